Context: an optimization exercise on an open-source flow, tuned for a short achievable clock period and few clock cycles. The choices shown serve that exercise and are no tape-out recipe.
At most, simulation tests tie the RTL to the original design; equivalence was not proved.
The runs stand in the order in which they began. Some may have run side by side, so a run need not build on the results above it, and the first need not be the original design.
The series may have gaps, and a smaller design here may also do less where the tests do not look.
For run 1, only the layout was checked, not whether the RTL still works.

### config.mk
export PLATFORM = sky130hd
export DESIGN_NAME = core
export DESIGN_NICKNAME = core
export VERILOG_FILES = /design/flow/design.v
export SDC_FILE = /design/flow/constraint.sdc
export NUM_CORES = 4
export LEC_CHECK = 0
export CAP_MARGIN = 20
export CORE_MARGIN = 2
export CORE_UTILIZATION = 40
export PLACE_DENSITY = 0.6
export SLEW_MARGIN = 20
### constraint.sdc
create_clock -name core_clock -period 10.0 [get_ports {clk}]
set_input_delay 2.0000 -clock core_clock [delete_from_list [all_inputs] [get_ports {clk}]]
set_output_delay 2.0000 -clock core_clock [all_outputs]
set_load 0.01 [all_outputs]
### design.v
typedef logic [31:0] word;
localparam true = 1'b1;
localparam false = 1'b0;
localparam one = 1'b1;
localparam zero = 1'b0;
typedef logic [32-1:0] instruction;
typedef logic [4:0] regname; 
typedef logic [6:0] opcode;
typedef logic [2:0] funct3;
typedef logic [6:0] funct7;
typedef logic [4:0] shamt;
typedef enum {
     r_format = 0
    ,i_format
    ,s_format
    ,b_format
    ,u_format
    ,j_format
} instr_format;
typedef enum logic[2:0] {
	ADD_SUB_BEQ = 3'b000,
	SLL_BNE = 3'b001,
	SLT = 3'b010,
	SLTU = 3'b011,
	XOR_BLT = 3'b100,
	SRL_SRA_BGE = 3'b101,
	OR_BLTU = 3'b110,
	AND_BGEU = 3'b111
}	funct3_t;
typedef enum logic [6:0] {
	ADD_SRL = 7'b0000000,
	SUB_SRA = 7'b0100000
} funct7_t;
function automatic logic [4:0] get_rd(logic [31:0] instr);
  get_rd = instr[11:7];
endfunction
function automatic logic [4:0] get_rs1(logic [31:0] instr);
  get_rs1 = instr[19:15];
endfunction
function automatic logic [4:0] get_rs2(logic [31:0] instr);
  get_rs2 = instr[24:20];
endfunction
typedef enum logic [4:0] {
    q_load   = 5'b00000,
    q_store  = 5'b01000,
    q_op     = 5'b01100,
    q_op_i   = 5'b00100,
    q_auipc  = 5'b00101,
    q_lui    = 5'b01101,
    q_jal    = 5'b11011,
    q_jalr   = 5'b11001,
    q_branch = 5'b11000,
    q_unknown = 5'b11111
} opcode_q;
function automatic logic [4:0] get_opcode(logic [31:0] instr);
    case (instr[6:2])
            q_load:     get_opcode = q_load;
            q_store:    get_opcode = q_store;
            q_branch:   get_opcode = q_branch;
            q_jalr:     get_opcode = q_jalr;
            q_jal:      get_opcode = q_jal;
            q_op_i:     get_opcode = q_op_i;
            q_op:       get_opcode = q_op;
            q_auipc:    get_opcode = q_auipc;
            q_lui:      get_opcode = q_lui;
        default:
            get_opcode = q_unknown;
    endcase
endfunction
function automatic logic [2:0] get_funct3(logic [31:0] instr);
  get_funct3 = instr[14:12];
endfunction
function automatic logic [6:0] get_funct7(logic [31:0] instr);
  get_funct7 = instr[31:25];
endfunction
function automatic logic [2:0] get_format(logic [4:0] op);
    case(op)
        q_load, q_op_i, q_jalr:  get_format = i_format;
        q_op:                     get_format = r_format;
        q_store:                  get_format = s_format;
        q_lui, q_auipc:           get_format = u_format;
        q_branch:                 get_format = b_format;
        q_jal:                    get_format = j_format;   
        default:                  get_format = r_format;
    endcase
endfunction
function automatic logic [32-1:0] get_imm(logic [31:0] instr, logic [2:0] format);
    case(format)
        i_format : get_imm = { {(32 - 32 + 21){instr[31]}},           instr[30:25], instr[24:21], instr[20] };
        s_format : get_imm = { {(32 - 32 + 21){instr[31]}},           instr[30:25], instr[11:8], instr[7] };
        b_format: get_imm = {{20{instr[31]}}, instr[7], instr[30:25], instr[11:8], 1'b0};  
        u_format : get_imm = { instr[31], instr[30:20], instr[19:12], {12{1'b0}} };
        j_format: get_imm = {{12{instr[31]}}, instr[19:12], instr[20], instr[30:25], instr[24:21], 1'b0};  
        default: get_imm = {32{1'b0}};       
    endcase 
endfunction
function automatic logic [4:0] get_shamt(logic [31:0] instr);
    get_shamt = instr[24:20];
endfunction
function automatic logic get_writeback(logic [4:0] in);
    case (in)
        q_load:   get_writeback = 1'b1;
        q_op_i:   get_writeback = 1'b1;
        q_op:     get_writeback = 1'b1;
        q_auipc:  get_writeback = 1'b1;
        q_lui:    get_writeback = 1'b1;
        q_jal:    get_writeback = 1'b1;
        q_jalr:   get_writeback = 1'b1;
        default:  get_writeback = 1'b0;
    endcase
endfunction
typedef enum logic [2:0] {
     memory_b = 0
    ,memory_h = 1
    ,memory_w = 2
    ,memory_bu = 4
    ,memory_hu = 5
}   memory_op;
function automatic logic [2:0] cast_to_memory_op(logic [2:0] in);
    case (in)
        memory_b: cast_to_memory_op = memory_b;
        memory_h: cast_to_memory_op = memory_h;
        memory_w: cast_to_memory_op = memory_w;
        memory_bu: cast_to_memory_op = memory_bu;
        memory_hu: cast_to_memory_op = memory_hu;
        default: cast_to_memory_op = memory_b;
    endcase;
endfunction
function automatic logic [31:0] shuffle_load_data(logic [31:0] in, logic [31:0] low_addr); begin
    case (low_addr[1:0])
        2'b00:  shuffle_load_data = { in[31:24], in[23:16], in[15:8], in[7:0] };
        2'b01:  shuffle_load_data = { in[7:0], in[31:24], in[23:16], in[15:8] };
        2'b10:  shuffle_load_data = { in[15:8], in[7:0], in[31:24], in[23:16] };
        2'b11:  shuffle_load_data = { in[23:16], in[15:8], in[7:0], in[31:24] };
    endcase
end
endfunction
function automatic logic [31:0] shuffle_store_data(logic [31:0] in, logic [31:0] low_addr); begin
    case (low_addr[1:0])
        2'b00:  shuffle_store_data = { in[31:24], in[23:16], in[15:8], in[7:0] };
        2'b01:  shuffle_store_data = { in[23:16], in[15:8], in[7:0], in[31:24] };
        2'b10:  shuffle_store_data = { in[15:8], in[7:0], in[31:24], in[23:16] };
        2'b11:  shuffle_store_data = { in[7:0], in[31:24], in[23:16], in[15:8] };
    endcase
end
endfunction
function automatic logic [31:0] subset_load_data(logic [31:0] in, logic [2:0] op);
    case (op)
        memory_b:   subset_load_data = { {24{in[7]}}, in[7:0] };
        memory_h:   subset_load_data = { {16{in[15]}}, in[15:0] };
        memory_w:   subset_load_data = in;
        memory_bu:  subset_load_data = { {24{1'b0}}, in[7:0] };
        memory_hu:  subset_load_data = { {16{1'b0}}, in[15:0] };
        default:    subset_load_data = in;
    endcase
endfunction
function automatic logic [3:0] shuffle_store_mask(logic [3:0] mask, logic [31:0] low_addr);
    case (low_addr[1:0])
        2'b00:  shuffle_store_mask = { mask[3], mask[2], mask[1], mask[0] };
        2'b01:  shuffle_store_mask = { mask[2], mask[1], mask[0], mask[3] };
        2'b10:  shuffle_store_mask = { mask[1], mask[0], mask[3], mask[2] };
        2'b11:  shuffle_store_mask = { mask[0], mask[3], mask[2], mask[1] };
    endcase
endfunction
function automatic logic [3:0] memory_mask(logic [2:0] op);
    case (op)
        memory_b, memory_bu:    memory_mask = 4'b0001;
        memory_h, memory_hu:    memory_mask = 4'b0011;
        default:                memory_mask = 4'b1111;
    endcase
endfunction
module register_file(
	input logic clk,
	input logic rst,
	input logic read_enable,
	input logic write_enable,
	input logic [31:0] write_data,  
	input logic [4:0] rs1,  
	input logic [4:0] rs2,  
	input logic [4:0] rd,   
	output logic [31:0] read_data1,
	output logic [31:0] read_data2
);
	logic [31:0] registers [31:0];
	always_ff@(posedge clk) begin
		if (rst) begin
			for (int i = 0; i<32; i++)
				registers[i] <= 32'b0;
		end
		else if (write_enable & rd != 0) 
			registers[rd] <= write_data;
	end
	always_ff@(posedge clk) begin
		if (read_enable) begin
			read_data1 <= registers[rs1];
			read_data2 <= registers[rs2];
		end
	end
endmodule
module alu (
    input logic enable,
    input logic [31:0] pc,
    input logic [31:0] operand_1,
    input logic [31:0] operand_2,
    input logic [4:0] opcode_t,
    input logic [31:0] immediate,
    input logic [2:0] function3,
    input logic [6:0] function7,
    output logic [31:0] result,
    output logic [31:0] next_pc
);
    always_comb begin
        result = 32'b0;
        if (enable) begin
            next_pc = pc + 4;  
            case (opcode_t)
                q_load, q_store: result = operand_1 + $signed(immediate); 
                q_op: begin
                    case (function3)
                        ADD_SUB_BEQ: begin
                            case (function7)
                                ADD_SRL: result = operand_1 + operand_2;
                                SUB_SRA: result = operand_1 - operand_2;
                                default: result = 32'b0;
                            endcase
                        end
                        SLL_BNE: result = operand_1 << operand_2[4:0];
                        SLT: result = ($signed(operand_1) < $signed(operand_2)) ? 32'b1 : 32'b0;  
                        SLTU: result = (operand_1 < operand_2) ? 32'b1 : 32'b0; 
                        XOR_BLT: result = operand_1 ^ operand_2;
                        SRL_SRA_BGE: begin
                            case (function7)
                                ADD_SRL: result = operand_1 >> operand_2[4:0]; 
                                SUB_SRA: result = $signed(operand_1) >>> operand_2[4:0]; 
                                default: result = 32'b0;
                            endcase
                        end
                        OR_BLTU: result = operand_1 | operand_2;
                        AND_BGEU: result = operand_1 & operand_2;
                        default: result = 32'b0;
                    endcase
                end
                q_op_i: begin
                    case (function3)
                        ADD_SUB_BEQ: result = operand_1 + $signed(immediate); 
                        SLL_BNE: result = operand_1 << immediate[4:0];
                        SLT: result = ($signed(operand_1) < $signed(immediate)) ? 32'b1 : 32'b0; 
                        SLTU: result = (operand_1 < immediate) ? 32'b1 : 32'b0; 
                        XOR_BLT: result = operand_1 ^ immediate;
                        SRL_SRA_BGE: begin
                            case (function7)
                                ADD_SRL: result = operand_1 >> immediate[4:0]; 
                                SUB_SRA: result = $signed(operand_1) >>> immediate[4:0]; 
                                default: result = 32'b0;
                            endcase
                        end
                        OR_BLTU: result = operand_1 | immediate;
                        AND_BGEU: result = operand_1 & immediate;
                        default: result = 32'b0;
                    endcase
                end
                q_branch: begin
                    case (function3)
                        ADD_SUB_BEQ: if (operand_1 == operand_2) next_pc = pc + $signed(immediate);
                        SLL_BNE: if (operand_1 != operand_2) next_pc = pc + $signed(immediate);
                        XOR_BLT: if ($signed(operand_1) < $signed(operand_2)) next_pc = pc + $signed(immediate);
                        SRL_SRA_BGE: if ($signed(operand_1) >= $signed(operand_2)) next_pc = pc + $signed(immediate);
                        OR_BLTU: if (operand_1 < operand_2) next_pc = pc + immediate;
                        AND_BGEU: if (operand_1 >= operand_2) next_pc = pc + immediate;
                        default: next_pc = pc + 4;
                    endcase
                end
                q_lui: result = immediate;
                q_auipc: result = pc + immediate;
                q_jal: begin
                    result = pc + 4;
                    next_pc = pc + $signed(immediate);
                end
                q_jalr: begin
                    result = pc + 4;
                    next_pc = (operand_1 + $signed(immediate)) & ~32'b1;  
                end
                default: result = 32'b0;
            endcase
        end else begin
            result = 32'b0;  
            next_pc = pc;    
        end
    end
endmodule
module core(
    input logic       clk
    ,input logic      reset
    ,input logic      [32-1:0] reset_pc
    ,output logic     imem_valid
    ,output logic     [32-1:0] imem_addr
    ,input  logic     imem_ready
    ,input  logic     imem_rvalid
    ,input  logic     [31:0] imem_rdata
    ,output logic     dmem_valid
    ,output logic     [32-1:0] dmem_addr
    ,output logic     [31:0] dmem_wdata
    ,output logic     [3:0] dmem_rmask
    ,output logic     [3:0] dmem_wmask
    ,input  logic     dmem_ready
    ,input  logic     dmem_rvalid
    ,input  logic     [31:0] dmem_rdata
    );
typedef enum logic [2:0] {
    stage_fetch
    ,stage_decode
    ,stage_execute
    ,stage_mem
    ,stage_writeback
}   stage;
stage   current_stage;
logic [4:0] inst_code;
funct3 inst_funct3;
funct7 inst_funct7;
word imm;
regname rs1;
regname rs2;
regname rd;
word data1;
word data2;
word write_data;
word alu_data;
word alu_result;
logic [2:0] format;
logic write_enable;
logic read_enable;
logic exec_enable;
logic wb_valid;
logic is_mem_op;
logic memory_stage_complete;
logic fetch_pending;
word pc;
word next_pc;
register_file r (
    .clk(clk), 
    .rst(reset), 
    .read_enable(read_enable),
    .write_enable(write_enable), 
    .write_data(write_data), 
    .rs1(rs1), 
    .rs2(rs2), 
    .rd(rd), 
    .read_data1(data1), 
    .read_data2(data2)
);
alu a (
    .enable(exec_enable),
    .pc(pc),
    .operand_1(data1), 
    .operand_2(data2), 
    .opcode_t(inst_code), 
    .immediate(imm), 
    .function3(inst_funct3), 
    .function7(inst_funct7), 
    .result(alu_data),
    .next_pc(next_pc)
);
instruction latched_instruction;
always @(posedge clk) begin
	if (current_stage == stage_fetch && fetch_pending && imem_rvalid) 
		latched_instruction <= imem_rdata;
end
instruction fetched_instruction;
assign fetched_instruction = latched_instruction;
assign imem_addr = pc;
assign imem_valid = (stage_fetch == current_stage) && !fetch_pending;
always_ff @(posedge clk) begin
    if (reset)
        fetch_pending <= false;
    else if (imem_valid && imem_ready)
        fetch_pending <= true;
    else if (imem_rvalid)
        fetch_pending <= false;
end
assign read_enable = (current_stage == stage_decode) ? true : false;
assign wb_valid = get_writeback(inst_code);
assign is_mem_op = (inst_code == q_load || inst_code == q_store);
always_comb begin
    if (is_mem_op) begin
        if (dmem_rvalid)
            memory_stage_complete = true;
        else
            memory_stage_complete = false;
    end else
        memory_stage_complete = true;
end
assign write_enable = (memory_stage_complete && current_stage == stage_writeback && wb_valid) ? true: false;
always_comb begin
	inst_code = get_opcode(fetched_instruction);
	inst_funct3 = get_funct3(fetched_instruction);
	inst_funct7 = get_funct7(fetched_instruction);
	rs1 = get_rs1(fetched_instruction);
	rs2 = get_rs2(fetched_instruction);
	rd = get_rd(fetched_instruction); 
	format = get_format(inst_code);
	imm = get_imm(fetched_instruction, format);
end
assign exec_enable = (current_stage == stage_execute) ? true : false;
always_ff @(posedge clk) begin
    if (exec_enable)
        alu_result <= alu_data;
end
always_comb begin
    dmem_valid = false;
    dmem_addr = 0;
    dmem_wdata = 0;
    dmem_rmask = 0;
    dmem_wmask = 0;
    if (current_stage == stage_mem && is_mem_op) begin
        dmem_addr = alu_result[32 - 1:0];
        dmem_valid = true;
        if (inst_code == q_store) begin
            dmem_wmask = shuffle_store_mask(memory_mask(cast_to_memory_op(inst_funct3)), alu_result);
            dmem_wdata = shuffle_store_data(data2, alu_result);
        end else begin
            dmem_rmask = shuffle_store_mask(memory_mask(cast_to_memory_op(inst_funct3)), alu_result);
        end
    end
end
always_comb begin
    if (inst_code == q_load)
        write_data = subset_load_data(
                    shuffle_load_data(dmem_rdata, alu_result),
                    cast_to_memory_op(inst_funct3));
    else
        write_data = alu_result;
end
always @(posedge clk) begin
   if (reset)
      pc <= reset_pc;
   else if (current_stage == stage_execute)
      pc <= next_pc;
end
always_ff @(posedge clk) begin
    if (reset)
        current_stage <= stage_fetch;
    else begin
        case (current_stage)
            stage_fetch: begin
                if (fetch_pending && imem_rvalid)
                    current_stage <= stage_decode;
            end stage_decode: begin
                current_stage <= stage_execute;
            end stage_execute: begin
                current_stage <= stage_mem;
            end stage_mem: begin
                if (!is_mem_op || dmem_ready)
                    current_stage <= stage_writeback;
            end stage_writeback: begin
                if (memory_stage_complete)
                    current_stage <= stage_fetch;
            end default: begin
                current_stage <= stage_fetch;
            end
        endcase
    end
end
endmodule
### run.sh
#!/bin/bash
# synth_recipe.tcl (not shown) runs the flow's synth.tcl, then flattens the netlist and writes it again
# the make line also repeats each setting of config.mk as NAME=value (left out here)
make -C /OpenROAD-flow-scripts/flow DESIGN_CONFIG=/design/flow/config.mk WORK_HOME=/design/flow/orfs CLKGATE_MAP_FILE= SYNTH_SCRIPT=/design/flow/synth_recipe.tcl finish
==> results.ini, run 1 <==
[floorplan]
pin_count=208
floorplan.die.height_um=456
std_cell_rows=165
floorplan.initialDensity_pct=40.3
placeableCoreArea_mm2=0.203
fp.dieArea_mm2=0.208
chipWidth_um=456

[detailed_routing]
drt_wl_total_um=367000
first_pass_iters=6
post-route-drc-count=0
vias_per_cell=6.78
ant_nets=0
dr.first_iter.drc_count=9894
via_count=66975
detail_route.wl_per_cell_um=37.1

[finish]
layout.nets=7446
layout-area-overhead-vs-synth_pct=11.6
post_route_cells_drive_above_1_share_pct=19.8
stdcell_area_mm2=0.0911

[clocking]
clock_sink_count=1191
worst_setup_hold_path_clk_slew_ps=60
max-clock-path-buffers=3
cts_htree_levels=4
hold_buf_count_cts=0
numCtsBuffers=132
post-cts-setup-buffers=0
clock_latency_ps=810
post_cts_sizing=0
cts_tree=built
cts-root-buf=sky130_fd_sc_hd__clkbuf_16

[critical_path]
critical_path_peak_fanout=23
nature_of_the_critical_path_startpoint=flop
cp_common_cell=sky130_fd_sc_hd__a21oi_1
worstSetupEndpointType=flop
crit-reg2reg-capture=alu_result[29]
cp_slowest_cell=sky130_fd_sc_hd__a211oi_1
worstSetupPathType=flop to flop
critPathRequiredTime_ps=10490
register_to_register_setup_slack_ps=3190
path_cells=buf_4 > clkinv_1 > nor2_1 > buf_4 > nand3b_1 > nand2_1 > a21oi_1 > inv_1 > ha_1 > nand2b_1 > a21oi_1 > o21ai_0 > nand4_1 > a211oi_1 > o2111ai_1 > a21oi_1 > nor3_1 > o32ai_1 > nand3_1
critical_path_buf_inv_count=4
data_arrival_critical_path_ps=7300
cpPeakStageDelay_ps=810
crit-reg2reg-launch=a.opcode_t[0]
worst_reg_to_reg_path_cell_count=19
timing.critical_path.max_delay_family=compound AO/OA/AOI/OAI gates

[worst_hold_path]
hp-class=flop to flop
worstHoldPathCells=2
worst_hold_startpoint=fetch_pending
hold_ep=current_stage[2]

[synthesis]
postSynth.topFlopCell=sky130_fd_sc_hd__edfxtp_1
sequential_fraction_of_the_synthesis_area_pct=43.7
dominant_combinational_cell_family_by_area_after_synthesis=multiplexers
synth_adder_area_share_pct=3.93
netlist_instances=7156
post_synth_xor_area_fraction_pct=1.19
synth_async_sr_flop_share_pct=0
synth-compound-area-share_pct=11.9
synth-warning-count=3
post_synth_mux_area_share_pct=22.7
synth.cell_area_mm2=0.0816
ys_seq_elements=1191
yosys.area_share.simple_pct=12.3
syn_area_per_cell_um2=11.4
synth_cell_type_count=111
synth_edf_count=1182

[place]
port_buffers=205
place_congestion=1.06
dpl-instance-area_mm2=0.0868
hpwl_um=249000

[sta]
slew-limit-headroom_pct=13.6
final-hold-violation-count=0
setup_viol=0
tns_ps=0
worst_clock_skew_ps=28.8
max_freq_mhz=147
grt_setup_unrepaired=no
period_minus_slack_ps=6810
final_min_period_over_clock_period_pct=68.1
report.final.slew_viol_count=0
tightest_slew_ps=1280

[global_route]
grt_pass1_vias=64223
grtUsageTotal_pct=34.5
grt_pass1_wl_um=505000
globalRouteOverflowTotal=0
antenna_found_initial=26
grt_start_max_net_pins=124

[run_status]
outcome=finished clean

[run]
cap_violations=0

-- worst reg2reg max path, stage by stage, from the launching register on --
cell and delay (ps):
sky130_fd_sc_hd__dfxtp_1 320, sky130_fd_sc_hd__buf_4 350, sky130_fd_sc_hd__clkinv_1 560, sky130_fd_sc_hd__nor2_1 290, sky130_fd_sc_hd__buf_4 220, sky130_fd_sc_hd__nand3b_1 350, sky130_fd_sc_hd__nand2_1 610, sky130_fd_sc_hd__a21oi_1 260
sky130_fd_sc_hd__inv_1 290, sky130_fd_sc_hd__ha_1 360, sky130_fd_sc_hd__nand2b_1 150, sky130_fd_sc_hd__a21oi_1 60, sky130_fd_sc_hd__o21ai_0 260, sky130_fd_sc_hd__nand4_1 250, sky130_fd_sc_hd__a211oi_1 810, sky130_fd_sc_hd__o2111ai_1 280
sky130_fd_sc_hd__a21oi_1 320, sky130_fd_sc_hd__nor3_1 110, sky130_fd_sc_hd__o32ai_1 490, sky130_fd_sc_hd__nand3_1 190
-- flip-flops by register name, indices dropped and copies added, names as in the netlist --
register             count
pc                      32
alu_result              32
r.read_data2            32
fetch_pending            1
a.opcode_t               5
latched_instruction     30
r.registers           1024
current_stage            3
r.read_data1            32
-- cells in the final DEF, fill, tap and decap left out, drive strengths merged, types with 19 or more instances in the layout --
cell type      instances
nor3                  79
a21o                  48
o31ai                 30
a221oi                45
a21oi                343
nand2                368
o211ai                93
and3                  90
mux4                 747
xnor2                 65
nand3                169
o221ai                34
a211oi                92
nor2                1396
a22oi                 27
ha                   250
a211o                 27
and2                  19
o21bai                28
or3                   36
nor2b                 29
mux2                  90
inv                  188
o21ai                385
clkinv                59
clkdlybuf4s50        204
o311ai                22
clkbuf               167
a31oi                 52
nor4                  29
nand2b                36
o21a                  23
mux2i                 72
xor2                  41
buf                  242
edfxtp              1182
nand4                 28
o22ai                 78
conb                  32
-- cell type report --
cell class,count,area (um^2)
Tap cell,2672,3340
Multi-Input combinational cell,5130,43100
Inverter,189,712
Clock inverter,69,721
Fill cell,18572,111000
Timing Repair Buffer,446,4010
Sequential cell,1191,35700
Antenna cell,11,27.5
Clock buffer,167,3520
-- metrics by stage --
| step | setup WS (ps) | utilization, % | instances | hold slack [ps] |
|---|---|---|---|---|
| floorplan | 4270 | - | 7187 | 489 |
| global placement | 3510 | 42.8 | 9622 | 534 |
| detailed placement | 3590 | 42.9 | 9627 | 555 |
| CTS | 3570 | 45.0 | 9863 | 573 |
| global route | 3120 | 45.0 | 9865 | 603 |
| finish | 3190 | 45.0 | 9875 | 569 |
-- kinds of logic (layout without fill, tap and decap cells) --
logic type,Yosys count,count (layout)
and+or+nand+nor,2335,2335
muxes,909,909
buffers and inverters,866,871
AOI/OAI and AO/OA,1493,1493
DFF,1191,1191
other,1,43
xor gates and xnor gates,107,107
adders and majority gates,254,254
-- worst max-delay path by stage --
stage                           from              end  slack [ps]  cells after the start
global route           a.opcode_t[0]           pc[29]        3120                     19
CTS                    a.opcode_t[0]   alu_result[29]        3570                     19
finish                 a.opcode_t[0]   alu_result[29]        3190                     19
floorplan           current_stage[0]  r.read_data1[0]        4270                      1
global placement       a.opcode_t[0]           pc[30]        3510                     17
detailed placement     a.opcode_t[0]           pc[29]        3590                     19
-- synth_stat cells, types with 21 or more instances --
| cell type | instances | area share, % |
|---|---|---|
| sky130_fd_sc_hd__mux4_2 | 747 | 21 |
| sky130_fd_sc_hd__o311ai_0 | 21 | 0.23 |
| sky130_fd_sc_hd__o211ai_1 | 92 | 0.85 |
| sky130_fd_sc_hd__o21a_1 | 23 | 0.21 |
| sky130_fd_sc_hd__a22oi_1 | 27 | 0.25 |
| sky130_fd_sc_hd__a21o_1 | 48 | 0.44 |
| sky130_fd_sc_hd__a31oi_1 | 52 | 0.40 |
| sky130_fd_sc_hd__inv_1 | 178 | 0.82 |
| sky130_fd_sc_hd__edfxtp_1 | 1182 | 43 |
| sky130_fd_sc_hd__xnor2_1 | 64 | 0.69 |
| sky130_fd_sc_hd__buf_1 | 93 | 0.43 |
| sky130_fd_sc_hd__nand4_1 | 28 | 0.21 |
| sky130_fd_sc_hd__a211o_1 | 27 | 0.29 |
| sky130_fd_sc_hd__o31ai_1 | 30 | 0.28 |
| sky130_fd_sc_hd__ha_1 | 250 | 3.8 |
| sky130_fd_sc_hd__a21oi_1 | 343 | 2.1 |
| sky130_fd_sc_hd__o21bai_1 | 28 | 0.26 |
| sky130_fd_sc_hd__o21ai_1 | 27 | 0.17 |
| sky130_fd_sc_hd__nor2b_1 | 29 | 0.22 |
| sky130_fd_sc_hd__and3_1 | 90 | 0.69 |
| sky130_fd_sc_hd__mux2_2 | 90 | 1.2 |
| sky130_fd_sc_hd__o22ai_1 | 78 | 0.60 |
| sky130_fd_sc_hd__mux2i_1 | 72 | 0.88 |
| sky130_fd_sc_hd__nand2b_1 | 36 | 0.28 |
| sky130_fd_sc_hd__or3_1 | 35 | 0.27 |
| sky130_fd_sc_hd__nor4_1 | 25 | 0.19 |
| sky130_fd_sc_hd__xor2_1 | 41 | 0.44 |
| sky130_fd_sc_hd__o21ai_0 | 356 | 2.2 |
| sky130_fd_sc_hd__o221ai_1 | 34 | 0.36 |
| sky130_fd_sc_hd__nor3_1 | 76 | 0.47 |
| sky130_fd_sc_hd__buf_2 | 86 | 0.53 |
| sky130_fd_sc_hd__a211oi_1 | 89 | 0.82 |
| sky130_fd_sc_hd__nor2_1 | 1392 | 6.4 |
| sky130_fd_sc_hd__nand2_1 | 368 | 1.7 |
| sky130_fd_sc_hd__clkbuf_1 | 484 | 2.2 |
| sky130_fd_sc_hd__a221oi_1 | 44 | 0.47 |
| sky130_fd_sc_hd__nand3_1 | 168 | 1.0 |
-- metal layers --
layer / routed length [um] / track usage (%)
met3: 36000 / 6.37
met1: 129000 / 42.5
met2: 168000 / 54.0
met5: 74 / 0
met4: 33200 / 26.1
Power of run 1 is not shown: the default activity estimate is doubtful for this run.
==> run 2: changes to the inputs <==
==> design.v (replaced) <==
module core(
    input  logic        clk,
    input  logic        reset,
    input  logic [31:0] reset_pc,
    output logic        imem_valid,
    output logic [31:0] imem_addr,
    input  logic        imem_ready,
    input  logic        imem_rvalid,
    input  logic [31:0] imem_rdata,
    output logic        dmem_valid,
    output logic [31:0] dmem_addr,
    output logic [31:0] dmem_wdata,
    output logic [3:0]  dmem_rmask,
    output logic [3:0]  dmem_wmask,
    input  logic        dmem_ready,
    input  logic        dmem_rvalid,
    input  logic [31:0] dmem_rdata
);
    logic [31:0] pc_f;       
    logic [31:0] pc_dn;      
    logic [1:0]  out_cnt;    
    logic [1:0]  disc_cnt;   
    logic [1:0]  fq_cnt;     
    logic [31:0] fq0, fq1;
    logic        e_valid;
    logic [31:0] e_pc, e_link, e_imm, e_a, e_b;
    logic        e_fa_m, e_fa_w, e_fb_m, e_fb_w;
    logic        e_use_imm, e_sub, e_alt;
    logic [2:0]  e_f3;
    logic        e_is_load, e_is_store, e_is_br, e_is_jal, e_is_jalr;
    logic        e_sel_add, e_sel_sll, e_sel_slt, e_sel_sltu, e_sel_xor,
                 e_sel_sr, e_sel_or, e_sel_and, e_sel_pcimm, e_sel_link;
    logic [4:0]  e_rd;
    logic        e_wen;
    logic        m_valid;
    logic [31:0] m_res, m_wdata;
    logic [3:0]  m_rmask, m_wmask;
    logic        m_is_load, m_mem, m_issued;
    logic [4:0]  m_rd;
    logic        m_wen;
    logic [2:0]  m_f3;
    logic        w_valid;
    logic [31:0] w_res;
    logic        w_is_load, w_mem;
    logic [4:0]  w_rd;
    logic        w_wen;
    logic [2:0]  w_f3;
    logic [31:0] rf [1:31];
    logic w_done, m_go, hazard, d_go, take, redirect;
    logic [31:0] target;
    assign w_done = !w_valid || !w_mem || dmem_rvalid;
    assign m_go   = (!m_valid || !m_mem || m_issued || dmem_ready) && w_done;
    logic f_acc, resp_ok, d_avail;
    logic [31:0] d_inst;
    assign imem_addr  = pc_f;
    assign imem_valid = ({1'b0, out_cnt} + {1'b0, fq_cnt}) < 3'd2;
    assign f_acc      = imem_valid && imem_ready;
    assign resp_ok    = imem_rvalid && (disc_cnt == 2'd0);
    assign d_inst     = (fq_cnt != 2'd0) ? fq0 : imem_rdata;
    assign d_avail    = (fq_cnt != 2'd0) || resp_ok;
    assign take       = d_avail && d_go && !redirect;
    logic [1:0] out_next;
    assign out_next = out_cnt + {1'b0, f_acc} - {1'b0, imem_rvalid};
    always_ff @(posedge clk) begin
        if (reset) begin
            pc_f     <= reset_pc;
            pc_dn    <= reset_pc;
            out_cnt  <= 2'd0;
            disc_cnt <= 2'd0;
            fq_cnt   <= 2'd0;
        end else begin
            out_cnt <= out_next;
            if (redirect) begin
                pc_f     <= target;
                pc_dn    <= target;
                disc_cnt <= out_next;
                fq_cnt   <= 2'd0;
            end else begin
                if (f_acc) pc_f <= pc_f + 32'd4;
                if (take) pc_dn <= pc_dn + 32'd4;
                if (imem_rvalid && disc_cnt != 2'd0) disc_cnt <= disc_cnt - 2'd1;
                case (fq_cnt)
                    2'd0: if (resp_ok && !take) begin
                        fq0 <= imem_rdata; fq_cnt <= 2'd1;
                    end
                    2'd1: begin
                        if (take && resp_ok) fq0 <= imem_rdata;
                        else if (take) fq_cnt <= 2'd0;
                        else if (resp_ok) begin fq1 <= imem_rdata; fq_cnt <= 2'd2; end
                    end
                    default: begin
                        if (take) begin
                            fq0 <= fq1;
                            if (resp_ok) fq1 <= imem_rdata;
                            else fq_cnt <= 2'd1;
                        end
                    end
                endcase
            end
        end
    end
    logic [4:0] d_op, d_rs1, d_rs2, d_rd;
    logic [2:0] d_f3;
    logic d_is_lui, d_is_auipc, d_is_jal, d_is_jalr, d_is_br, d_is_load,
          d_is_store, d_is_opi, d_is_op, d_wen, d_use1, d_use2;
    logic [31:0] d_imm, d_ra, d_rb;
    assign d_op  = d_inst[6:2];
    assign d_f3  = d_inst[14:12];
    assign d_rs1 = d_inst[19:15];
    assign d_rs2 = d_inst[24:20];
    assign d_rd  = d_inst[11:7];
    assign d_is_load  = d_op == 5'b00000;
    assign d_is_store = d_op == 5'b01000;
    assign d_is_op    = d_op == 5'b01100;
    assign d_is_opi   = d_op == 5'b00100;
    assign d_is_auipc = d_op == 5'b00101;
    assign d_is_lui   = d_op == 5'b01101;
    assign d_is_jal   = d_op == 5'b11011;
    assign d_is_jalr  = d_op == 5'b11001;
    assign d_is_br    = d_op == 5'b11000;
    assign d_wen  = (d_is_load || d_is_op || d_is_opi || d_is_auipc || d_is_lui ||
                     d_is_jal || d_is_jalr) && (d_rd != 5'd0);
    assign d_use1 = d_is_load || d_is_store || d_is_op || d_is_opi || d_is_jalr || d_is_br;
    assign d_use2 = d_is_store || d_is_op || d_is_br;
    always_comb begin
        if (d_is_store)
            d_imm = {{21{d_inst[31]}}, d_inst[30:25], d_inst[11:7]};
        else if (d_is_br)
            d_imm = {{20{d_inst[31]}}, d_inst[7], d_inst[30:25], d_inst[11:8], 1'b0};
        else if (d_is_lui || d_is_auipc)
            d_imm = {d_inst[31:12], 12'b0};
        else if (d_is_jal)
            d_imm = {{12{d_inst[31]}}, d_inst[19:12], d_inst[20], d_inst[30:21], 1'b0};
        else
            d_imm = {{21{d_inst[31]}}, d_inst[30:20]};
    end
    logic [31:0] w_ld_sh, w_ld, w_wd;
    assign w_ld_sh = dmem_rdata >> {w_res[1:0], 3'b000};
    always_comb begin
        case (w_f3)
            3'b000:  w_ld = {{24{w_ld_sh[7]}}, w_ld_sh[7:0]};
            3'b001:  w_ld = {{16{w_ld_sh[15]}}, w_ld_sh[15:0]};
            3'b100:  w_ld = {24'b0, w_ld_sh[7:0]};
            3'b101:  w_ld = {16'b0, w_ld_sh[15:0]};
            default: w_ld = w_ld_sh;
        endcase
    end
    assign w_wd = w_is_load ? w_ld : w_res;
    always_comb begin
        if (w_valid && w_wen && w_rd == d_rs1) d_ra = w_wd;
        else if (d_rs1 == 5'd0) d_ra = 32'b0;
        else d_ra = rf[d_rs1];
        if (w_valid && w_wen && w_rd == d_rs2) d_rb = w_wd;
        else if (d_rs2 == 5'd0) d_rb = 32'b0;
        else d_rb = rf[d_rs2];
    end
    logic d_fa_m, d_fa_w, d_fb_m, d_fb_w;
    assign d_fa_m = d_use1 && e_valid && e_wen && e_rd == d_rs1;
    assign d_fa_w = d_use1 && m_valid && m_wen && m_rd == d_rs1 && !d_fa_m;
    assign d_fb_m = d_use2 && e_valid && e_wen && e_rd == d_rs2;
    assign d_fb_w = d_use2 && m_valid && m_wen && m_rd == d_rs2 && !d_fb_m;
    assign hazard = (e_valid && e_is_load && e_wen &&
                     ((d_use1 && e_rd == d_rs1) || (d_use2 && e_rd == d_rs2))) ||
                    (m_valid && m_is_load && m_wen &&
                     ((d_use1 && m_rd == d_rs1) || (d_use2 && m_rd == d_rs2)));
    assign d_go = m_go && !hazard;
    logic [31:0] fa, fb, opb, sum, sll_r, res;
    logic [32:0] sr_r;
    logic eq, ltu, lt, cond, taken;
    assign fa  = e_fa_m ? m_res : (e_fa_w ? w_res : e_a);
    assign fb  = e_fb_m ? m_res : (e_fb_w ? w_res : e_b);
    assign opb = e_use_imm ? e_imm : fb;
    assign sum = fa + (e_sub ? ~opb : opb) + {31'b0, e_sub};
    assign eq  = fa == opb;
    assign ltu = fa < opb;
    assign lt  = (fa[31] ^ opb[31]) ? fa[31] : ltu;
    assign sll_r = fa << opb[4:0];
    assign sr_r  = $signed({e_alt & fa[31], fa}) >>> opb[4:0];
    assign res = ({32{e_sel_add}}   & sum)
               | ({32{e_sel_sll}}   & sll_r)
               | ({32{e_sel_slt}}   & {31'b0, lt})
               | ({32{e_sel_sltu}}  & {31'b0, ltu})
               | ({32{e_sel_xor}}   & (fa ^ opb))
               | ({32{e_sel_sr}}    & sr_r[31:0])
               | ({32{e_sel_or}}    & (fa | opb))
               | ({32{e_sel_and}}   & (fa & opb))
               | ({32{e_sel_pcimm}} & (e_pc + e_imm))
               | ({32{e_sel_link}}  & e_link);
    always_comb begin
        case (e_f3)
            3'b000:  cond = eq;
            3'b001:  cond = !eq;
            3'b100:  cond = lt;
            3'b101:  cond = !lt;
            3'b110:  cond = ltu;
            3'b111:  cond = !ltu;
            default: cond = 1'b0;
        endcase
    end
    assign taken    = e_valid && (e_is_jal || e_is_jalr || (e_is_br && cond));
    assign redirect = taken && m_go;
    assign target   = e_is_jalr ? {sum[31:1], 1'b0} : (e_pc + e_imm);
    logic [3:0] e_lanes;
    always_comb begin
        case (e_f3[1:0])
            2'b00:   e_lanes = 4'b0001 << sum[1:0];
            2'b01:   e_lanes = 4'b0011 << sum[1:0];
            default: e_lanes = 4'b1111;
        endcase
    end
    assign dmem_valid = m_valid && m_mem && !m_issued;
    assign dmem_addr  = m_res;
    assign dmem_wdata = m_wdata;
    assign dmem_rmask = m_rmask;
    assign dmem_wmask = m_wmask;
    always_ff @(posedge clk) begin
        if (reset) begin
            e_valid <= 1'b0;
        end else if (m_go) begin
            e_valid <= take;
        end
        if (m_go) begin
            e_pc      <= pc_dn;
            e_link    <= pc_dn + 32'd4;
            e_imm     <= d_imm;
            e_a       <= d_is_lui ? 32'b0 : d_ra;
            e_b       <= d_rb;
            e_fa_m    <= d_fa_m;
            e_fa_w    <= d_fa_w;
            e_fb_m    <= d_fb_m;
            e_fb_w    <= d_fb_w;
            e_use_imm <= !(d_is_op || d_is_br);
            e_sub     <= d_is_op && d_inst[30] && d_f3 == 3'b000;
            e_alt     <= d_inst[30];
            e_f3      <= d_f3;
            e_is_load <= d_is_load;
            e_is_store<= d_is_store;
            e_is_br   <= d_is_br;
            e_is_jal  <= d_is_jal;
            e_is_jalr <= d_is_jalr;
            e_sel_add <= ((d_is_op || d_is_opi) && d_f3 == 3'b000) || d_is_lui ||
                         d_is_load || d_is_store;
            e_sel_sll <= (d_is_op || d_is_opi) && d_f3 == 3'b001;
            e_sel_slt <= (d_is_op || d_is_opi) && d_f3 == 3'b010;
            e_sel_sltu<= (d_is_op || d_is_opi) && d_f3 == 3'b011;
            e_sel_xor <= (d_is_op || d_is_opi) && d_f3 == 3'b100;
            e_sel_sr  <= (d_is_op || d_is_opi) && d_f3 == 3'b101;
            e_sel_or  <= (d_is_op || d_is_opi) && d_f3 == 3'b110;
            e_sel_and <= (d_is_op || d_is_opi) && d_f3 == 3'b111;
            e_sel_pcimm <= d_is_auipc;
            e_sel_link  <= d_is_jal || d_is_jalr;
            e_rd      <= d_rd;
            e_wen     <= d_wen;
        end else begin
            e_a    <= fa;
            e_b    <= fb;
            e_fa_m <= 1'b0;
            e_fa_w <= 1'b0;
            e_fb_m <= 1'b0;
            e_fb_w <= 1'b0;
        end
    end
    always_ff @(posedge clk) begin
        if (reset) begin
            m_valid  <= 1'b0;
            m_issued <= 1'b0;
        end else if (m_go) begin
            m_valid  <= e_valid;
            m_issued <= 1'b0;
        end else if (dmem_valid && dmem_ready) begin
            m_issued <= 1'b1;
        end
        if (m_go) begin
            m_res     <= res;
            m_wdata   <= fb << {sum[1:0], 3'b000};
            m_rmask   <= e_is_load ? e_lanes : 4'b0;
            m_wmask   <= e_is_store ? e_lanes : 4'b0;
            m_is_load <= e_is_load;
            m_mem     <= e_is_load || e_is_store;
            m_rd      <= e_rd;
            m_wen     <= e_wen;
            m_f3      <= e_f3;
        end
    end
    always_ff @(posedge clk) begin
        if (reset) begin
            w_valid <= 1'b0;
        end else if (m_valid && m_go) begin
            w_valid <= 1'b1;
        end else if (w_done) begin
            w_valid <= 1'b0;
        end
        if (m_valid && m_go) begin
            w_res     <= m_res;
            w_is_load <= m_is_load;
            w_mem     <= m_mem;
            w_rd      <= m_rd;
            w_wen     <= m_wen;
            w_f3      <= m_f3;
        end
    end
    always_ff @(posedge clk) begin
        if (w_valid && w_wen && w_done)
            rf[w_rd] <= w_wd;
    end
endmodule
==> run 2 against run 1 <==
Fmax decreased by 4.9%. Synthesized area decreased by 2.0%. Sequential share of layout area increased by 7.8 points. Core utilization increased by 0.40 points. Register-to-register slack got worse by 350 ps.
==> results.ini, run 2 <==
[run_status]
outcome=finished clean

[finish]
layout-area-overhead-vs-synth_pct=13.1
layoutNonFillerInstCount=10146
fillerInstances=18163
stdcell_area_mm2=0.0905
post_route_cells_drive_above_1_share_pct=9.63
layout.cells.most_common=sky130_fd_sc_hd__edfxtp_1
most-common-layout-cells=sky130_fd_sc_hd__edfxtp_1 (1,361), sky130_fd_sc_hd__nand2_1 (1,301), sky130_fd_sc_hd__mux2i_1 (543), sky130_fd_sc_hd__a21oi_1 (415), sky130_fd_sc_hd__nor2_1 (331)
largest_register_ffs=992
layout.nets=7626
max_flop_register=rf

[global_route]
grtUsageTotal_pct=28.7
globalRouteOverflowTotal=0
grt_start_max_net_pins=136
grt_pass1_vias=61912
antenna_found_initial=21
grt_pass1_wl_um=432000

[detailed_routing]
drt_wl_total_um=302000
m1WireLength_um=118000
first_pass_iters=6
via_count=64686
route.met3.wl_um=33500
dr.first_iter.drc_count=8494
met2WireLength_um=134000
route.top_layer_used=met5
vias_per_cell=6.38
ant_nets=0
detail_route.wl_per_cell_um=29.8
post-route-drc-count=0

[worst_hold_path]
hp-class=flop to flop

[sta]
report.final.slew_viol_count=0
tns_ps=0
worst_clock_skew_ps=48.7
grt_setup_unrepaired=no
slew-limit-headroom_pct=17.3
period_minus_slack_ps=7170
final-hold-violation-count=0
tightest_slew_ps=1240
worst_slack_ps=2830
setup_viol=0
final_min_period_over_clock_period_pct=71.7
max_freq_mhz=140

[clocking]
worst_setup_hold_path_clk_slew_ps=60
post-cts-setup-buffers=0
cts-root-buf=sky130_fd_sc_hd__clkbuf_16
clock_latency_ps=850
cts_htree_levels=4
post_cts_sizing=0
clock_sink_count=1439
hold_buf_count_cts=0
max-clock-path-buffers=3
numCtsBuffers=157
cts_tree=built

[synthesis]
synth.cell_area_mm2=0.0800
yosys.area.top_type=sky130_fd_sc_hd__edfxtp_1
synth_area_leaders=sky130_fd_sc_hd__edfxtp_1 (51%), sky130_fd_sc_hd__mux2i_1 (6.8%), sky130_fd_sc_hd__nand2_1 (6.1%)
syn_area_per_cell_um2=10.8
yosysTopAreaCellShare_pct=51.1
synth-warning-count=1
netlist_instances=7401
netlist_top_cells_count=sky130_fd_sc_hd__edfxtp_1 (1,361), sky130_fd_sc_hd__nand2_1 (1,305), sky130_fd_sc_hd__mux2i_1 (547)
sequential_fraction_of_the_synthesis_area_pct=53.0
synth_async_sr_flop_share_pct=0
dominant_combinational_cell_family_by_area_after_synthesis=compound AO/OA/AOI/OAI gates
synth_most_common_cell=sky130_fd_sc_hd__edfxtp_1
yosys.area_share.simple_pct=13.7
post_synth_mux_area_share_pct=9.98
synth_cell_type_count=97
synth_edf_count=1361
ys_seq_elements=1439
postSynth.topFlopCell=sky130_fd_sc_hd__edfxtp_1
synth_adder_area_share_pct=2.61
post_synth_xor_area_fraction_pct=1.86
synth-compound-area-share_pct=15.3

[place]
port_buffers=205
place_congestion=0.981
placed_cells_incl_taps=9855
dpl-instance-area_mm2=0.0852
hpwl_um=190000
placement.setup.worst_slack_ps=2970

[critical_path]
critical_path_peak_fanout=30
worstSetupEndpointType=flop
nature_of_the_critical_path_startpoint=flop
worstSetupPathType=flop to flop
critPathRequiredTime_ps=10460
data_arrival_critical_path_ps=7630

[floorplan]
chipWidth_um=451
floorplan.die.height_um=451
floorplan.initialDensity_pct=40.2
fp.dieArea_mm2=0.204
placeableCoreArea_mm2=0.199
std_cell_rows=164
pin_count=208

[run]
cap_violations=0

-- run 2: cell count changes after synthesis, moves of 81 or more --
cell	previous run	this run
sky130_fd_sc_hd__nor2_1	1392	374
sky130_fd_sc_hd__nand2_1	368	1305
sky130_fd_sc_hd__mux4_2	747	65
sky130_fd_sc_hd__mux2i_1	72	547
sky130_fd_sc_hd__a311oi_1	12	327
sky130_fd_sc_hd__o21ai_0	356	129
sky130_fd_sc_hd__a211oi_1	89	299
sky130_fd_sc_hd__edfxtp_1	1182	1361
sky130_fd_sc_hd__nand3_1	168	328
sky130_fd_sc_hd__and3_1	90	224
sky130_fd_sc_hd__ha_1	250	162
sky130_fd_sc_hd__a21oi_1	343	424
-- run 2: final cells by class --
type                    instances  area, um^2  share of cell area [%]
clock inverters                90        1030                    1.14
inverters                     114         430                   0.476
repair buffers                405        3770                    4.17
multi-input cells            5242       35300                    39.0
well taps                    2656        3320                    3.67
diodes                          4        10.0                  0.0111
clock buffers                 196        4150                    4.58
flip-flops and latches       1439       42400                    46.9
-- run 2: routing by layer --
layer	vias to the layer above	global-route usage [%]
met3	805	7.00
li1	28118	-
met5	-	0
met2	3963	43.8
met1	31784	37.9
met4	16	14.6
-- run 2: kinds of logic (layout without fill, tap and decap cells) --
family,after synthesis,after routing
other,0,4
buffers and inverters,720,805
AOI/OAI and AO/OA,1725,1725
DFF,1439,1439
xor gates and xnor gates,170,170
adders and majority gates,165,165
and+or+nand+nor,2478,2478
muxes,704,704
-- run 2: per-stage QoR --
step                hold WS (ps)  util, %
CTS                          440     45.4
floorplan                    400        -
global placement             408     42.8
detailed placement           426     42.8
finish                       440     45.4
global route                 457     45.4
-- run 2: critical path, stage by stage (launching register included) --
cell and delay (ps):
sky130_fd_sc_hd__dfxtp_2 680, sky130_fd_sc_hd__buf_4 400, sky130_fd_sc_hd__mux2i_1 220, sky130_fd_sc_hd__nor2_1 50, sky130_fd_sc_hd__a21oi_1 390, sky130_fd_sc_hd__nor2_1 80
sky130_fd_sc_hd__a21oi_1 350, sky130_fd_sc_hd__ha_1 330, sky130_fd_sc_hd__nor4bb_1 730, sky130_fd_sc_hd__nand4_1 670, sky130_fd_sc_hd__nor4_1 660, sky130_fd_sc_hd__a21o_1 190
sky130_fd_sc_hd__nand3_1 140, sky130_fd_sc_hd__a221o_1 290, sky130_fd_sc_hd__buf_4 250, sky130_fd_sc_hd__a21oi_4 410, sky130_fd_sc_hd__inv_4 250, sky130_fd_sc_hd__nor3_4 220
sky130_fd_sc_hd__buf_4 400
-- run 2: worst paths after layout --
check | from | endpoint | slack [ps] | depth (start not counted)
setup / recovery | e_fb_w | fq1[24] | 2830 | 18
hold / removal | m_f3[0] | w_f3[0] | 440 | 0
setup reg to reg | e_fb_w | fq1[24] | 2830 | 18
hold reg to reg | m_f3[0] | w_f3[0] | 440 | 0
Testbench counts for the RTL of run 2, summed over its fixed seeds: cycles 16,467.
Power of run 2 is not shown: the default activity estimate is doubtful for this run.
==> run 3: changes to the inputs <==
==> design.v (replaced) <==
module ks_add (
    input  logic [31:0] a,
    input  logic [31:0] b,
    input  logic        cin,
    output logic [31:0] s,
    output logic        cout
);
    logic [31:0] p0, g0, g1, p1, g2, p2, g3, p3, g4, p4, g5;
    always_comb begin
        p0 = a ^ b;
        g0 = a & b;
        g0[0] = g0[0] | (p0[0] & cin);
        for (int i = 0; i < 32; i++) begin
            g1[i] = (i >= 1) ? (g0[i] | (p0[i] & g0[i-1])) : g0[i];
            p1[i] = (i >= 1) ? (p0[i] & p0[i-1]) : p0[i];
        end
        for (int i = 0; i < 32; i++) begin
            g2[i] = (i >= 2) ? (g1[i] | (p1[i] & g1[i-2])) : g1[i];
            p2[i] = (i >= 2) ? (p1[i] & p1[i-2]) : p1[i];
        end
        for (int i = 0; i < 32; i++) begin
            g3[i] = (i >= 4) ? (g2[i] | (p2[i] & g2[i-4])) : g2[i];
            p3[i] = (i >= 4) ? (p2[i] & p2[i-4]) : p2[i];
        end
        for (int i = 0; i < 32; i++) begin
            g4[i] = (i >= 8) ? (g3[i] | (p3[i] & g3[i-8])) : g3[i];
            p4[i] = (i >= 8) ? (p3[i] & p3[i-8]) : p3[i];
        end
        for (int i = 0; i < 32; i++) begin
            g5[i] = (i >= 16) ? (g4[i] | (p4[i] & g4[i-16])) : g4[i];
        end
        s[0] = p0[0] ^ cin;
        for (int i = 1; i < 32; i++)
            s[i] = p0[i] ^ g5[i-1];
        cout = g5[31];
    end
endmodule
module core(
    input  logic        clk,
    input  logic        reset,
    input  logic [31:0] reset_pc,
    output logic        imem_valid,
    output logic [31:0] imem_addr,
    input  logic        imem_ready,
    input  logic        imem_rvalid,
    input  logic [31:0] imem_rdata,
    output logic        dmem_valid,
    output logic [31:0] dmem_addr,
    output logic [31:0] dmem_wdata,
    output logic [3:0]  dmem_rmask,
    output logic [3:0]  dmem_wmask,
    input  logic        dmem_ready,
    input  logic        dmem_rvalid,
    input  logic [31:0] dmem_rdata
);
    logic        ev_slow, ev_fast, ev_dred, facc_q;
    logic [31:0] cand_t, cand_t4, cand_d;
    logic [31:0] pc_seq;     
    logic [31:0] pc_dq;      
    logic [1:0]  out_cnt;    
    logic [1:0]  disc_cnt;   
    logic [1:0]  fq_cnt;
    logic [31:0] fq [0:2];
    logic [31:1] fq_oh1 [0:2];   
    logic        fq_pred [0:2];  
    logic        fp [0:2];       
    logic        btb_v   [0:3];
    logic [31:2] btb_tag [0:3];
    logic [31:2] btb_tgt [0:3];
    logic [1:0]  btb_rr;
    logic [31:1] fq_oh2 [0:2];
    logic        e_valid;
    logic [31:0] e_target, e_link, e_pc, e_a, e_b, e_sd;
    logic        e_pred;     
    logic        e_fast;     
    logic        e_btb;      
    logic        e_sub, e_alt;
    logic [2:0]  e_f3;
    logic        e_is_load, e_is_store, e_is_br, e_is_jal, e_is_jalr;
    logic        e_sel_add, e_sel_sll, e_sel_slt, e_sel_sltu, e_sel_xor,
                 e_sel_sr, e_sel_or, e_sel_and, e_sel_pcimm, e_sel_link;
    logic [4:0]  e_rd;
    logic        e_wen;      
    logic        x_valid;
    logic [4:0]  x_rd;
    logic [31:0] x_res;
    logic        m_valid;
    logic [31:0] m_addr, m_wdata;
    logic [3:0]  m_rmask, m_wmask;
    logic [4:0]  m_rd;
    logic [2:0]  m_f3;
    logic        m_load;
    logic [2:0]  sq_cnt;
    logic [1:0]  sq_wp, sq_rp;
    logic [31:0] sq_addr  [0:3];
    logic [31:0] sq_wdata [0:3];
    logic [3:0]  sq_rmask [0:3];
    logic [3:0]  sq_wmask [0:3];
    logic [4:0]  sq_rd    [0:3];
    logic [2:0]  sq_f3    [0:3];
    logic        sq_load  [0:3];
    logic [1:0]  oq_cnt, oq_wp, oq_rp;
    logic [4:0]  oq_rd    [0:3];
    logic [2:0]  oq_f3    [0:3];
    logic [1:0]  oq_alow  [0:3];
    logic        oq_load  [0:3];
    logic        wb_valid;
    logic [4:0]  wb_rd;
    logic [2:0]  wb_f3;
    logic [1:0]  wb_alow;
    logic [31:0] wb_data;
    logic [31:1] pending;
    logic        sq_ld_valid;    
    logic [4:0]  sq_ld_rd;
    logic [31:0] rf [1:31];
    logic take, d_shift, redirect, hazard, d_redir, d_pred;
    logic [31:0] d_tgt;
    logic [31:0] target;
    logic f_acc, resp_ok, d_valid;
    logic [1:0] out_next;
    logic [31:0] pc_f, pc_d;
    assign pc_f = ev_slow ? cand_t : ev_fast ? (facc_q ? cand_t4 : cand_t) :
                  ev_dred ? cand_d : pc_seq;
    assign pc_d = (ev_slow || ev_fast) ? cand_t : ev_dred ? cand_d : pc_dq;
    logic        fast_redir, slow_redir;
    logic [31:0] fast_tgt, fast_tgt4;
    assign fast_tgt   = e_pred ? e_link : e_target;
    assign fast_tgt4  = fast_tgt + 32'd4;
    assign imem_addr  = fast_redir ? fast_tgt : pc_f;
    assign imem_valid = ({1'b0, out_cnt} + {1'b0, fq_cnt}) < 3'd3;
    assign f_acc      = imem_valid && imem_ready;
    assign resp_ok    = imem_rvalid && (disc_cnt == 2'd0);
    assign out_next   = out_cnt + {1'b0, f_acc} - {1'b0, imem_rvalid};
    assign d_valid    = fq_cnt != 2'd0;
    logic        f_hit;
    logic [31:0] f_ptgt;
    always_comb begin
        f_hit  = 1'b0;
        f_ptgt = pc_f + 32'd4;
        for (int i = 0; i < 4; i++)
            if (btb_v[i] && btb_tag[i] == pc_f[31:2]) begin
                f_hit  = 1'b1;
                f_ptgt = {btb_tgt[i], 2'b00};
            end
    end
    logic [1:0] fp_pos;
    assign fp_pos = out_cnt - {1'b0, imem_rvalid};
    always_ff @(posedge clk) begin
        for (int i = 0; i < 3; i++) begin
            if (f_acc && fp_pos == i[1:0])
                fp[i] <= f_hit && !fast_redir;
            else if (imem_rvalid)
                fp[i] <= fp[(i < 2) ? i + 1 : i];
        end
    end
    always_ff @(posedge clk) begin
        cand_t  <= reset ? reset_pc : (e_pred ? e_link : target);
        cand_t4 <= fast_tgt4;
        cand_d  <= d_tgt;
        facc_q  <= f_acc;
        pc_seq  <= f_acc ? f_ptgt : pc_f;
        pc_dq   <= d_shift ? (d_pred ? d_tgt : pc_d + 32'd4) : pc_d;
        if (reset) begin
            ev_slow  <= 1'b1;
            ev_fast  <= 1'b0;
            ev_dred  <= 1'b0;
            out_cnt  <= 2'd0;
            disc_cnt <= 2'd0;
            fq_cnt   <= 2'd0;
        end else begin
            ev_slow <= slow_redir;
            ev_fast <= fast_redir;
            ev_dred <= d_redir;
            out_cnt <= out_next;
            if (redirect || d_redir) begin
                disc_cnt <= fast_redir ? out_next - {1'b0, f_acc} : out_next;
                fq_cnt   <= 2'd0;
            end else begin
                if (imem_rvalid && disc_cnt != 2'd0) disc_cnt <= disc_cnt - 2'd1;
                fq_cnt <= fq_cnt + {1'b0, resp_ok} - {1'b0, d_shift};
            end
        end
    end
    logic [31:1] in_oh1, in_oh2;
    always_comb begin
        for (int r = 1; r < 32; r++) begin
            in_oh1[r] = imem_rdata[19:15] == r[4:0];
            in_oh2[r] = imem_rdata[24:20] == r[4:0];
        end
    end
    logic [31:0] fq_keep [0:2];
    logic [31:0] fq_next [0:2];
    logic [31:1] oh1_keep [0:2], oh1_next [0:2], oh2_keep [0:2], oh2_next [0:2];
    logic        pr_keep [0:2], pr_next [0:2];
    always_comb begin
        for (int i = 0; i < 3; i++) begin
            if (fq_cnt == i[1:0]) begin    
                fq_keep[i] = imem_rdata; oh1_keep[i] = in_oh1; oh2_keep[i] = in_oh2;
                pr_keep[i] = fp[0];
            end else begin
                fq_keep[i] = fq[i]; oh1_keep[i] = fq_oh1[i]; oh2_keep[i] = fq_oh2[i];
                pr_keep[i] = fq_pred[i];
            end
            if (fq_cnt == i[1:0] + 2'd1) begin
                fq_next[i] = imem_rdata; oh1_next[i] = in_oh1; oh2_next[i] = in_oh2;
                pr_next[i] = fp[0];
            end else begin
                pr_next[i]  = fq_pred[(i < 2) ? i + 1 : i];
                fq_next[i]  = fq[(i < 2) ? i + 1 : i];
                oh1_next[i] = fq_oh1[(i < 2) ? i + 1 : i];
                oh2_next[i] = fq_oh2[(i < 2) ? i + 1 : i];
            end
        end
    end
    always_ff @(posedge clk) begin
        for (int i = 0; i < 3; i++) begin
            fq[i]     <= d_shift ? fq_next[i]  : fq_keep[i];
            fq_oh1[i] <= d_shift ? oh1_next[i] : oh1_keep[i];
            fq_oh2[i] <= d_shift ? oh2_next[i] : oh2_keep[i];
            fq_pred[i] <= d_shift ? pr_next[i] : pr_keep[i];
        end
    end
    logic [31:0] d_inst;
    logic [4:0]  d_op, d_rs1, d_rs2, d_rd;
    logic [2:0]  d_f3;
    logic d_is_lui, d_is_auipc, d_is_jal, d_is_jalr, d_is_br, d_is_load,
          d_is_store, d_is_opi, d_is_op, d_wen, d_use1, d_use2, d_mem;
    logic [31:0] d_imm, d_ra, d_rb;
    assign d_inst = fq[0];
    assign d_op   = d_inst[6:2];
    assign d_f3   = d_inst[14:12];
    assign d_rs1  = d_inst[19:15];
    assign d_rs2  = d_inst[24:20];
    assign d_rd   = d_inst[11:7];
    assign d_is_load  = d_op == 5'b00000;
    assign d_is_store = d_op == 5'b01000;
    assign d_is_op    = d_op == 5'b01100;
    assign d_is_opi   = d_op == 5'b00100;
    assign d_is_auipc = d_op == 5'b00101;
    assign d_is_lui   = d_op == 5'b01101;
    assign d_is_jal   = d_op == 5'b11011;
    assign d_is_jalr  = d_op == 5'b11001;
    assign d_is_br    = d_op == 5'b11000;
    assign d_mem      = d_is_load || d_is_store;
    assign d_wen  = (d_is_load || d_is_op || d_is_opi || d_is_auipc || d_is_lui ||
                     d_is_jal || d_is_jalr) && (d_rd != 5'd0);
    assign d_use1 = d_is_load || d_is_store || d_is_op || d_is_opi || d_is_jalr || d_is_br;
    assign d_use2 = d_is_store || d_is_op || d_is_br;
    always_comb begin
        if (d_is_store)
            d_imm = {{21{d_inst[31]}}, d_inst[30:25], d_inst[11:7]};
        else if (d_is_br)
            d_imm = {{20{d_inst[31]}}, d_inst[7], d_inst[30:25], d_inst[11:8], 1'b0};
        else if (d_is_lui || d_is_auipc)
            d_imm = {d_inst[31:12], 12'b0};
        else if (d_is_jal)
            d_imm = {{12{d_inst[31]}}, d_inst[19:12], d_inst[20], d_inst[30:21], 1'b0};
        else
            d_imm = {{21{d_inst[31]}}, d_inst[30:20]};
    end
    logic [31:0] rf_a, rf_b;
    always_comb begin
        rf_a = 32'b0;
        rf_b = 32'b0;
        for (int r = 1; r < 32; r++) begin
            rf_a = rf_a | ({32{fq_oh1[0][r]}} & rf[r]);
            rf_b = rf_b | ({32{fq_oh2[0][r]}} & rf[r]);
        end
        d_ra = (x_valid && x_rd == d_rs1) ? x_res : rf_a;
        d_rb = (x_valid && x_rd == d_rs2) ? x_res : rf_b;
    end
    logic [2:0] mem_inflight;
    assign mem_inflight = sq_cnt + {2'b0, m_valid} +
                          {2'b0, e_valid && (e_is_load || e_is_store)};
    logic d_pend1, d_pend2, d_pendd;
    assign d_pend1 = |(fq_oh1[0] & pending);
    assign d_pend2 = |(fq_oh2[0] & pending);
    assign d_pendd = (d_rd  != 5'd0) && pending[d_rd];
    assign hazard = (d_use1 && d_pend1) || (d_use2 && d_pend2) || (d_wen && d_pendd) ||
                    (d_mem && mem_inflight >= 3'd3);
    assign d_shift = d_valid && !hazard;
    logic d_fa, d_fb;
    assign d_fa = d_use1 && e_valid && e_wen && e_rd == d_rs1;
    assign d_fb = e_valid && e_wen && e_rd == d_rs2;
    assign take    = d_shift && !redirect;
    assign d_pred  = fq_pred[0];
    assign d_tgt   = pc_d + d_imm;
    assign d_redir = d_shift && d_is_jal && !d_pred && !redirect;
    logic [31:0] fa, fb, opb, sum, sll_r, res;
    logic [32:0] sr_r;
    logic eq, ltu, lt, ge_u, cond, taken;
    assign fa  = e_a;
    assign opb = e_b;        
    assign fb  = e_sd;       
    ks_add add_i (.a(fa), .b(opb ^ {32{e_sub}}), .cin(e_sub), .s(sum), .cout());
    ks_add cmp_i (.a(fa), .b(~opb), .cin(1'b1), .s(), .cout(ge_u));
    assign eq  = fa == opb;
    assign ltu = !ge_u;
    assign lt  = (fa[31] ^ opb[31]) ? fa[31] : ltu;
    assign sll_r = fa << opb[4:0];
    assign sr_r  = $signed({e_alt & fa[31], fa}) >>> opb[4:0];
    assign res = ({32{e_sel_add}}   & sum)
               | ({32{e_sel_sll}}   & sll_r)
               | ({32{e_sel_slt}}   & {31'b0, lt})
               | ({32{e_sel_sltu}}  & {31'b0, ltu})
               | ({32{e_sel_xor}}   & (fa ^ opb))
               | ({32{e_sel_sr}}    & sr_r[31:0])
               | ({32{e_sel_or}}    & (fa | opb))
               | ({32{e_sel_and}}   & (fa & opb))
               | ({32{e_sel_pcimm}} & e_target)
               | ({32{e_sel_link}}  & e_link);
    always_comb begin
        case (e_f3)
            3'b000:  cond = eq;
            3'b001:  cond = !eq;
            3'b100:  cond = lt;
            3'b101:  cond = !lt;
            3'b110:  cond = ltu;
            3'b111:  cond = !ltu;
            default: cond = 1'b0;
        endcase
    end
    assign taken    = e_is_jal || e_is_jalr || (e_is_br && cond);
    assign redirect = e_valid && (taken != e_pred);
    assign fast_redir = e_valid && e_fast && ((eq ^ e_f3[0]) != e_pred);
    assign slow_redir = redirect && !e_fast;
    assign target   = e_is_jalr ? {sum[31:1], 1'b0} : e_target;
    logic [3:0] e_lanes;
    always_comb begin
        case (e_f3[1:0])
            2'b00:   e_lanes = 4'b0001 << sum[1:0];
            2'b01:   e_lanes = 4'b0011 << sum[1:0];
            default: e_lanes = 4'b1111;
        endcase
    end
    always_ff @(posedge clk) begin
        if (reset) e_valid <= 1'b0;
        else       e_valid <= take;
        e_target  <= d_tgt;
        e_fast    <= d_is_br && d_f3[2:1] == 2'b00;
        e_pc      <= pc_d;
        e_pred    <= d_pred || d_is_jal;
        e_btb     <= d_pred;
        e_link    <= pc_d + 32'd4;
        e_a       <= d_fa ? res : (d_is_lui ? 32'b0 : d_ra);
        e_b       <= (d_is_op || d_is_br) ? (d_fb ? res : d_rb) : d_imm;
        e_sd      <= d_fb ? res : d_rb;
        e_sub     <= d_is_op && d_inst[30] && d_f3 == 3'b000;
        e_alt     <= d_inst[30];
        e_f3      <= d_f3;
        e_is_load <= d_is_load;
        e_is_store<= d_is_store;
        e_is_br   <= d_is_br;
        e_is_jal  <= d_is_jal;
        e_is_jalr <= d_is_jalr;
        e_sel_add <= ((d_is_op || d_is_opi) && d_f3 == 3'b000) || d_is_lui ||
                     d_is_load || d_is_store;
        e_sel_sll <= (d_is_op || d_is_opi) && d_f3 == 3'b001;
        e_sel_slt <= (d_is_op || d_is_opi) && d_f3 == 3'b010;
        e_sel_sltu<= (d_is_op || d_is_opi) && d_f3 == 3'b011;
        e_sel_xor <= (d_is_op || d_is_opi) && d_f3 == 3'b100;
        e_sel_sr  <= (d_is_op || d_is_opi) && d_f3 == 3'b101;
        e_sel_or  <= (d_is_op || d_is_opi) && d_f3 == 3'b110;
        e_sel_and <= (d_is_op || d_is_opi) && d_f3 == 3'b111;
        e_sel_pcimm <= d_is_auipc;
        e_sel_link  <= d_is_jal || d_is_jalr;
        e_rd      <= d_rd;
        e_wen     <= d_wen && !d_is_load;
    end
    always_ff @(posedge clk) begin
        if (reset) begin
            for (int i = 0; i < 4; i++) btb_v[i] <= 1'b0;
            btb_rr <= 2'd0;
        end else if (e_valid && taken && !e_btb && (e_is_br || e_is_jal)) begin
            btb_v[btb_rr]   <= 1'b1;
            btb_tag[btb_rr] <= e_pc[31:2];
            btb_tgt[btb_rr] <= e_target[31:2];
            btb_rr <= btb_rr + 2'd1;
        end
    end
    always_ff @(posedge clk) begin
        if (reset) x_valid <= 1'b0;
        else       x_valid <= e_valid && e_wen;
        x_rd  <= e_rd;
        x_res <= res;
    end
    always_ff @(posedge clk) begin
        if (reset) m_valid <= 1'b0;
        else       m_valid <= e_valid && (e_is_load || e_is_store);
        m_addr  <= sum;
        m_wdata <= fb << {sum[1:0], 3'b000};
        m_rmask <= e_is_load ? e_lanes : 4'b0;
        m_wmask <= e_is_store ? e_lanes : 4'b0;
        m_rd    <= e_rd;
        m_f3    <= e_f3;
        m_load  <= e_is_load;
    end
    logic        req_sq;      
    logic        req_valid, acc;
    logic [4:0]  req_rd;
    logic [2:0]  req_f3;
    logic        req_load;
    assign req_sq     = sq_cnt != 3'd0;
    assign req_valid  = req_sq || m_valid;
    assign dmem_valid = req_valid && (oq_cnt != 2'd3);
    assign dmem_addr  = req_sq ? sq_addr[sq_rp]  : m_addr;
    assign dmem_wdata = req_sq ? sq_wdata[sq_rp] : m_wdata;
    assign dmem_rmask = req_sq ? sq_rmask[sq_rp] : m_rmask;
    assign dmem_wmask = req_sq ? sq_wmask[sq_rp] : m_wmask;
    assign req_rd     = req_sq ? sq_rd[sq_rp]    : m_rd;
    assign req_f3     = req_sq ? sq_f3[sq_rp]    : m_f3;
    assign req_load   = req_sq ? sq_load[sq_rp]  : m_load;
    assign acc        = dmem_valid && dmem_ready;
    logic sq_push, sq_pop;
    assign sq_pop  = acc && req_sq;
    assign sq_push = m_valid && !(acc && !req_sq);
    logic oq_push, oq_pop;
    assign oq_push = acc;
    assign oq_pop  = dmem_rvalid && (oq_cnt != 2'd0);
    always_ff @(posedge clk) begin
        if (reset) begin
            sq_cnt <= 3'd0;
            sq_wp  <= 2'd0;
            sq_rp  <= 2'd0;
            oq_cnt <= 2'd0;
            oq_wp  <= 2'd0;
            oq_rp  <= 2'd0;
        end else begin
            oq_wp  <= oq_wp + {1'b0, oq_push};
            oq_rp  <= oq_rp + {1'b0, oq_pop};
            sq_cnt <= sq_cnt + {2'b0, sq_push} - {2'b0, sq_pop};
            sq_wp  <= sq_wp + {1'b0, sq_push};
            sq_rp  <= sq_rp + {1'b0, sq_pop};
            oq_cnt <= oq_cnt + {1'b0, oq_push} - {1'b0, oq_pop};
        end
    end
    always_ff @(posedge clk) begin
        for (int i = 0; i < 4; i++) begin
            if (sq_wp == i[1:0]) begin
                sq_addr[i]  <= m_addr;
                sq_wdata[i] <= m_wdata;
                sq_rmask[i] <= m_rmask;
                sq_wmask[i] <= m_wmask;
                sq_rd[i]    <= m_rd;
                sq_f3[i]    <= m_f3;
                sq_load[i]  <= m_load;
            end
        end
        for (int i = 0; i < 4; i++) begin
            if (oq_wp == i[1:0]) begin
                oq_rd[i]   <= req_rd;
                oq_f3[i]   <= req_f3;
                oq_alow[i] <= dmem_addr[1:0];
                oq_load[i] <= req_load;
            end
        end
    end
    always_ff @(posedge clk) begin
        if (reset) wb_valid <= 1'b0;
        else       wb_valid <= oq_pop && oq_load[oq_rp];
        wb_rd   <= oq_rd[oq_rp];
        wb_f3   <= oq_f3[oq_rp];
        wb_alow <= oq_alow[oq_rp];
        wb_data <= dmem_rdata;
    end
    logic [31:0] wb_sh, wb_ld;
    assign wb_sh = wb_data >> {wb_alow, 3'b000};
    always_comb begin
        case (wb_f3)
            3'b000:  wb_ld = {{24{wb_sh[7]}}, wb_sh[7:0]};
            3'b001:  wb_ld = {{16{wb_sh[15]}}, wb_sh[15:0]};
            3'b100:  wb_ld = {24'b0, wb_sh[7:0]};
            3'b101:  wb_ld = {16'b0, wb_sh[15:0]};
            default: wb_ld = wb_sh;
        endcase
    end
    always_ff @(posedge clk) begin
        if (reset) sq_ld_valid <= 1'b0;
        else       sq_ld_valid <= d_shift && d_is_load && d_wen && redirect;
        sq_ld_rd <= d_rd;
        for (int i = 1; i < 32; i++) begin
            if (reset)
                pending[i] <= 1'b0;
            else if (d_shift && d_is_load && d_wen && d_rd == i[4:0])
                pending[i] <= 1'b1;
            else if ((wb_valid && wb_rd == i[4:0]) || (sq_ld_valid && sq_ld_rd == i[4:0]))
                pending[i] <= 1'b0;
        end
    end
    always_ff @(posedge clk) begin
        for (int i = 1; i < 32; i++) begin
            if (x_valid && x_rd == i[4:0])
                rf[i] <= x_res;
            else if (wb_valid && wb_rd == i[4:0])
                rf[i] <= wb_ld;
        end
    end
endmodule
--- a/config.mk
+++ b/config.mk
@@ -9,4 +9,6 @@
 export CORE_MARGIN = 2
 export CORE_UTILIZATION = 40
-export PLACE_DENSITY = 0.6
+export PLACE_DENSITY = 0.45
+export SETUP_SLACK_MARGIN = 5
 export SLEW_MARGIN = 20
+export TNS_END_PERCENT = 100
==> run 3 against run 2 <==
Register-to-register slack improved by 1300 ps. Critical path depth down 4. Final area grew 60%. Worst setup slack better by 680 ps. Synthesized cell count rose by 61%. Clock skew rose by 15 ps. First-iteration DRC count increased by 140%.
==> results.ini, run 3 <==
[run_status]
outcome=finished clean

[synthesis]
synth.cell_area_mm2=0.125
synth_edf_count=1793
synth_cell_type_count=113
ys_seq_elements=2449
netlist_instances=11935
synth_area_leaders=sky130_fd_sc_hd__edfxtp_1 (43%), sky130_fd_sc_hd__dfxtp_1 (10%), sky130_fd_sc_hd__o21ai_0 (4.1%)
sequential_fraction_of_the_synthesis_area_pct=53.5
postSynth.topFlopCell=sky130_fd_sc_hd__edfxtp_1
netlist_top_cells_count=sky130_fd_sc_hd__edfxtp_1 (1,793), sky130_fd_sc_hd__nand2_1 (1,190), sky130_fd_sc_hd__nor2_1 (1,026)
synth_async_sr_flop_share_pct=0
yosys.area.top_type=sky130_fd_sc_hd__edfxtp_1
syn_area_per_cell_um2=10.5
synth-warning-count=27
synth_most_common_cell=sky130_fd_sc_hd__edfxtp_1
yosysTopAreaCellShare_pct=43.0

[finish]
layout_top_registers=rf x992, sq_addr x128, sq_wdata x128
layout.nets=12247
largest_register_ffs=992
max_flop_register=rf
post_route_cells_drive_above_1_share_pct=15.5
layout-area-overhead-vs-synth_pct=15.8
layout.cells.most_common=sky130_fd_sc_hd__edfxtp_1
stdcell_area_mm2=0.145
most-common-layout-cells=sky130_fd_sc_hd__edfxtp_1 (1,793), sky130_fd_sc_hd__nand2_1 (1,120), sky130_fd_sc_hd__nor2_1 (997), sky130_fd_sc_hd__o21ai_0 (992), sky130_fd_sc_hd__a21oi_1 (865)

[critical_path]
cpPeakStageDelay_ps=490
path_cells=inv_1 > ha_1 > nor4_4 > or3b_4 > nor4_4 > xnor2_2 > xnor2_2 > buf_12 > buf_12 > and3_4 > buf_12 > buf_6 > mux2i_4 > buf_6
cp_slowest_cell=sky130_fd_sc_hd__or3b_4
worstSetupEndpointType=primary output
nature_of_the_critical_path_startpoint=flop
worstSetupPathType=flop to primary output
critical_path_peak_fanout=6
critPathRequiredTime_ps=8000
data_arrival_critical_path_ps=4480
cp_common_cell=sky130_fd_sc_hd__buf_12

[detailed_routing]
via_count=112913
detail_route.wl_per_cell_um=41.8
vias_per_cell=6.89
dr.first_iter.drc_count=20405
first_pass_iters=13
drt_wl_total_um=685000
post-route-drc-count=0
ant_nets=0

[clocking]
cts_htree_levels=5
cts-root-buf=sky130_fd_sc_hd__clkbuf_16
worst_setup_hold_path_clk_slew_ps=60
numCtsBuffers=291
clock_sink_count=2449
clock_latency_ps=950
max-clock-path-buffers=4
cts_tree=built

[sta]
final_min_period_over_clock_period_pct=64.8
setup_viol=0
period_minus_slack_ps=6480
final-hold-violation-count=0
tns_ps=0
grt_setup_unrepaired=yes
worst_clock_skew_ps=63.3
max_freq_mhz=154
tightest_slew_ps=1390
report.final.slew_viol_count=0
slew-limit-headroom_pct=7.37

[floorplan]
pin_count=208
std_cell_rows=205
floorplan.die.height_um=563
placeableCoreArea_mm2=0.312
floorplan.initialDensity_pct=40.2
fp.dieArea_mm2=0.317
chipWidth_um=563

[global_route]
grt_pass1_wl_um=909000
met1_usage_pct=52.4
grtUsageTotal_pct=41.7
gr-usage-met3_pct=13.7
gr_busiest_metal=met2
grt_start_max_net_pins=145
antenna_found_initial=69
grt_pass1_vias=103717
globalRouteOverflowTotal=0
grt_use_met2_pct=60.6

[place]
place_congestion=0.994
port_buffers=205
hpwl_um=429000
dpl-instance-area_mm2=0.133

[run]
cap_violations=0

[worst_hold_path]
hp-class=flop to flop

[run 3: changes by cell type after synthesis, sizes merged, moves of 137 or more]
cell    delta
a211oi   -210
a21oi    +465
a221oi   +277
a22o     +277
a22oi    +438
a311oi   -323
and3     -177
clkbuf   +393
dfxtp    +578
edfxtp   +432
mux2     +137
mux2i    -331
nor2     +654
o21ai    +898
[run 3: logic make-up after synthesis]
kind of cell    Yosys count  share of synthesized area, %
xor+xnor                252                          1.76
fa+ha+maj               191                          1.94
flops                  2449                          53.5
mux                     602                          6.62
buf+inv                1303                          4.13
compound gates         3797                          19.8
simple gates           3341                          12.3
[run 3: repair_timing]
action | in CTS | in global routing
buffers inserted | 73 | 37
gates resized for setup | 398 | 99
hold buffers | 0 | 0
cloned | 13 | 4
endpoints found under the setup margin | 785 | 525
pin swaps | 14 | 10
[run 3: path summary, 6_finish.rpt]
kind / start / endpoint / slack [ps] / depth (start not counted)
worst min-delay path: e_rd[4] / x_rd[4] / 450 / 0
worst min register to register: e_rd[4] / x_rd[4] / 450 / 0
worst max register to register: e_b[27] / btb_tag[2][11] / 4180 / 14
worst max-delay path: e_b[27] / imem_addr[20] / 3520 / 14
[run 3: area by class of cell]
| type | instances | area [um^2] |
|---|---|---|
| antenna | 51 | 128 |
| inverter | 226 | 866 |
| multi-input combinational | 8189 | 54700 |
| sequential | 2449 | 67100 |
| clock inverter | 160 | 1890 |
| fill | 28852 | 167000 |
| tap | 4140 | 5180 |
| clock buffer | 369 | 7860 |
| timing repair buffer | 797 | 7280 |
[run 3: metal layers]
metal / vias up / wire, um
met3: 2605 / 87100
met5: - / 476
li1: 45367 / -
met2: 9334 / 288000
met4: 44 / 56000
met1: 55563 / 254000
[run 3: critical path: cells and delay by family, from the launching register on]
kind                       cells  cell delay [ps]
muxes                          1              210
xor gates and xnor gates       2              400
DFF                            1              370
and+or+nand+nor                4             1500
adders and majority gates      1              370
buffers and inverters          6              720
[run 3: metrics by stage]
step           instances  hold WS, ps  utilization, %  worst slack (ps)
3_3_place_gp       15668          454            42.5              2790
6_report           16381          445            46.5              3520
3_5_place_dp       15671          458            42.6              2800
5_1_grt            16343          457            46.5              3450
4_1_cts            16286          452            46.2              3350
2_1_floorplan      11935          329               -              4990
Testbench counts for the RTL of run 3, summed over its fixed seeds: cycles 16,826.
Power of run 3 is not shown: the default activity estimate is doubtful for this run.
==> run 4: changes to the inputs <==
--- a/design.v
+++ b/design.v
@@ -338,5 +338,5 @@
         else       e_valid <= take;
         e_target  <= d_tgt;
-        e_fast    <= d_is_br && d_f3[2:1] == 2'b00;
+        e_fast    <= 1'b0;    
         e_pc      <= pc_d;
         e_pred    <= d_pred || d_is_jal;
@@ -368,13 +368,21 @@
         e_wen     <= d_wen && !d_is_load;
     end
+    logic        bi_valid;
+    logic [31:2] bi_tag, bi_tgt;
     always_ff @(posedge clk) begin
+        bi_tag <= e_pc[31:2];
+        bi_tgt <= e_target[31:2];
         if (reset) begin
+            bi_valid <= 1'b0;
             for (int i = 0; i < 4; i++) btb_v[i] <= 1'b0;
             btb_rr <= 2'd0;
-        end else if (e_valid && taken && !e_btb && (e_is_br || e_is_jal)) begin
-            btb_v[btb_rr]   <= 1'b1;
-            btb_tag[btb_rr] <= e_pc[31:2];
-            btb_tgt[btb_rr] <= e_target[31:2];
-            btb_rr <= btb_rr + 2'd1;
+        end else begin
+            bi_valid <= e_valid && taken && !e_btb && (e_is_br || e_is_jal);
+            if (bi_valid) begin
+                btb_v[btb_rr]   <= 1'b1;
+                btb_tag[btb_rr] <= bi_tag;
+                btb_tgt[btb_rr] <= bi_tgt;
+                btb_rr <= btb_rr + 2'd1;
+            end
         end
     end
--- a/config.mk
+++ b/config.mk
@@ -9,5 +9,5 @@
 export CORE_MARGIN = 2
 export CORE_UTILIZATION = 40
-export PLACE_DENSITY = 0.45
+export PLACE_DENSITY = 0.5
 export SETUP_SLACK_MARGIN = 5
 export SLEW_MARGIN = 20
==> run 4 against run 3 <==
Die area fell by 3.5%. Critical path depth did not move. Largest cell class unchanged. Via count is 7.2% lower. First-iteration DRC count decreased by 10%. Still clean on timing, DRC and antenna. Register-to-register slack better by 680 ps. Critical endpoint is now e_sd[28]. Final area decreased by 4.1%. Clock skew is 1.2 ps lower. Flip-flop and latch count is 26 higher. Highest routed layer unchanged. Global-route usage decreased by 3.1 points. Cell count decreased by 6.2%. Count of clock-buffer cells in the layout up 27.
==> results.ini, run 4 <==
[synthesis]
sequential_fraction_of_the_synthesis_area_pct=55.9
synth-compound-area-share_pct=19.2
syn_area_per_cell_um2=10.8
synth_async_sr_flop_share_pct=0
dominant_combinational_cell_family_by_area_after_synthesis=compound AO/OA/AOI/OAI gates
yosys.area_share.simple_pct=11.0
synth_adder_area_share_pct=2.00
netlist_instances=11143
synth_edf_count=1793
ys_seq_elements=2475
yosys.area.top_type=sky130_fd_sc_hd__edfxtp_1
synth_cell_type_count=96
synth.cell_area_mm2=0.121
synth-warning-count=27
post_synth_xor_area_fraction_pct=2.10
netlist_top_cells_count=sky130_fd_sc_hd__edfxtp_1 (1,793), sky130_fd_sc_hd__nand2_1 (1,133), sky130_fd_sc_hd__nor2_1 (903)
synth_most_common_cell=sky130_fd_sc_hd__edfxtp_1
postSynth.topFlopCell=sky130_fd_sc_hd__edfxtp_1
synth_area_leaders=sky130_fd_sc_hd__edfxtp_1 (45%), sky130_fd_sc_hd__dfxtp_1 (11%), sky130_fd_sc_hd__a21oi_1 (3.6%)
yosysTopAreaCellShare_pct=44.6
post_synth_mux_area_share_pct=6.08

[critical_path]
register_to_register_setup_slack_ps=4860
nature_of_the_critical_path_startpoint=flop
crit-reg2reg-launch=e_sub
crit_startpoint=e_sub
critPathRequiredTime_ps=10720
timing.critical_path.max_delay_family=compound AO/OA/AOI/OAI gates
worst_reg_to_reg_path_cell_count=14
crit-reg2reg-capture=e_sd[28]
critical_path_peak_fanout=32
worst_setup_path_endpoint=e_sd[28]
cp_common_cell=sky130_fd_sc_hd__buf_4
critical_path_buf_inv_count=3
cp_num_cells=14
worstSetupEndpointType=flop
cpPeakStageDelay_ps=760
path_cells=buf_4 > mux2_2 > inv_1 > fa_1 > nor2b_1 > o31a_1 > a211o_1 > o2111ai_1 > nand3b_1 > a31oi_1 > xnor2_2 > a211oi_1 > buf_4 > o21ai_0
data_arrival_critical_path_ps=5860
cp_slowest_cell=sky130_fd_sc_hd__o21ai_0
worstSetupPathType=flop to flop

[detailed_routing]
post-route-drc-count=0
vias_per_cell=6.82
first_pass_iters=14
ant_nets=0
drt_wl_total_um=612000
via_count=104742
dr.first_iter.drc_count=18324
detail_route.wl_per_cell_um=39.9

[worst_hold_path]
hp-class=flop to flop

[global_route]
grtUsageTotal_pct=38.6
grt_pass1_wl_um=821000
globalRouteOverflowTotal=0
grt_start_max_net_pins=152
grt_pass1_vias=96302
antenna_found_initial=59

[place]
placement.setup.worst_slack_ps=4130
placed_cells_incl_taps=14712
place_congestion=1.01
port_buffers=205
hpwl_um=370000

[clocking]
max-clock-path-buffers=4
cts_tree=built
numCtsBuffers=289
clock_sink_count=2475
clock_latency_ps=960
hold_buf_count_cts=0
worst_setup_hold_path_clk_slew_ps=60
cts_htree_levels=5
cts-root-buf=sky130_fd_sc_hd__clkbuf_16

[finish]
layout-area-overhead-vs-synth_pct=15.1
most-common-layout-cells=sky130_fd_sc_hd__edfxtp_1 (1,793), sky130_fd_sc_hd__nand2_1 (1,097), sky130_fd_sc_hd__nor2_1 (881), sky130_fd_sc_hd__a21oi_1 (840), sky130_fd_sc_hd__o21ai_0 (814)
layout_top_registers=rf x992, sq_addr x128, sq_wdata x128
max_flop_register=rf
layoutNonFillerInstCount=15363
layout.nets=11413
largest_register_ffs=992
layout.cells.most_common=sky130_fd_sc_hd__edfxtp_1
post_route_cells_drive_above_1_share_pct=14.0

[sta]
setup_viol=0
report.final.slew_viol_count=0
worst_slack_ps=4860
tns_ps=0
period_minus_slack_ps=5140
tightest_slew_ps=1330
final-hold-violation-count=0
grt_setup_unrepaired=yes
worst_clock_skew_ps=62.1
final_min_period_over_clock_period_pct=51.4
max_freq_mhz=195
slew-limit-headroom_pct=11.1

[floorplan]
std_cell_rows=201
pin_count=208
placeableCoreArea_mm2=0.300
chipWidth_um=554
fp.dieArea_mm2=0.306
floorplan.die.height_um=554
floorplan.initialDensity_pct=40.2

[run_status]
outcome=finished clean

[run]
cap_violations=0

run 4: cell count changes in the layout (fill, tap and decap cells not counted), moves of 70 or more:
cell                      change
sky130_fd_sc_hd__nor2_1     -116
sky130_fd_sc_hd__buf_4       -77
sky130_fd_sc_hd__mux2i_1     -73
sky130_fd_sc_hd__o21ai_0    -178
sky130_fd_sc_hd__xnor2_1     +70
sky130_fd_sc_hd__nand3_1     -71
run 4: logic make-up after synthesis:
group | after synthesis
buf+inv | 1190
flops | 2475
compound gates | 3529
simple gates | 2962
mux | 508
fa+ha+maj | 190
xor+xnor | 289
run 4: per-stage QoR:
step	instance area [um^2]	utilization (%)	hold slack, ps
finish	139000	46.3	321
detailed placement	128000	42.5	312
floorplan	121000	-	310
global route	139000	46.3	329
global placement	128000	42.5	311
CTS	138000	46.1	323
run 4: final cells by class:
cell class                 count  area (um^2)
fill                       27546       161000
sequential                  2475        67500
multi-input combinational   7480        49600
clock buffer                 396         8270
timing repair buffer         691         6420
tap                         3958         4950
clock inverter               133         1470
inverter                     184          699
antenna                       46          115
run 4: how the worst min path moves through the flow:
stage / from / end / cells past startpoint
6_report: e_pc[2] / bi_tag[2] / 0
4_1_cts: e_pc[2] / bi_tag[2] / 0
3_3_place_gp: e_pc[30] / bi_tag[30] / 0
2_1_floorplan: e_pc[10] / bi_tag[10] / 0
5_1_grt: e_pc[25] / bi_tag[25] / 0
3_5_place_dp: e_pc[12] / bi_tag[12] / 0
run 4: layer usage:
layer,routed length (um),track usage (%),part of all wire (%)
met5,590,0.516,0.096
met1,224000,47.9,37
met2,257000,56.3,42
met4,49400,25.3,8.1
met3,81400,14.0,13
run 4: what timing repair did:
item / CTS / global route
cloned: 11 / 0
gates resized for setup: 103 / 66
setup endpoints to repair: 524 / 216
setup buffers: 38 / 22
pin swaps: 10 / 4
Testbench counts for the RTL of run 4, summed over its fixed seeds: cycles 17,564.
Power of run 4 is not shown: the default activity estimate is doubtful for this run.
==> run 5: changes to the inputs <==
--- a/design.v
+++ b/design.v
@@ -54,6 +54,6 @@
     input  logic [31:0] dmem_rdata
 );
-    logic        ev_slow, ev_fast, ev_dred, facc_q;
-    logic [31:0] cand_t, cand_t4, cand_d;
+    logic        ev_slow, ev_dred;
+    logic [31:0] cand_t, cand_d;
     logic [31:0] pc_seq;     
     logic [31:0] pc_dq;      
@@ -73,5 +73,4 @@
     logic [31:0] e_target, e_link, e_pc, e_a, e_b, e_sd;
     logic        e_pred;     
-    logic        e_fast;     
     logic        e_btb;      
     logic        e_sub, e_alt;
@@ -120,16 +119,14 @@
     logic [1:0] out_next;
     logic [31:0] pc_f, pc_d;
-    assign pc_f = ev_slow ? cand_t : ev_fast ? (facc_q ? cand_t4 : cand_t) :
-                  ev_dred ? cand_d : pc_seq;
-    assign pc_d = (ev_slow || ev_fast) ? cand_t : ev_dred ? cand_d : pc_dq;
-    logic        fast_redir, slow_redir;
-    logic [31:0] fast_tgt, fast_tgt4;
-    assign fast_tgt   = e_pred ? e_link : e_target;
-    assign fast_tgt4  = fast_tgt + 32'd4;
-    assign imem_addr  = fast_redir ? fast_tgt : pc_f;
+    assign pc_f = ev_slow ? cand_t : ev_dred ? cand_d : pc_seq;
+    assign pc_d = ev_slow ? cand_t : ev_dred ? cand_d : pc_dq;
+    assign imem_addr  = pc_f;
     assign imem_valid = ({1'b0, out_cnt} + {1'b0, fq_cnt}) < 3'd3;
     assign f_acc      = imem_valid && imem_ready;
     assign resp_ok    = imem_rvalid && (disc_cnt == 2'd0);
-    assign out_next   = out_cnt + {1'b0, f_acc} - {1'b0, imem_rvalid};
+    logic [1:0] out_inc, out_dec;
+    assign out_inc    = out_cnt + 2'd1;
+    assign out_dec    = out_cnt - 2'd1;
+    assign out_next   = (f_acc == imem_rvalid) ? out_cnt : (f_acc ? out_inc : out_dec);
     assign d_valid    = fq_cnt != 2'd0;
     logic        f_hit;
@@ -149,5 +146,5 @@
         for (int i = 0; i < 3; i++) begin
             if (f_acc && fp_pos == i[1:0])
-                fp[i] <= f_hit && !fast_redir;
+                fp[i] <= f_hit;
             else if (imem_rvalid)
                 fp[i] <= fp[(i < 2) ? i + 1 : i];
@@ -156,12 +153,9 @@
     always_ff @(posedge clk) begin
         cand_t  <= reset ? reset_pc : (e_pred ? e_link : target);
-        cand_t4 <= fast_tgt4;
         cand_d  <= d_tgt;
-        facc_q  <= f_acc;
         pc_seq  <= f_acc ? f_ptgt : pc_f;
         pc_dq   <= d_shift ? (d_pred ? d_tgt : pc_d + 32'd4) : pc_d;
         if (reset) begin
             ev_slow  <= 1'b1;
-            ev_fast  <= 1'b0;
             ev_dred  <= 1'b0;
             out_cnt  <= 2'd0;
@@ -169,10 +163,9 @@
             fq_cnt   <= 2'd0;
         end else begin
-            ev_slow <= slow_redir;
-            ev_fast <= fast_redir;
+            ev_slow <= redirect;
             ev_dred <= d_redir;
             out_cnt <= out_next;
             if (redirect || d_redir) begin
-                disc_cnt <= fast_redir ? out_next - {1'b0, f_acc} : out_next;
+                disc_cnt <= out_next;
                 fq_cnt   <= 2'd0;
             end else begin
@@ -323,6 +316,4 @@
     assign taken    = e_is_jal || e_is_jalr || (e_is_br && cond);
     assign redirect = e_valid && (taken != e_pred);
-    assign fast_redir = e_valid && e_fast && ((eq ^ e_f3[0]) != e_pred);
-    assign slow_redir = redirect && !e_fast;
     assign target   = e_is_jalr ? {sum[31:1], 1'b0} : e_target;
     logic [3:0] e_lanes;
@@ -338,5 +329,4 @@
         else       e_valid <= take;
         e_target  <= d_tgt;
-        e_fast    <= 1'b0;    
         e_pc      <= pc_d;
         e_pred    <= d_pred || d_is_jal;
@@ -381,9 +371,11 @@
             if (bi_valid) begin
                 btb_v[btb_rr]   <= 1'b1;
-                btb_tag[btb_rr] <= bi_tag;
-                btb_tgt[btb_rr] <= bi_tgt;
                 btb_rr <= btb_rr + 2'd1;
             end
         end
+        if (bi_valid) begin
+            btb_tag[btb_rr] <= bi_tag;
+            btb_tgt[btb_rr] <= bi_tgt;
+        end
     end
     always_ff @(posedge clk) begin
==> flow/run.sh (new file) <==
#!/bin/bash
# Layout flow: the standard flow (standard.sh, which runs the standard
# synthesis and the ORFS steps) with two settings changed through the
# environment:
#  - timing repair aims at a setup slack of SETUP_SLACK_MARGIN ns below the
#    (unchanged) 10 ns clock, so it keeps improving paths past 5 ns;
#  - the port buffers that ORFS inserts use buf_4 cells.
# make's output goes to flow_make.log; each ORFS step writes its own log
# under orfs/logs/.
set -uo pipefail
export SETUP_SLACK_MARGIN=7
export BUFFER_PORTS_ARGS="-buffer_cell sky130_fd_sc_hd__buf_4"
bash standard.sh > flow_make.log 2>&1
==> standard.sh (new file) <==
#!/bin/bash
# synth_recipe.tcl (not shown) runs the flow's synth.tcl, then flattens the netlist and writes it again
# the make line also repeats each setting of config.mk as NAME=value (left out here)
make -C /OpenROAD-flow-scripts/flow DESIGN_CONFIG=/design/flow/config.mk WORK_HOME=/design/flow/orfs CLKGATE_MAP_FILE= SYNTH_SCRIPT=/design/flow/synth_recipe.tcl "${@:-finish}"
--- a/config.mk
+++ b/config.mk
@@ -10,5 +10,4 @@
 export CORE_UTILIZATION = 40
 export PLACE_DENSITY = 0.5
-export SETUP_SLACK_MARGIN = 5
 export SLEW_MARGIN = 20
 export TNS_END_PERCENT = 100
removed: run.sh
==> run 5 against run 4 <==
Worst setup slack improved by 480 ps. Largest cell class unchanged. Critical path type is now flop to primary output. Still clean on timing, DRC and antenna. Cell count increased by 7.7%. Sequential share of layout area decreased by 6.6 points. Synthesized area increased by 0.74%. Core utilization increased by 6.9 points. Global-route usage increased by 3.0 points. Hold slack improved by 0.55 ps. Wire length increased by 9.5%. First-iteration DRC count increased by 15%.
==> results.ini, run 5 <==
[detailed_routing]
vias_per_cell=6.88
detail_route.wl_per_cell_um=40.5
post-route-drc-count=0
via_count=113871
first_pass_iters=12
ant_nets=0
drt_wl_total_um=671000
dr.first_iter.drc_count=21039

[finish]
post_route_cells_drive_above_1_share_pct=30.4
max_flop_register=rf
layout.nets=12579
fillerInstances=25747
layout_top_registers=rf x992, sq_addr x128, sq_wdata x128
layout.area.seq_mm2=0.0676
area_of_the_multi_input_gates_mm2=0.0594
stdcell_area_mm2=0.161
largest_register_ffs=992
layout-area-overhead-vs-synth_pct=32.4
layout.cells.most_common=sky130_fd_sc_hd__edfxtp_1
most-common-layout-cells=sky130_fd_sc_hd__edfxtp_1 (1,793), sky130_fd_sc_hd__nand2_1 (1,031), sky130_fd_sc_hd__nor2_1 (912), sky130_fd_sc_hd__buf_4 (815), sky130_fd_sc_hd__a21oi_1 (716)

[global_route]
antenna_found_initial=45
grt_pass1_vias=104652
globalRouteOverflowTotal=0
grt_start_max_net_pins=97
grtUsageTotal_pct=41.6
grt_pass1_wl_um=888000

[synthesis]
synth_cell_type_count=110
netlist_instances=11395
sequential_fraction_of_the_synthesis_area_pct=55.5
synth_async_sr_flop_share_pct=0
synth_most_common_cell=sky130_fd_sc_hd__edfxtp_1
synth.cell_area_mm2=0.122
synth_area_leaders=sky130_fd_sc_hd__edfxtp_1 (44%), sky130_fd_sc_hd__dfxtp_1 (11%), sky130_fd_sc_hd__nand2_1 (3.7%)
netlist_top_cells_count=sky130_fd_sc_hd__edfxtp_1 (1,793), sky130_fd_sc_hd__nand2_1 (1,193), sky130_fd_sc_hd__nor2_1 (975)
ys_seq_elements=2475
postSynth.topFlopCell=sky130_fd_sc_hd__edfxtp_1
synth_edf_count=1793
yosysTopAreaCellShare_pct=44.2
synth-warning-count=27
yosys.area.top_type=sky130_fd_sc_hd__edfxtp_1
syn_area_per_cell_um2=10.7

[critical_path]
data_arrival_critical_path_ps=2660
critical_path_peak_fanout=5
critPathRequiredTime_ps=8000
cp_slowest_cell=sky130_fd_sc_hd__mux4_2
worstSetupPathType=flop to primary output
worstSetupEndpointType=primary output
cpPeakStageDelay_ps=490
nature_of_the_critical_path_startpoint=flop
path_cells=buf_12 > buf_8 > buf_16 > mux4_2 > mux2_4 > buf_6

[clocking]
numCtsBuffers=285
clock_latency_ps=940
cts_htree_levels=5
clock_sink_count=2475
cts-root-buf=sky130_fd_sc_hd__clkbuf_16
cts_tree=built
hold_buf_count_cts=0
max-clock-path-buffers=4
worst_setup_hold_path_clk_slew_ps=60

[sta]
whs_ps=321
tightest_slew_ps=1230
worst_slack_ps=5340
final_min_period_over_clock_period_pct=46.6
max_freq_mhz=214
tns_ps=0
period_minus_slack_ps=4660
worst_clock_skew_ps=59.2
slew-limit-headroom_pct=18.0
final-hold-violation-count=0
report.final.slew_viol_count=0
grt_setup_unrepaired=yes
setup_viol=0

[place]
port_buffers=205
hpwl_um=379000
dpl-instance-area_mm2=0.130
place_congestion=1.02
placement.setup.worst_slack_ps=4340

[floorplan]
pin_count=208
floorplan.die.height_um=556
fp.dieArea_mm2=0.309
chipWidth_um=556
floorplan.initialDensity_pct=40.2
placeableCoreArea_mm2=0.303
std_cell_rows=202

[run_status]
outcome=finished clean

[run]
cap_violations=0

[worst_hold_path]
hp-class=flop to flop

run 5: kinds of logic (layout without fill, tap and decap cells):
family / Yosys count / count (layout) / synth area share [%]
AOI/OAI and AO/OA: 3576 / 3582 / 19.2
and+or+nand+nor: 3080 / 3112 / 11.2
DFF: 2475 / 2475 / 55.5
buffers and inverters: 1294 / 2386 / 4.15
muxes: 502 / 502 / 6.00
xor gates and xnor gates: 280 / 280 / 2.04
adders and majority gates: 188 / 188 / 1.96
other: 0 / 46 / 0
run 5: worst paths after layout:
| path | endpoint | start | slack (ps) | cells past startpoint |
|---|---|---|---|---|
| worst max-delay path | dmem_addr[11] | sq_rp[0] | 5340 | 6 |
| worst min-delay path | bi_tag[2] | e_pc[2] | 320 | 0 |
| worst max register to register | fq[2][12] | fq_oh1[0][13] | 5750 | 19 |
| worst min register to register | bi_tag[2] | e_pc[2] | 320 | 0 |
run 5: through the flow:
stage | instances | util, %
after global placement | 14965 | 42.8
final | 16549 | 53.2
after detailed placement | 14969 | 42.8
after floorplan | 11395 | -
after CTS | 16263 | 51.2
after global routing | 16517 | 53.2
run 5: area by class of cell:
| cell class | instances | area share, % |
|---|---|---|
| Sequential cell | 2475 | 42.0 |
| Multi-Input combinational cell | 7664 | 36.9 |
| Timing Repair Buffer | 1584 | 11.5 |
| Clock buffer | 378 | 4.92 |
| Tap cell | 3978 | 3.09 |
| Clock inverter | 145 | 0.771 |
| Inverter | 277 | 0.744 |
| Antenna cell | 46 | 0.0714 |
| Timing Repair inverter | 2 | 0.0287 |
run 5: worst max-delay path, delay by kind of cell (launching register included):
kind     cells  cell delay (ps)
buf+inv      4              540
flops        1              410
mux          2              780
run 5: layer usage:
layer | global-route usage [%] | up-vias | wire length [um]
met5 | 0.594 | - | 587
met4 | 28.9 | 50 | 59500
met3 | 14.4 | 2879 | 91800
met2 | 59.5 | 10028 | 277000
met1 | 52.4 | 55926 | 241000
li1 | - | 44988 | -
run 5: repair_timing:
action / CTS / global route
cloned: 129 / 19
setup buffers: 642 / 219
setup endpoints to repair: 2725 / 2213
pin swaps: 353 / 293
resized for setup: 1652 / 842
Testbench counts for the RTL of run 5, summed over its fixed seeds: cycles 17,564.
Power of run 5 is not shown: the default activity estimate is doubtful for this run.

static timing again, ports no longer ideal:
Ports are ideal in the flow. The routed layouts listed here were re-timed in OpenROAD. Step 1 (the two cells are an assumption about what drives the block):
set clk [get_ports {clk}]
set_driving_cell -lib_cell sky130_fd_sc_hd__clkbuf_16 $clk
set_driving_cell -lib_cell sky130_fd_sc_hd__buf_2 [delete_from_list [all_inputs] $clk]
Step 2, shift: input delay + t, output delay - t, t = (earliest + latest rising clock arrival at the registers) / 2. This alone moves slack from input paths to output paths. Slacks: ideal ports / drivers / drivers and shift; pairs: ideal ports / drivers.
run	t, ns	setup WS [ns]	worst setup path after step 2	worst slew at a driven data input, ns	pins driven straight from the clock port
run 1	0.874	3.187 / 3.187 / 3.187	register to register	0.08	1
run 2	0.921	2.835 / 2.835 / 2.835	register to register	0.09	1
run 3	1.026	3.519 / 3.415 / 4.177	register to register	0.08	1
run 4	1.027	4.860 / 4.860 / 4.860	register to register	0.18	1
run 5	1.017	5.337 / 5.234 / 5.746	register to register	0.08	1
After both steps setup and hold are still met in every run listed.
